What follows belongs to an exercise in optimizing a design on an open flow for a short achievable clock period and few clock cycles; a production flow would make more cautious choices. At most, simulation tests tie the RTL to the original design; equivalence was not proved. Order is by start time. A run may have started before the one above it ended, and the first run may already hold edits. Some runs may be left out. An edit can pass the tests and still lose a function that they never use. Only the layout flow was run in run 2; the RTL was not checked for function there.

==> flow/design.v <==
`timescale 1ns / 1ps
module ControlUnit (
    input  logic        clk,
    input  logic        reset,
    input  logic [31:0] instrCode,
    output logic        regFileWe,
    output logic [ 3:0] aluControl,
    output logic        aluSrcMuxSel,
    output logic        dataWe,
    output logic [ 2:0] RFWDSrcMuxSel,
    output logic        branch,
    output logic        jal,
    output logic        jalr,
    output logic        PCEn,
    output logic        transfer,
    input  logic        ready
);
    wire [6:0] opcode = instrCode[6:0];
    wire [3:0] operators = {
        instrCode[30], instrCode[14:12]
    };   
    logic [10:0] signals;
    assign {PCEn, regFileWe, aluSrcMuxSel, dataWe, RFWDSrcMuxSel, branch, jal, jalr,transfer} = signals;
    typedef enum {
        FETCH,
        DECODE,
        R_EXE,
        I_EXE,
        B_EXE,
        LU_EXE,
        AU_EXE,
        J_EXE,
        JL_EXE,
        S_EXE,
        S_MEM,
        L_EXE,
        L_MEM,
        L_WB
    } state_e;
    state_e state, state_next;
    always_ff @(posedge clk, posedge reset) begin
        if (reset) state <= FETCH;
        else state <= state_next;
    end
    always_comb begin
        state_next = state;
        case (state)
            FETCH:  state_next = DECODE;
            DECODE: begin
                case (opcode)
                    7'b0110011:  state_next = R_EXE;
                    7'b0100011:  state_next = S_EXE;
                    7'b0000011:  state_next = L_EXE;
                    7'b0010011:  state_next = I_EXE;
                    7'b1100011:  state_next = B_EXE;
                    7'b0110111: state_next = LU_EXE;
                    7'b0010111: state_next = AU_EXE;
                    7'b1101111:  state_next = J_EXE;
                    7'b1100111: state_next = JL_EXE;
                endcase
            end
            R_EXE:  state_next = FETCH;
            S_EXE:  state_next = S_MEM;
            S_MEM:  if (ready) state_next = FETCH;
            L_EXE:  state_next = L_MEM;
            L_MEM:  if (ready) state_next = L_WB;
            L_WB:   state_next = FETCH;
            I_EXE:  state_next = FETCH;
            B_EXE:  state_next = FETCH;
            LU_EXE: state_next = FETCH;
            AU_EXE: state_next = FETCH;
            J_EXE:  state_next = FETCH;
            JL_EXE: state_next = FETCH;
        endcase
    end
    always_comb begin
        signals = 11'b0_0_0_0_000_0_0_0_0;
        aluControl = operators;
        case (state)
            FETCH:  signals = 11'b1_0_0_0_000_0_0_0_0;
            DECODE: signals = 11'b0_0_0_0_000_0_0_0_0;
            R_EXE:  signals = 11'b0_1_0_0_000_0_0_0_0;
            S_EXE: begin
                signals    = 11'b0_0_1_0_000_0_0_0_0;
                aluControl = 4'b0000;
            end
            S_MEM: begin
                signals    = 11'b0_0_1_1_000_0_0_0_1;
                aluControl = 4'b0000;
            end
            L_EXE: begin
                signals = 11'b0_0_1_0_001_0_0_0_0;
                aluControl = 4'b0000;
            end
            L_MEM: begin
                signals    = 11'b0_0_1_0_001_0_0_0_1;
                aluControl = 4'b0000;
            end
            L_WB:   signals = 11'b0_1_1_0_001_0_0_0_0;
            I_EXE: begin
                signals = 11'b0_1_1_0_000_0_0_0_0;
                if (operators == 4'b1101)
                    aluControl = operators;   
                else aluControl = {1'b0, operators[2:0]};   
            end
            B_EXE:  signals = 11'b0_0_0_0_000_1_0_0_0;
            LU_EXE: signals = 11'b0_1_0_0_010_0_0_0_0;
            AU_EXE: signals = 11'b0_1_0_0_011_0_0_0_0;
            J_EXE:  signals = 11'b0_1_0_0_100_0_1_0_0;
            JL_EXE: begin
                signals    = 11'b0_1_0_0_100_0_1_1_0;
                aluControl = 4'b0000;
            end
        endcase
    end
endmodule
`timescale 1ns / 1ps
module DataPath (
    input  logic        clk,
    input  logic        reset,
    input  logic        regFileWe,
    input  logic [ 3:0] aluControl,
    input  logic        aluSrcMuxSel,
    input  logic [ 2:0] RFWDSrcMuxSel,
    input  logic        branch,
    input  logic        jal,
    input  logic        jalr,
    input  logic        PCEn,
    output logic [31:0] instrMemAddr,
    input  logic [31:0] instrCode,
    output logic [31:0] dataAddr,
    output logic [31:0] dataWData,
    input  logic [31:0] dataRData
);
    logic [31:0] aluResult, RFData1, RFData2;
    logic [31:0] PCSrcData, PCOutData, PC_Imm_Adder_SrcMuxOut;
    logic [31:0] immExt, aluSrcMuxOut, RFWDSrcMuxOut;
    logic btaken, PCSrcMuxSel;
    logic [31:0] PC_Imm_AdderResult, PC_4_AdderResult, PCSrcMuxOut;
    logic [31:0] DecReg_RFData1, DecReg_RFData2, DecReg_immExt;
    logic [31:0] ExeReg_aluResult, ExeReg_RFData2, ExeReg_PCSrcMuxOut, MemAccReg_dataRData;
    assign instrMemAddr = PCOutData;
    assign dataAddr     = ExeReg_aluResult;
    assign dataWData    = ExeReg_RFData2;
    assign PCSrcMuxSel  = jal | (btaken & branch);
    RegisterFile U_RegFile (
        .clk(clk),
        .we(regFileWe),
        .RAddr1(instrCode[19:15]),
        .RAddr2(instrCode[24:20]),
        .WAddr(instrCode[11:7]),
        .WData(RFWDSrcMuxOut),
        .RData1(RFData1),
        .RData2(RFData2)
    );
    register U_DecReg_RFRD1 (
        .clk  (clk),
        .reset(reset),
        .d    (RFData1),
        .q    (DecReg_RFData1)
    );
    register U_DecReg_RFRD2 (
        .clk  (clk),
        .reset(reset),
        .d    (RFData2),
        .q    (DecReg_RFData2)
    );
    register U_ExeReg_RFRD2 (
        .clk  (clk),
        .reset(reset),
        .d    (DecReg_RFData2),
        .q    (ExeReg_RFData2)
    );
    mux_2x1 U_ALUSrcMux (
        .sel(aluSrcMuxSel),
        .x0 (DecReg_RFData2),
        .x1 (DecReg_immExt),
        .y  (aluSrcMuxOut)
    );
    register U_MemAccReg_dataRData (
        .clk  (clk),
        .reset(reset),
        .d    (dataRData),
        .q    (MemAccReg_dataRData)
    );
    mux_5x1 U_RFWDSrcMux (
        .sel(RFWDSrcMuxSel),
        .x0 (aluResult),
        .x1 (MemAccReg_dataRData),
        .x2 (DecReg_immExt),
        .x3 (PC_Imm_AdderResult),
        .x4 (PC_4_AdderResult),
        .y  (RFWDSrcMuxOut)
    );
    alu U_ALU (
        .aluControl(aluControl),
        .a(DecReg_RFData1),
        .b(aluSrcMuxOut),
        .btaken(btaken),
        .result(aluResult)
    );
    register U_ExeReg_ALU (
        .clk  (clk),
        .reset(reset),
        .d    (aluResult),
        .q    (ExeReg_aluResult)
    );
    extend U_ImmExtend (
        .instrCode(instrCode),
        .immExt(immExt)
    );
    register U_DecReg_ImmExtend (
        .clk  (clk),
        .reset(reset),
        .d    (immExt),
        .q    (DecReg_immExt)
    );
    mux_2x1 U_PC_Imm_Adder_SrcMux (
        .sel(jalr),
        .x0 (PCOutData),
        .x1 (RFData1),
        .y  (PC_Imm_Adder_SrcMuxOut)
    );
    adder U_PC_Imm_Adder (
        .a(DecReg_immExt),
        .b(PC_Imm_Adder_SrcMuxOut),
        .y(PC_Imm_AdderResult)
    );
    adder U_PC_4_Adder (
        .a(32'd4),
        .b(PCOutData),
        .y(PC_4_AdderResult)
    );
    mux_2x1 U_PCSrcMux (
        .sel(PCSrcMuxSel),
        .x0 (PC_4_AdderResult),
        .x1 (PC_Imm_AdderResult),
        .y  (PCSrcMuxOut)
    );
    register U_ExeReg_PCSrcMux (
        .clk  (clk),
        .reset(reset),
        .d    (PCSrcMuxOut),
        .q    (ExeReg_PCSrcMuxOut)
    );
    registerEn U_PC (
        .clk  (clk),
        .reset(reset),
        .en   (PCEn),
        .d    (ExeReg_PCSrcMuxOut),
        .q    (PCOutData)
    );
endmodule
module alu (
    input  logic [ 3:0] aluControl,
    input  logic [31:0] a,
    input  logic [31:0] b,
    output logic        btaken,
    output logic [31:0] result
);
    always_comb begin
        case (aluControl)
            4'b0000:    result = a + b;
            4'b1000:    result = a - b;
            4'b0001:    result = a << b[4:0];
            4'b0101:    result = a >> b[4:0];
            4'b1101:    result = $signed(a) >>> b[4:0];
            4'b0010:    result = ($signed(a) < $signed(b)) ? 1 : 0;
            4'b0011:   result = (a < b) ? 1 : 0;
            4'b0100:    result = a ^ b;
            4'b0110:     result = a | b;
            4'b0111:    result = a & b;
            default: result = 32'bx;
        endcase
    end
    always_comb begin : branch_processor
        btaken = 1'b0;
        case (aluControl[2:0])
            3'b000:    btaken = (a == b);
            3'b001:    btaken = (a != b);
            3'b100:    btaken = ($signed(a) < $signed(b));
            3'b101:    btaken = ($signed(a) >= $signed(b));
            3'b110:   btaken = (a < b);
            3'b111:   btaken = (a >= b);
            default: btaken = 1'b0;
        endcase
    end
endmodule
module register (
    input  logic        clk,
    input  logic        reset,
    input  logic [31:0] d,
    output logic [31:0] q
);
    always_ff @(posedge clk, posedge reset) begin
        if (reset) q <= 0;
        else q <= d;
    end
endmodule
module registerEn (
    input  logic        clk,
    input  logic        reset,
    input  logic        en,
    input  logic [31:0] d,
    output logic [31:0] q
);
    always_ff @(posedge clk, posedge reset) begin
        if (reset) q <= 0;
        else begin
            if (en) q <= d;
        end
    end
endmodule
module adder (
    input  logic [31:0] a,
    input  logic [31:0] b,
    output logic [31:0] y
);
    assign y = a + b;
endmodule
module RegisterFile (
    input  logic        clk,
    input  logic        we,
    input  logic [ 4:0] RAddr1,
    input  logic [ 4:0] RAddr2,
    input  logic [ 4:0] WAddr,
    input  logic [31:0] WData,
    output logic [31:0] RData1,
    output logic [31:0] RData2
);
    logic [31:0] RegFile[0:2**5-1];
    always_ff @(posedge clk) begin
        if (we) RegFile[WAddr] <= WData;
    end
    assign RData1 = (RAddr1 != 0) ? RegFile[RAddr1] : 32'b0;
    assign RData2 = (RAddr2 != 0) ? RegFile[RAddr2] : 32'b0;
endmodule
module mux_2x1 (
    input  logic        sel,
    input  logic [31:0] x0,
    input  logic [31:0] x1,
    output logic [31:0] y
);
    always_comb begin
        case (sel)
            1'b0:    y = x0;
            1'b1:    y = x1;
            default: y = 32'bx;
        endcase
    end
endmodule
module mux_5x1 (
    input  logic [ 2:0] sel,
    input  logic [31:0] x0,
    input  logic [31:0] x1,
    input  logic [31:0] x2,
    input  logic [31:0] x3,
    input  logic [31:0] x4,
    output logic [31:0] y
);
    always_comb begin
        y = 32'bx;
        case (sel)
            3'd0: y = x0;
            3'd1: y = x1;
            3'd2: y = x2;
            3'd3: y = x3;
            3'd4: y = x4;
        endcase
    end
endmodule
module extend (
    input  logic [31:0] instrCode,
    output logic [31:0] immExt
);
    wire [6:0] opcode = instrCode[6:0];
    wire [2:0] func3 = instrCode[14:12];
    always_comb begin
        immExt = 32'bx;
        case (opcode)
            7'b0110011: immExt = 32'bx;
            7'b0000011: immExt = {{20{instrCode[31]}}, instrCode[31:20]};
            7'b0100011:
            immExt = {{20{instrCode[31]}}, instrCode[31:25], instrCode[11:7]};
            7'b0010011: begin
                case (func3)
                    3'b001:  immExt = {27'b0, instrCode[24:20]};
                    3'b101:  immExt = {27'b0, instrCode[24:20]};
                    3'b011:  immExt = {{20{instrCode[31]}}, instrCode[31:20]};
                    default: immExt = {{20{instrCode[31]}}, instrCode[31:20]};
                endcase
            end
            7'b1100011:
            immExt = {
                {20{instrCode[31]}},
                instrCode[7],
                instrCode[30:25],
                instrCode[11:8],
                1'b0
            };
            7'b0110111: immExt = {instrCode[31:12], 12'b0};
            7'b0010111: immExt = {instrCode[31:12], 12'b0};
            7'b1101111:
            immExt = {
                {12{instrCode[31]}},
                instrCode[19:12],
                instrCode[20],
                instrCode[30:21],
                1'b0
            };
            7'b1100111: immExt = {{20{instrCode[31]}}, instrCode[31:20]};
            default: immExt = 32'bx;
        endcase
    end
endmodule
`timescale 1ns / 1ps
module RV32I_Core (
    input  logic        clk,
    input  logic        reset,
    input  logic [31:0] instrCode,
    output logic [31:0] instrMemAddr,
    output logic        dataWe,
    output logic [31:0] dataAddr,
    output logic [31:0] dataWData,
    input  logic [31:0] dataRData,
    output logic        transfer,
    input  logic        ready
);
    logic        regFileWe;
    logic [ 3:0] aluControl;
    logic        aluSrcMuxSel;
    logic [ 2:0] RFWDSrcMuxSel;
    logic        branch;
    logic        jal;
    logic        jalr;
    logic        PCEn;
    ControlUnit U_ControlUnit (.*);
    DataPath U_DataPath (.*);
endmodule
==> flow/run.sh <==
#!/bin/bash
# synth_recipe.tcl (not shown) runs the flow's synth.tcl, then flattens the netlist and writes it again
# the make line also repeats each setting of config.mk as NAME=value (left out here)
make -C /OpenROAD-flow-scripts/flow DESIGN_CONFIG=/design/flow/config.mk WORK_HOME=/design/flow/orfs CLKGATE_MAP_FILE= SYNTH_SCRIPT=/design/flow/synth_recipe.tcl finish
==> flow/config.mk <==
export PLATFORM = sky130hd
export DESIGN_NAME = RV32I_Core
export DESIGN_NICKNAME = RV32I_Core
export VERILOG_FILES = /design/flow/design.v
export SDC_FILE = /design/flow/constraint.sdc
export NUM_CORES = 4
export LEC_CHECK = 0
export CAP_MARGIN = 20
export CORE_MARGIN = 2
export CORE_UTILIZATION = 40
export SLEW_MARGIN = 20
==> flow/constraint.sdc <==
create_clock -name core_clock -period 12.0 [get_ports {clk}]
set_input_delay 2.4000 -clock core_clock [delete_from_list [all_inputs] [get_ports {clk}]]
set_output_delay 2.4000 -clock core_clock [all_outputs]
set_load 0.01 [all_outputs]
==> impl_metrics.csv, run 1 <==
group,metric,value,unit
die,die_w,417,microns
die,core.rowCount,151,
yosys,synth_compound_gate_area_share,0.0934,
placement,dp.cells,6772,
finish,nNetsFinal,4891,
placement,place_area,72600,sq um
clocking,h-tree-depth,4,
global_route,grt_use_met3,0.0467,
drt,vias_per_cell,6.55,
sta,maxSlewHeadroom,0.154,
sta,rsz0062_at_grt,"no",
setup_path,r2r_setup_slack,3.58,ns
placement,gp_congestion,0.975,
status,run_status,"finished clean",
setup_path,path_class,"input port to flip-flop",
die,io_pins,165,
yosys,synth.distinct_cells,95,
clocking,hold_buffers,0,
global_route,grt-ovfl-total,0,
finish,synthToLayoutAreaGrowth,13.3,%
finish,final_area,77300,sq um
die,die_area,174000,sq um
clocking,clock_tree.buffer_depth,3,
global_route,grt_pass1_wl,334000,microns
yosys,muxShareOfSynthArea,0.240,
drt,wl,235000,microns
yosys,syn-num-nets,4811,
clocking,root_buffer,"clkbuf_16",
clocking,clk_pin_slew_worst_paths,0.06,ns
global_route,grt_max_degree,160,
clocking,numCtsBuffers,142,
sta,worst_pin_slew,1.27,ns
yosys,synth_adder_area_share,0.0230,
global_route,met2_usage,0.440,
sta,hold_viol_final,0,
finish,drive_gt1_frac,0.245,
sta,skew,0.0455,ns
job,cap_viol_max_count,0,
placement,numPortBuffers,164,
global_route,grt_util_met1,0.355,
yosys,ys_ff_latch,1284,
setup_path,arrival,9.09,ns
finish,finalNonFillerCells,7039,
yosys,ys_warn_count,8,
setup_path,crit_end,"U_DataPath.U_RegFile.RegFile[10][29]",
min_path,hp-class,"flip-flop to flip-flop",
clocking,tritoncts,"built",
sta,worst_slack,3.37,ns
sta,final.setup.tns,0,ns
global_route,grtUsageTotal,0.268,
yosys,synth_edf_count,1024,
die,initial_core_util,0.403,
yosys,async_flop_share,0.202,
sta,setup_viol,0,
setup_path,end_kind,"flip-flop",
sta,clock.fmax,116,MHz
setup_path,r2r.worst_path.cells,17,
yosys,synthFlopType,"edfxtp_1",
drt,drt_iter0_markers,6188,
global_route,first_global_vias,45100,
setup_path,crit_required,12.47,ns
setup_path,rr_endpoint,"U_DataPath.U_RegFile.RegFile[8][12]",
die,chipHeight,417,microns
placement,pre_cts_slack,1.89,ns
die,core_area,169000,sq um
clocking,cts_setup_buffers,0,
drt,first_pass_iters,14,
sta,fin_crit,8.63,ns
drt,drc,0,
drt,wire_per_inst,33.4,microns
sta,drv_slew,0,
yosys,syn_area_per_cell,14.8,sq um
clocking,clk_latency,0.80,ns
yosys,synth_top_family_by_area,"multiplexers",
sta,period_share,0.719,
global_route,antenna_found_initial,8,
yosys,synth_area,68200,sq um
clocking,cts_resized,0,
placement,detailed_place_hpwl,152000,microns
drt,vias,46100,
yosys,netlist_instances,4620,
setup_path,worstReg2RegStart,"U_ControlUnit.state[1]",
global_route,grt_most_used_layer,"met2",
yosys,yosysSeqAreaShare,0.546,
setup_path,startpoint_type,"input port",
clocking,cts.sink_count,1284,
setup_path,startpoint,"instrCode[16]",
yosys,synth_xor_area_frac,0.00886,
setup_path,cp_max_fo,90,
yosys,synthSimpleGateAreaFrac,0.0618,
drt,drtAntennaViolNets,0,
==> how the worst min path moves through the flow <==
stage | slack (ns) | depth (start not counted) | endpoint | startpoint
finish | 0.41 | 0 | U_DataPath.U_ExeReg_RFRD2.q[0] | U_DataPath.U_DecReg_RFRD2.q[0]
global placement | 0.40 | 0 | U_DataPath.U_ExeReg_RFRD2.q[1] | U_DataPath.U_DecReg_RFRD2.q[1]
detailed placement | 0.40 | 0 | U_DataPath.U_ExeReg_RFRD2.q[11] | U_DataPath.U_DecReg_RFRD2.q[11]
floorplan | 0.35 | 0 | U_DataPath.U_ExeReg_RFRD2.q[10] | U_DataPath.U_DecReg_RFRD2.q[10]
global route | 0.43 | 0 | U_DataPath.U_ExeReg_RFRD2.q[0] | U_DataPath.U_DecReg_RFRD2.q[0]
CTS | 0.41 | 0 | U_DataPath.U_ExeReg_RFRD2.q[0] | U_DataPath.U_DecReg_RFRD2.q[0]
==> per-layer routing <==
metal / wire length [microns] / up-vias
li1: - / 18900
met1: 89400 / 24200
met2: 114000 / 2572
met3: 21000 / 484
met4: 10200 / 4
met5: 34 / -
==> critical path, cell delays in order <==
cell      delay [ns]
buf_8           0.54
buf_4           0.63
buf_4           0.48
mux4_2          0.35
mux4_2          0.46
nand2b_1        0.09
a21oi_1         0.19
mux2_2          0.32
ha_1            0.36
nand2_1         0.12
o21ai_0         0.17
nand2_1         0.07
a31oi_1         0.34
a21oi_1         0.32
o41ai_1         0.79
a21o_1          0.27
mux2i_1         0.21
a21oi_1         0.08
o21ba_2         0.73
==> kinds of logic after synthesis <==
| group | after synthesis |
|---|---|
| buf+inv | 466 |
| compound gates | 955 |
| flops | 1284 |
| simple gates | 901 |
| fa+ha+maj | 124 |
| mux | 821 |
| xor+xnor | 69 |
==> final cells by class <==
type                    count  area [sq um]
clock buffers             192          3940
clock inverters            68           766
inverters                 127           497
repair buffers            275          2540
diodes                      5          12.5
well taps                2218          2780
multi-input cells        2870         29500
flip-flops and latches   1284         37300
fillers                 14700         92100
==> Yosys cell counts, types with 20 or more instances <==
cell type  instances  area [sq um]
a211oi_1          51           383
a21o_1            58           435
a21oi_1          282          1410
a221oi_1          32           280
a31oi_1           20           125
buf_1             70           263
clkbuf_1         241           905
dfrtp_1          260          6510
edfxtp_1        1024         30700
ha_1             122          1530
inv_1            120           450
mux2_2            90          1010
mux2i_1           81           811
mux4_2           641         14400
nand2_1          201           754
nand2b_1          56           350
nand3_1          115           576
nor2_1           278          1040
nor2b_1           21           131
nor3_1           110           551
o211ai_1          37           278
o21a_1            44           330
o21ai_0          164           821
o221ai_1          26           228
o22ai_1           25           156
o31ai_1           21           158
xnor2_1           38           333
xor2_1            31           272
==> placed cells by master, fill, tap and decap left out, types with 26 or more instances in the layout <==
cell	instances
xnor2_1	38
mux4_2	641
xor2_1	31
a21oi_1	281
nor2_4	35
inv_1	119
dfrtp_1	260
edfxtp_1	1024
o21a_1	33
a211oi_1	51
mux2_2	90
clkbuf_16	146
buf_4	110
nand3_1	114
o211ai_1	37
mux2i_1	81
clkdlybuf4s50_1	152
clkbuf_1	35
ha_1	122
a221oi_1	31
nor3_1	108
o21ai_0	164
nand2_1	200
a21o_1	57
nand2b_1	56
nor2_1	243
o221ai_1	26
==> state kept, by name (all words and copies together), names as in the netlist <==
signal,count
U_ControlUnit.state,4
U_DataPath.U_ExeReg_RFRD2.q,32
U_DataPath.U_PC.q,32
U_DataPath.U_DecReg_RFRD1.q,32
U_DataPath.U_DecReg_RFRD2.q,32
U_DataPath.U_ExeReg_ALU.q,32
U_DataPath.U_DecReg_ImmExtend.q,32
U_DataPath.U_MemAccReg_dataRData.q,32
U_DataPath.U_ExeReg_PCSrcMux.q,32
U_DataPath.U_RegFile.RegFile,1024
==> metrics by stage <==
step / util / hold slack (ns)
after global placement: 0.428 / 0.402
after detailed placement: 0.428 / 0.399
final: 0.456 / 0.414
after floorplan: - / 0.349
after global routing: 0.456 / 0.427
after CTS: 0.456 / 0.415
Testbench counts, summed over its fixed seeds: cycles 110,900.
Power of run 1 is not shown: the default activity estimate is doubtful for this run.
==> run 2: changes to the inputs <==
==> flow/design.v (replaced) <==
`timescale 1ns / 1ps
module RV32I_Core (
    input  logic        clk,
    input  logic        reset,
    input  logic [31:0] instrCode,
    output logic [31:0] instrMemAddr,
    output logic        dataWe,
    output logic [31:0] dataAddr,
    output logic [31:0] dataWData,
    input  logic [31:0] dataRData,
    output logic        transfer,
    input  logic        ready
);
    logic [31:0] pc;
    logic        d_valid;
    logic [31:0] d_instr, d_pc;
    logic        e_wen, e_load, e_mem, e_store, e_br, e_jalr;
    logic [ 4:0] e_rd;
    logic [31:0] e_opA, e_opB, e_sdata, e_alt, e_altPC;
    logic        e_sAdd, e_sSub, e_sSll, e_sSrl, e_sSra, e_sSlt, e_sSltu;
    logic        e_sXor, e_sOr, e_sAnd, e_sAlt;
    logic        e_rEq, e_rNe, e_rLt, e_rGe, e_rLtu, e_rGeu;
    logic        m_mem, m_we, m_load, m_wen;
    logic [ 4:0] m_rd;
    logic [31:0] m_result, m_wdata;
    logic        w_wen;
    logic [ 4:0] w_rd;
    logic [31:0] w_result;
    logic [31:0] rf[1:31];
    assign instrMemAddr = pc;
    wire [6:0] op = d_instr[6:0];
    wire [2:0] f3 = d_instr[14:12];
    wire       f7b5 = d_instr[30];
    wire [4:0] rs1 = d_instr[19:15];
    wire [4:0] rs2 = d_instr[24:20];
    wire [4:0] rd = d_instr[11:7];
    wire isR = (op == 7'b0110011);
    wire isI = (op == 7'b0010011);
    wire isL = (op == 7'b0000011);
    wire isS = (op == 7'b0100011);
    wire isB = (op == 7'b1100011);
    wire isLUI = (op == 7'b0110111);
    wire isAUIPC = (op == 7'b0010111);
    wire isJAL = (op == 7'b1101111);
    wire isJALR = (op == 7'b1100111);
    wire useRs1 = isR | isI | isL | isS | isB | isJALR;
    wire useRs2 = isR | isS | isB;
    wire dWen = (isR | isI | isL | isLUI | isAUIPC | isJAL | isJALR) & (rd != 5'd0);
    wire [31:0] immI = {{20{d_instr[31]}}, d_instr[31:20]};
    wire [31:0] immS = {{20{d_instr[31]}}, d_instr[31:25], d_instr[11:7]};
    wire [31:0] immB = {{20{d_instr[31]}}, d_instr[7], d_instr[30:25], d_instr[11:8], 1'b0};
    wire [31:0] immJ = {{12{d_instr[31]}}, d_instr[19:12], d_instr[20], d_instr[30:21], 1'b0};
    wire [31:0] immU = {d_instr[31:12], 12'b0};
    wire [31:0] pcImm = d_pc + (isJAL ? immJ : isAUIPC ? immU : immB);
    wire [31:0] pc4 = d_pc + 32'd4;
    wire predT = isB & d_instr[31];
    wire redirectD = d_valid & (isJAL | predT);
    wire [31:0] sum = e_opA + e_opB;
    wire [31:0] diff = e_opA - e_opB;
    wire [4:0] sh = e_opB[4:0];
    wire [31:0] sllv = e_opA << sh;
    wire [31:0] srlv = e_opA >> sh;
    wire [31:0] srav = $signed(e_opA) >>> sh;
    wire eq = (e_opA == e_opB);
    wire lt = ($signed(e_opA) < $signed(e_opB));
    wire ltu = (e_opA < e_opB);
    wire [31:0] eResult =
        ({32{e_sAdd}} & sum) |
        ({32{e_sSub}} & diff) |
        ({32{e_sSll}} & sllv) |
        ({32{e_sSrl}} & srlv) |
        ({32{e_sSra}} & srav) |
        ({32{e_sSlt}} & {31'b0, lt}) |
        ({32{e_sSltu}} & {31'b0, ltu}) |
        ({32{e_sXor}} & (e_opA ^ e_opB)) |
        ({32{e_sOr}} & (e_opA | e_opB)) |
        ({32{e_sAnd}} & (e_opA & e_opB)) |
        ({32{e_sAlt}} & e_alt);
    wire brRedirect = (e_rEq & eq) | (e_rNe & ~eq) | (e_rLt & lt) | (e_rGe & ~lt) |
                      (e_rLtu & ltu) | (e_rGeu & ~ltu);
    wire redirectE = e_jalr | brRedirect;
    wire [31:0] targetE = e_jalr ? {sum[31:1], 1'b0} : e_altPC;
    assign transfer = m_mem;
    assign dataWe = m_we;
    assign dataAddr = m_result;
    assign dataWData = m_wdata;
    wire mstall = m_mem & ~ready;
    wire [31:0] mFwd = m_load ? dataRData : m_result;
    wire e1 = e_wen & (e_rd == rs1);
    wire m1 = m_wen & (m_rd == rs1);
    wire w1 = w_wen & (w_rd == rs1);
    wire e2 = e_wen & (e_rd == rs2);
    wire m2 = m_wen & (m_rd == rs2);
    wire w2 = w_wen & (w_rd == rs2);
    wire [31:0] rf1 = (rs1 == 5'd0) ? 32'd0 : rf[rs1];
    wire [31:0] rf2 = (rs2 == 5'd0) ? 32'd0 : rf[rs2];
    wire [31:0] v1o = m1 ? mFwd : w1 ? w_result : rf1;
    wire [31:0] v2o = m2 ? mFwd : w2 ? w_result : rf2;
    wire [31:0] v1 = e1 ? eResult : v1o;
    wire [31:0] v2 = e2 ? eResult : v2o;
    wire hazard = d_valid & e_load & ((useRs1 & e1) | (useRs2 & e2));
    wire holdD = mstall | hazard;
    wire goE = d_valid & ~hazard & ~redirectE;
    wire bImm = isI | isL | isS | isJALR;
    wire [31:0] imm = isS ? immS : immI;
    always_ff @(posedge clk, posedge reset) begin
        if (reset) begin
            pc <= 32'd0;
            d_valid <= 1'b0;
        end else begin
            if (redirectE) pc <= targetE;
            else if (!holdD) pc <= redirectD ? pcImm : pc + 32'd4;
            if (redirectE) d_valid <= 1'b0;
            else if (!holdD) d_valid <= ~redirectD;
        end
    end
    always_ff @(posedge clk) begin
        if (!holdD) begin
            d_instr <= instrCode;
            d_pc <= pc;
        end
    end
    always_ff @(posedge clk, posedge reset) begin
        if (reset) begin
            e_wen <= 1'b0;
            e_load <= 1'b0;
            e_mem <= 1'b0;
            e_br <= 1'b0;
            e_jalr <= 1'b0;
            e_rEq <= 1'b0;
            e_rNe <= 1'b0;
            e_rLt <= 1'b0;
            e_rGe <= 1'b0;
            e_rLtu <= 1'b0;
            e_rGeu <= 1'b0;
        end else if (!mstall) begin
            e_wen <= goE & dWen;
            e_load <= goE & isL;
            e_mem <= goE & (isL | isS);
            e_br <= goE & isB;
            e_jalr <= goE & isJALR;
            e_rEq <= goE & isB & (f3 == 3'b000) & ~predT | goE & isB & (f3 == 3'b001) & predT;
            e_rNe <= goE & isB & (f3 == 3'b001) & ~predT | goE & isB & (f3 == 3'b000) & predT;
            e_rLt <= goE & isB & (f3 == 3'b100) & ~predT | goE & isB & (f3 == 3'b101) & predT;
            e_rGe <= goE & isB & (f3 == 3'b101) & ~predT | goE & isB & (f3 == 3'b100) & predT;
            e_rLtu <= goE & isB & (f3 == 3'b110) & ~predT | goE & isB & (f3 == 3'b111) & predT;
            e_rGeu <= goE & isB & (f3 == 3'b111) & ~predT | goE & isB & (f3 == 3'b110) & predT;
        end else if (redirectE) begin
            e_jalr <= 1'b0;
            e_rEq <= 1'b0;
            e_rNe <= 1'b0;
            e_rLt <= 1'b0;
            e_rGe <= 1'b0;
            e_rLtu <= 1'b0;
            e_rGeu <= 1'b0;
        end
    end
    always_ff @(posedge clk) begin
        if (!mstall) begin
            e_store <= isS;
            e_rd <= rd;
            e_opA <= v1;
            e_opB <= bImm ? imm : v2;
            e_sdata <= v2;
            e_alt <= isLUI ? immU : isAUIPC ? pcImm : pc4;
            e_altPC <= predT ? pc4 : pcImm;
            e_sAdd <= ((isR | isI) & f3 == 3'b000 & ~(isR & f7b5)) | isL | isS;
            e_sSub <= isR & f3 == 3'b000 & f7b5;
            e_sSll <= (isR | isI) & f3 == 3'b001;
            e_sSrl <= (isR | isI) & f3 == 3'b101 & ~f7b5;
            e_sSra <= (isR | isI) & f3 == 3'b101 & f7b5;
            e_sSlt <= (isR | isI) & f3 == 3'b010;
            e_sSltu <= (isR | isI) & f3 == 3'b011;
            e_sXor <= (isR | isI) & f3 == 3'b100;
            e_sOr <= (isR | isI) & f3 == 3'b110;
            e_sAnd <= (isR | isI) & f3 == 3'b111;
            e_sAlt <= isLUI | isAUIPC | isJAL | isJALR;
        end
    end
    always_ff @(posedge clk, posedge reset) begin
        if (reset) begin
            m_mem <= 1'b0;
            m_wen <= 1'b0;
            m_load <= 1'b0;
        end else if (!mstall) begin
            m_mem <= e_mem;
            m_wen <= e_wen;
            m_load <= e_load;
        end
    end
    always_ff @(posedge clk) begin
        if (!mstall) begin
            m_we <= e_store;
            m_rd <= e_rd;
            m_result <= eResult;
            m_wdata <= e_sdata;
        end
    end
    always_ff @(posedge clk, posedge reset) begin
        if (reset) w_wen <= 1'b0;
        else w_wen <= m_wen & ~mstall;
    end
    always_ff @(posedge clk) begin
        w_rd <= m_rd;
        w_result <= mFwd;
    end
    always_ff @(posedge clk) begin
        if (w_wen) rf[w_rd] <= w_result;
    end
endmodule
==> run 2 against run 1 <==
Compared with the run above:
- still clean on timing, DRC and antenna
- clock skew increased by 0.011 ns
- register-to-register slack improved by 3.1 ns
- via count increased by 11%
- worst setup slack improved by 3.3 ns
- cell area increased by 10%
- sequential share of layout area increased by 0.34 points
- count of clock-buffer cells in the layout decreased by 7
- cell count increased by 13%
==> impl_metrics.csv, run 2 <==
group,metric,value,unit
sta,setup_viol,0,
sta,worst_pin_slew,1.15,ns
clocking,h-tree-depth,4,
yosys,ys_warn_count,1,
finish,n_fill_cell,16500,
clocking,tritoncts,"built",
global_route,grt_pass1_wl,377000,microns
global_route,grtUsageTotal,0.272,
global_route,grt_max_degree,139,
clocking,clk_latency,0.80,ns
yosys,synth.area.top_cells,"edfxtp_1 (52%), mux4_2 (18%), mux2i_1 (3.3%), ha_1 (2.3%), a21oi_1 (1.7%)",
drt,drtAntennaViolNets,0,
finish,drive_gt1_frac,0.210,
global_route,grt-ovfl-total,0,
sta,rsz0062_at_grt,"no",
clocking,clk_pin_slew_worst_paths,0.06,ns
clocking,root_buffer,"clkbuf_16",
clocking,cts.sink_count,1397,
die,io_pins,165,
drt,wl_met2,130000,microns
drt,wl_met1,102000,microns
yosys,syn-num-nets,5504,
die,die_w,439,microns
clocking,clock_tree.buffer_depth,3,
yosys,syn_area_per_cell,14.3,sq um
yosys,synth_area,75800,sq um
sta,worst_slack,6.64,ns
finish,nNetsFinal,5559,
placement,detailed_place_hpwl,174000,microns
drt,drt_iter0_markers,6210,
drt,wl_met3,20100,microns
finish,regArea,41300,sq um
yosys,synth_edf_count,1303,
finish,multi_input_area,32500,sq um
yosys,synth.distinct_cells,89,
setup_path,cp_max_fo,24,
job,cap_viol_max_count,0,
yosys,synth_area_leader_cell,"edfxtp_1",
setup_path,startpoint_type,"flip-flop",
drt,first_pass_iters,6,
sta,period_share,0.446,
drt,vias,51400,
sta,fin_crit,5.36,ns
sta,maxSlewHeadroom,0.235,
placement,pre_cts_slack,6.04,ns
setup_path,arrival,5.90,ns
drt,drc,0,
yosys,ys_ff_latch,1397,
finish,final_area,85100,sq um
sta,hold_viol_final,0,
min_path,hp-class,"flip-flop to flip-flop",
finish,regMostFlops,"rf",
drt,wl,267000,microns
status,run_status,"finished clean",
drt,highest_layer,"met5",
finish,layout_commonest_cell,"edfxtp_1",
die,chipHeight,439,microns
yosys,synthFlopType,"edfxtp_1",
global_route,antenna_found_initial,8,
placement,place_area,80200,sq um
clocking,numCtsBuffers,152,
sta,skew,0.0566,ns
setup_path,path_class,"flip-flop to flip-flop",
drt,vias_per_cell,6.45,
yosys,yosysSeqAreaShare,0.544,
clocking,hold_buffers,0,
setup_path,end_kind,"flip-flop",
finish,synthToLayoutAreaGrowth,12.4,%
placement,numPortBuffers,164,
placement,gp_congestion,0.995,
drt,wire_per_inst,33.5,microns
setup_path,crit_required,12.54,ns
finish,largest_register_ffs,992,
finish,post-route-util,0.453,
sta,final.setup.tns,0,ns
sta,drv_slew,0,
clocking,cts_resized,0,
yosys,post-synth-top-count-cell,"edfxtp_1",
yosys,ys_top_cells_by_count,"edfxtp_1 (1303), mux4_2 (610), nor2_1 (344), nand2_1 (301), a21oi_1 (260)",
yosys,synth_top_area_frac,0.516,
die,initial_core_util,0.403,
yosys,async_flop_share,0.0336,
die,core.rowCount,159,
clocking,cts_setup_buffers,0,
sta,clock.fmax,187,MHz
die,core_area,188000,sq um
finish,layout_common_cells,"edfxtp_1 (1303), mux4_2 (610), nor2_1 (312)",
yosys,netlist_instances,5293,
global_route,first_global_vias,50500,
die,die_area,193000,sq um
==> run 2: cell types whose count changed after synthesis, sizes merged, moves of 45 or more <==
cell / delta
dfxtp: +47
nor3: -46
o21ai: +49
buf: +45
nand2: +100
dfrtp: -213
edfxtp: +279
mux2i: +166
nor2: +65
a211oi: +101
==> run 2: cell type report <==
| cell class | count | share of cell area |
|---|---|---|
| well taps | 2495 | 0.0367 |
| repair buffers | 302 | 0.0320 |
| multi-input cells | 3347 | 0.382 |
| clock buffers | 185 | 0.0472 |
| clock inverters | 90 | 0.0102 |
| flip-flops and latches | 1397 | 0.485 |
| inverters | 148 | 0.00663 |
| diodes | 2 | 0.0000588 |
==> run 2: kinds of logic after synthesis <==
group | after synthesis | share of synthesized area
AND/OR/NAND/NOR | 1032 | 0.0634
buffers and inverters | 549 | 0.0302
adder cells (fa/ha/maj) | 144 | 0.0241
flip-flops | 1397 | 0.544
XOR/XNOR | 116 | 0.0134
multiplexers | 923 | 0.224
AO/OA/AOI/OAI | 1132 | 0.101
==> run 2: metrics by stage <==
stage | std cells | hold WS (ns)
floorplan | 5293 | 0.400
global route | 7964 | 0.426
global placement | 7689 | 0.405
finish | 7966 | 0.419
detailed placement | 7689 | 0.405
CTS | 7964 | 0.418
==> run 2: final timing paths <==
path                       slack, ns         from          end  depth (start not counted)
max in group asynchronous       9.27        reset       m_load                          3
max                             6.64   d_instr[4]    e_alt[31]                         17
min reg2reg                     0.42  e_sdata[11]  m_wdata[11]                          0
min                             0.42  e_sdata[11]  m_wdata[11]                          0
min in group asynchronous       2.14        reset        pc[4]                          3
max reg2reg                     6.64   d_instr[4]    e_alt[31]                         17
==> run 2: metal layers <==
| metal | vias to the layer above | track usage |
|---|---|---|
| met4 | 2 | 0.136 |
| met2 | 2602 | 0.451 |
| met3 | 552 | 0.0417 |
| met1 | 26800 | 0.349 |
| met5 | - | 0 |
| li1 | 21500 | - |
==> run 2: worst max-delay path, cell delays in order, from the launching register on <==
cell	delay, ns
edfxtp_1	0.48
inv_1	0.09
nor2_1	0.24
and3_1	0.19
buf_4	0.29
nand2b_1	0.43
and2_1	0.49
a21o_1	0.22
ha_1	0.41
nand4_1	0.14
nor2_1	0.24
nand2_1	0.08
o32ai_1	0.66
o2111ai_1	0.36
and3_1	0.28
nor3_1	0.21
xnor2_1	0.16
mux2i_1	0.09
Power of run 2 is not shown: the default activity estimate is doubtful for this run.
==> run 3: changes to the inputs <==
==> flow/design.v (replaced) <==
`timescale 1ns / 1ps
module ks_add #(
    parameter int W = 32
) (
    input  logic [W-1:0] a,
    input  logic [W-1:0] b,
    input  logic         cin,
    output logic [W-1:0] s,
    output logic         cout
);
    localparam int L = 5;   
    logic [L:0][W-1:0] g;
    logic [L:0][W-1:0] p;
    logic [W-1:0] x;
    assign x = a ^ b;
    always_comb begin
        g[0] = a & b;
        p[0] = x;
        g[0][0] = (a[0] & b[0]) | (x[0] & cin);
        for (int l = 0; l < L; l++) begin
            for (int i = 0; i < W; i++) begin
                if (i >= (1 << l)) begin
                    g[l+1][i] = g[l][i] | (p[l][i] & g[l][i-(1<<l)]);
                    p[l+1][i] = p[l][i] & p[l][i-(1<<l)];
                end else begin
                    g[l+1][i] = g[l][i];
                    p[l+1][i] = p[l][i];
                end
            end
        end
    end
    assign s = x ^ {g[L][W-2:0], cin};
    assign cout = g[L][W-1];
endmodule
`timescale 1ns / 1ps
module RV32I_Core (
    input  logic        clk,
    input  logic        reset,
    input  logic [31:0] instrCode,
    output logic [31:0] instrMemAddr,
    output logic        dataWe,
    output logic [31:0] dataAddr,
    output logic [31:0] dataWData,
    input  logic [31:0] dataRData,
    output logic        transfer,
    input  logic        ready
);
    localparam int NB = 4;   
    localparam int NQ = 3;   
    logic [31:0] pc;
    logic [NB-1:0] b_valid;
    logic [31:2] b_pc[NB];
    logic [31:0] b_tgt[NB];
    logic [1:0] b_ptr;
    logic        bw_v, bw_inv;
    logic [NB-1:0] bw_invVec;
    logic [31:2] bw_pc;
    logic [31:0] bw_tgt;
    logic        d_valid, d_hit;
    logic [31:0] d_instr, d_pc;
    logic [NB-1:0] d_hitVec;
    logic        e_wen, e_load, e_mem, e_store, e_jalr;
    logic [ 4:0] e_rd;
    logic [31:0] e_opA, e_opB, e_sdata, e_alt;
    logic [ 3:0] e_shA;
    logic [ 7:0] e_shB;
    logic        e_sAdd, e_sSub, e_sSll, e_sSr, e_sSra, e_sSlt, e_sSltu;
    logic        e_sXor, e_sOr, e_sAnd, e_sAlt;
    logic        e_rEq, e_rNe, e_rLt, e_rGe, e_rLtu, e_rGeu;
    logic        w_wen;
    logic [ 4:0] w_rd;
    logic [31:0] w_result;
    logic [NQ-1:0] q_v;
    logic [NQ-1:0] q_we, q_ld;
    logic [ 4:0] q_rd[NQ];
    logic [31:0] q_addr[NQ];
    logic [31:0] q_wdata[NQ];
    logic [ 1:0] q_cnt;
    logic        w2_wen;
    logic [ 4:0] w2_rd;
    logic [31:0] w2_data;
    logic [31:0] rf[1:31];
    assign instrMemAddr = pc;
    logic [NB-1:0] bHitVec;
    logic [31:0] bTgt;
    always_comb begin
        bTgt = '0;
        for (int i = 0; i < NB; i++) begin
            bHitVec[i] = b_valid[i] & (b_pc[i] == pc[31:2]);
            bTgt = bTgt | ({32{bHitVec[i]}} & b_tgt[i]);
        end
    end
    wire bHit = |bHitVec;
    wire [31:0] pcNext4 = {pc[31:2] + 30'd1, pc[1:0]};
    wire [6:0] op = d_instr[6:0];
    wire [2:0] f3 = d_instr[14:12];
    wire       f7b5 = d_instr[30];
    wire [4:0] rs1 = d_instr[19:15];
    wire [4:0] rs2 = d_instr[24:20];
    wire [4:0] rd = d_instr[11:7];
    wire isR = (op == 7'b0110011);
    wire isI = (op == 7'b0010011);
    wire isL = (op == 7'b0000011);
    wire isS = (op == 7'b0100011);
    wire isB = (op == 7'b1100011);
    wire isLUI = (op == 7'b0110111);
    wire isAUIPC = (op == 7'b0010111);
    wire isJAL = (op == 7'b1101111);
    wire isJALR = (op == 7'b1100111);
    wire useRs1 = isR | isI | isL | isS | isB | isJALR;
    wire useRs2 = isR | isS | isB;
    wire rdNZ = (rd != 5'd0);
    wire dWen = (isR | isI | isLUI | isAUIPC | isJAL | isJALR) & rdNZ;
    wire dLdw = isL & rdNZ;
    wire dMem = isL | isS;
    wire [31:0] immI = {{20{d_instr[31]}}, d_instr[31:20]};
    wire [31:0] immS = {{20{d_instr[31]}}, d_instr[31:25], d_instr[11:7]};
    wire [31:0] immB = {{20{d_instr[31]}}, d_instr[7], d_instr[30:25], d_instr[11:8], 1'b0};
    wire [31:0] immJ = {{12{d_instr[31]}}, d_instr[19:12], d_instr[20], d_instr[30:21], 1'b0};
    wire [31:0] immU = {d_instr[31:12], 12'b0};
    logic [31:0] tgtB, tgtJ;
    logic [31:12] auiHi;
    ks_add #(32) u_tgtB (.a(d_pc), .b(immB), .cin(1'b0), .s(tgtB), .cout());
    ks_add #(32) u_tgtJ (.a(d_pc), .b(immJ), .cin(1'b0), .s(tgtJ), .cout());
    ks_add #(20) u_auipc (.a(d_pc[31:12]), .b(d_instr[31:12]), .cin(1'b0), .s(auiHi), .cout());
    wire [31:0] pc4 = {d_pc[31:2] + 30'd1, d_pc[1:0]};
    wire predT = isB & d_instr[31];
    wire wantT = isJAL | predT;
    wire redirectD = d_valid & (wantT ^ d_hit);
    wire [31:0] targetD = isJAL ? tgtJ : predT ? tgtB : pc4;
    logic [31:0] sum, diff;
    logic        noBorrow;
    ks_add #(32) u_sum (.a(e_opA), .b(e_opB), .cin(1'b0), .s(sum), .cout());
    ks_add #(32) u_diff (.a(e_opA), .b(~e_opB), .cin(1'b1), .s(diff), .cout(noBorrow));
    wire ltu = ~noBorrow;
    wire lt = ltu ^ e_opA[31] ^ e_opB[31];
    wire eq = (e_opA == e_opB);
    logic [31:0] sr1, sr2, sl1, sl2;
    wire fill = e_sSra & e_opA[31];
    always_comb begin
        for (int i = 0; i < 32; i++) begin
            sr1[i] = 1'b0;
            sl1[i] = 1'b0;
            for (int k = 0; k < 4; k++) begin
                sr1[i] = sr1[i] | (e_shA[k] & ((i + k < 32) ? e_opA[(i+k)%32] : fill));
                sl1[i] = sl1[i] | (e_shA[k] & ((i >= k) ? e_opA[(i-k+32)%32] : 1'b0));
            end
        end
        for (int i = 0; i < 32; i++) begin
            sr2[i] = 1'b0;
            sl2[i] = 1'b0;
            for (int j = 0; j < 8; j++) begin
                sr2[i] = sr2[i] | (e_shB[j] & ((i + 4 * j < 32) ? sr1[(i+4*j)%32] : fill));
                sl2[i] = sl2[i] | (e_shB[j] & ((i >= 4 * j) ? sl1[(i-4*j+32)%32] : 1'b0));
            end
        end
    end
    wire [31:0] eResult =
        ({32{e_sAdd}} & sum) |
        ({32{e_sSub}} & diff) |
        ({32{e_sSll}} & sl2) |
        ({32{e_sSr}} & sr2) |
        ({32{e_sSlt}} & {31'b0, lt}) |
        ({32{e_sSltu}} & {31'b0, ltu}) |
        ({32{e_sXor}} & (e_opA ^ e_opB)) |
        ({32{e_sOr}} & (e_opA | e_opB)) |
        ({32{e_sAnd}} & (e_opA & e_opB)) |
        ({32{e_sAlt}} & e_alt);
    wire brRedirect = (e_rEq & eq) | (e_rNe & ~eq) | (e_rLt & lt) | (e_rGe & ~lt) |
                      (e_rLtu & ltu) | (e_rGeu & ~ltu);
    wire redirectE = e_jalr | brRedirect;
    wire [31:0] targetE = e_jalr ? {sum[31:1], 1'b0} : e_alt;
    assign transfer = q_v[0];
    assign dataWe = q_we[0];
    assign dataAddr = q_addr[0];
    assign dataWData = q_wdata[0];
    wire pop = q_v[0] & ready;
    wire e1 = e_wen & (e_rd == rs1);
    wire w1 = w_wen & (w_rd == rs1);
    wire l1 = w2_wen & (w2_rd == rs1);
    wire e2 = e_wen & (e_rd == rs2);
    wire w2 = w_wen & (w_rd == rs2);
    wire l2 = w2_wen & (w2_rd == rs2);
    wire [31:0] rf1 = (rs1 == 5'd0) ? 32'd0 : rf[rs1];
    wire [31:0] rf2 = (rs2 == 5'd0) ? 32'd0 : rf[rs2];
    wire [31:0] v1o = w1 ? w_result : l1 ? w2_data : rf1;
    wire [31:0] v2o = w2 ? w_result : l2 ? w2_data : rf2;
    wire [31:0] v1 = e1 ? eResult : v1o;
    wire [31:0] v2 = e2 ? eResult : v2o;
    logic p1, p2, pd;
    always_comb begin
        p1 = e_load & (e_rd == rs1);
        p2 = e_load & (e_rd == rs2);
        pd = e_load & (e_rd == rd);
        for (int k = 0; k < NQ; k++) begin
            p1 = p1 | (q_v[k] & q_ld[k] & (q_rd[k] == rs1));
            p2 = p2 | (q_v[k] & q_ld[k] & (q_rd[k] == rs2));
            pd = pd | (q_v[k] & q_ld[k] & (q_rd[k] == rd));
        end
    end
    wire qFull = (q_cnt == 2'd3) | ((q_cnt == 2'd2) & e_mem);
    wire hazard = d_valid & ((useRs1 & p1) | (useRs2 & p2) | ((dWen | dLdw) & pd) |
                             (dMem & qFull));
    wire goE = d_valid & ~hazard & ~redirectE;
    wire bImm = isI | isL | isS | isJALR;
    wire [31:0] imm = isS ? immS : immI;
    wire [31:0] opB = bImm ? imm : v2;
    wire [31:0] pcNext = redirectE ? targetE :
                         hazard ? pc : redirectD ? targetD : bHit ? bTgt : pcNext4;
    always_ff @(posedge clk, posedge reset) begin
        if (reset) begin
            pc <= 32'd0;
            d_valid <= 1'b0;
        end else begin
            pc <= pcNext;
            d_valid <= ~redirectE & (hazard ? d_valid : ~redirectD);
        end
    end
    wire takeD = ~hazard;
    always_ff @(posedge clk) begin
        d_instr <= ({32{takeD}} & instrCode) | ({32{~takeD}} & d_instr);
        d_pc <= ({32{takeD}} & pc) | ({32{~takeD}} & d_pc);
        d_hit <= (takeD & bHit) | (~takeD & d_hit);
        d_hitVec <= ({NB{takeD}} & bHitVec) | ({NB{~takeD}} & d_hitVec);
    end
    always_ff @(posedge clk, posedge reset) begin
        if (reset) begin
            bw_v <= 1'b0;
            bw_inv <= 1'b0;
            b_valid <= '0;
            b_ptr <= '0;
        end else begin
            bw_v <= redirectD & ~hazard & wantT;
            bw_inv <= redirectD & ~hazard & d_hit;
            b_valid <= (b_valid & ~(bw_inv ? bw_invVec : '0)) |
                       (bw_v ? (NB'(1) << b_ptr) : '0);
            if (bw_v) b_ptr <= b_ptr + 1'b1;
        end
    end
    always_ff @(posedge clk) begin
        bw_invVec <= d_hitVec;
        bw_pc <= d_pc[31:2];
        bw_tgt <= targetD;
        for (int i = 0; i < NB; i++) begin
            if (bw_v && b_ptr == i) begin
                b_pc[i] <= bw_pc;
                b_tgt[i] <= bw_tgt;
            end
        end
    end
    always_ff @(posedge clk, posedge reset) begin
        if (reset) begin
            e_wen <= 1'b0;
            e_load <= 1'b0;
            e_mem <= 1'b0;
            e_jalr <= 1'b0;
            e_rEq <= 1'b0;
            e_rNe <= 1'b0;
            e_rLt <= 1'b0;
            e_rGe <= 1'b0;
            e_rLtu <= 1'b0;
            e_rGeu <= 1'b0;
        end else begin
            e_wen <= goE & dWen;
            e_load <= goE & dLdw;
            e_mem <= goE & dMem;
            e_jalr <= goE & isJALR;
            e_rEq <= goE & isB & ((f3 == 3'b000) & ~predT | (f3 == 3'b001) & predT);
            e_rNe <= goE & isB & ((f3 == 3'b001) & ~predT | (f3 == 3'b000) & predT);
            e_rLt <= goE & isB & ((f3 == 3'b100) & ~predT | (f3 == 3'b101) & predT);
            e_rGe <= goE & isB & ((f3 == 3'b101) & ~predT | (f3 == 3'b100) & predT);
            e_rLtu <= goE & isB & ((f3 == 3'b110) & ~predT | (f3 == 3'b111) & predT);
            e_rGeu <= goE & isB & ((f3 == 3'b111) & ~predT | (f3 == 3'b110) & predT);
        end
    end
    always_ff @(posedge clk) begin
        e_store <= isS;
        e_rd <= rd;
        e_opA <= v1;
        e_opB <= opB;
        e_sdata <= v2;
        for (int k = 0; k < 4; k++) e_shA[k] <= (opB[1:0] == k);
        for (int j = 0; j < 8; j++) e_shB[j] <= (opB[4:2] == j);
        e_alt <= isB ? (predT ? pc4 : tgtB) :
                 isLUI ? immU : isAUIPC ? {auiHi, d_pc[11:0]} : pc4;
        e_sAdd <= ((isR | isI) & f3 == 3'b000 & ~(isR & f7b5)) | isL | isS;
        e_sSub <= isR & f3 == 3'b000 & f7b5;
        e_sSll <= (isR | isI) & f3 == 3'b001;
        e_sSr <= (isR | isI) & f3 == 3'b101;
        e_sSra <= (isR | isI) & f3 == 3'b101 & f7b5;
        e_sSlt <= (isR | isI) & f3 == 3'b010;
        e_sSltu <= (isR | isI) & f3 == 3'b011;
        e_sXor <= (isR | isI) & f3 == 3'b100;
        e_sOr <= (isR | isI) & f3 == 3'b110;
        e_sAnd <= (isR | isI) & f3 == 3'b111;
        e_sAlt <= isLUI | isAUIPC | isJAL | isJALR;
    end
    always_ff @(posedge clk, posedge reset) begin
        if (reset) w_wen <= 1'b0;
        else w_wen <= e_wen;
    end
    always_ff @(posedge clk) begin
        w_rd <= e_rd;
        w_result <= eResult;
    end
    logic [NQ-1:0] bv, take, nv;
    always_comb begin
        for (int k = 0; k < NQ; k++) begin
            bv[k] = pop ? ((k + 1 < NQ) ? q_v[(k+1)%NQ] : 1'b0) : q_v[k];
            take[k] = e_mem & ~bv[k] & ((k == 0) ? 1'b1 : bv[(k+NQ-1)%NQ]);
            nv[k] = bv[k] | take[k];
        end
    end
    always_ff @(posedge clk, posedge reset) begin
        if (reset) begin
            q_v <= '0;
            q_cnt <= '0;
            w2_wen <= 1'b0;
        end else begin
            q_v <= nv;
            q_cnt <= q_cnt + {1'b0, e_mem} - {1'b0, pop};
            w2_wen <= pop & q_ld[0];
        end
    end
    always_ff @(posedge clk) begin
        for (int k = 0; k < NQ; k++) begin
            logic sh, tk, hd;
            sh = pop & ((k + 1 < NQ) ? q_v[(k+1)%NQ] : 1'b0);
            tk = take[k];
            hd = ~sh & ~tk;
            q_we[k] <= (sh & ((k + 1 < NQ) ? q_we[(k+1)%NQ] : 1'b0)) | (tk & e_store) | (hd & q_we[k]);
            q_ld[k] <= (sh & ((k + 1 < NQ) ? q_ld[(k+1)%NQ] : 1'b0)) | (tk & e_load) | (hd & q_ld[k]);
            q_rd[k] <= ({5{sh}} & ((k + 1 < NQ) ? q_rd[(k+1)%NQ] : 5'd0)) | ({5{tk}} & e_rd) |
                       ({5{hd}} & q_rd[k]);
            q_addr[k] <= ({32{sh}} & ((k + 1 < NQ) ? q_addr[(k+1)%NQ] : 32'd0)) | ({32{tk}} & sum) |
                         ({32{hd}} & q_addr[k]);
            q_wdata[k] <= ({32{sh}} & ((k + 1 < NQ) ? q_wdata[(k+1)%NQ] : 32'd0)) |
                          ({32{tk}} & e_sdata) | ({32{hd}} & q_wdata[k]);
        end
        w2_rd <= q_rd[0];
        w2_data <= dataRData;
    end
    always_ff @(posedge clk) begin
        for (int i = 1; i < 32; i++) begin
            logic a2, a1;
            a2 = w2_wen & (w2_rd == i);
            a1 = w_wen & (w_rd == i);
            rf[i] <= ({32{a2}} & w2_data) | ({32{a1 & ~a2}} & w_result) |
                     ({32{~a1 & ~a2}} & rf[i]);
        end
    end
endmodule
==> flow/flow/run.sh (new file) <==
#!/bin/bash
# Standard layout (standard synthesis unchanged), with repair_timing asked to
# leave extra setup slack so that the achieved period (12 ns less slack) is
# pushed down. make's full output goes to standard_make.log.
set -euo pipefail
bash standard.sh SETUP_SLACK_MARGIN=8.6 finish > standard_make.log 2>&1
==> flow/standard.sh (new file) <==
#!/bin/bash
# synth_recipe.tcl (not shown) runs the flow's synth.tcl, then flattens the netlist and writes it again
# the make line also repeats each setting of config.mk as NAME=value (left out here)
make -C /OpenROAD-flow-scripts/flow DESIGN_CONFIG=/design/flow/config.mk WORK_HOME=/design/flow/orfs CLKGATE_MAP_FILE= SYNTH_SCRIPT=/design/flow/synth_recipe.tcl "${@:-finish}"
--- a/flow/config.mk
+++ b/flow/config.mk
@@ -5,7 +5,8 @@
 export SDC_FILE = /design/flow/constraint.sdc
 export NUM_CORES = 4
 export LEC_CHECK = 0
+export ABC_CLOCK_PERIOD_IN_PS = 3000
 export CAP_MARGIN = 20
 export CORE_MARGIN = 2
-export CORE_UTILIZATION = 40
+export CORE_UTILIZATION = 65
 export SLEW_MARGIN = 20
removed: flow/run.sh
==> run 3 against run 2 <==
Compared with the run above:
- synthesized cell count increased by 110%
- area after synthesis grew 31%
- the flow now stops in 5_1_grt
==> impl_metrics.csv, run 3 <==
group,metric,value,unit
status,run_status,"stopped before the end",
status,haltStage,"5_1_grt",
status,tool.error,"[ERROR GRT-0232] Routing congestion too high. Check the congestion heatmap in the GUI.",
placement,gp_congestion,1.07,
clocking,numCtsBuffers,187,
yosys,synth.area.top_cells,"dfxtp_1 (29%), edfxtp_1 (12%), mux2i_1 (10%), a22oi_1 (7.4%), nand2_1 (5.0%)",
yosys,post-synth-top-count-cell,"dfxtp_1",
sta,timing.worst_endpoint.kind,"primary output",
yosys,synthSimpleGateAreaFrac,0.138,
yosys,synthFlopType,"dfxtp_1",
yosys,syn-num-nets,11500,
yosys,yosysSeqAreaShare,0.421,
yosys,synth_area_leader_cell,"dfxtp_1",
sta,worst_endpoint,"instrMemAddr[25]",
clocking,root_buffer,"clkbuf_16",
die,core.rowCount,143,
yosys,synth_area,99100,sq um
yosys,synth_compound_gate_area_share,0.226,
die,initial_core_util,0.653,
clocking,clock_tree.buffer_depth,3,
global_route,grtUsageTotal,0.755,
yosys,syn_area_per_cell,8.80,sq um
yosys,muxShareOfSynthArea,0.111,
die,io_pins,165,
yosys,ys_warn_count,41,
clocking,cts.sink_count,1877,
global_route,grt-ovfl-total,154,
die,chipHeight,395,microns
yosys,ys_top_cells_by_count,"dfxtp_1 (1431), nand2_1 (1321), mux2i_1 (1038), a22oi_1 (972), a21oi_1 (862)",
yosys,synth_adder_area_share,0.0210,
yosys,ys_ff_latch,1877,
global_route,grt_max_degree,72,
yosys,synth_edf_count,388,
placement,pre_cts_slack,6.63,ns
yosys,async_flop_share,0.0309,
clocking,h-tree-depth,4,
yosys,synth_xor_area_frac,0.0321,
clocking,hold_buffers,0,
placement,detailed_place_hpwl,292000,microns
die,die_w,395,microns
yosys,synth_top_family_by_area,"compound AO/OA/AOI/OAI gates",
yosys,netlist_instances,11300,
yosys,synth_top_area_frac,0.289,
yosys,synth.distinct_cells,102,
placement,numPortBuffers,164,
[run 3: cell types whose count changed after synthesis, moves of 518 or more]
| cell | delta |
|---|---|
| a21oi_1 | +602 |
| a22oi_1 | +947 |
| clkbuf_1 | +518 |
| dfxtp_1 | +1384 |
| edfxtp_1 | -915 |
| mux2i_1 | +791 |
| mux4_2 | -610 |
| nand2_1 | +1020 |
[run 3: repair_timing]
action,in CTS
setup endpoints to repair,586
gates cloned,24
resized for setup,1265
buffers inserted,300
pin swaps,133
[run 3: how the worst max path moves through the flow]
stage	endpoint	slack, ns
CTS	instrMemAddr[25]	8.04
floorplan	flip-flop	8.18
detailed placement	flip-flop	6.63
global placement	flip-flop	6.66
[run 3: kinds of logic after synthesis]
group,after synthesis
XOR/XNOR,363
AO/OA/AOI/OAI,3408
buffers and inverters,1298
AND/OR/NAND/NOR,3071
flip-flops,1877
multiplexers,1089
adder cells (fa/ha/maj),163
[run 3: per-stage QoR]
step / instance area (sq um) / instances
after floorplan: 99200 / 11300
after global placement: 102000 / 12600
after detailed placement: 102000 / 12600
after CTS: 115000 / 13300
[run 3: routing by layer]
metal	global-route usage	overflow
met5	0.337	0
met4	0.699	73
met3	0.599	6
met1	0.796	1
met2	0.894	74
Testbench counts for the RTL of run 3, summed over its fixed seeds: cycles 38,967.
==> run 4: changes to the inputs <==
--- a/flow/design.v
+++ b/flow/design.v
@@ -52,21 +52,39 @@
     logic [31:2] b_pc[NB];
     logic [31:0] b_tgt[NB];
     logic [1:0] b_ptr;
-    logic        bw_v, bw_inv;
+    logic        bw_v, bw_inv, be_v, be_inv;
+    logic [NB-1:0] be_invVec;
+    logic [31:2] be_pc;
+    logic [31:0] be_tgt;
     logic [NB-1:0] bw_invVec;
     logic [31:2] bw_pc;
     logic [31:0] bw_tgt;
     logic        d_valid, d_hit;
     logic [31:0] d_instr, d_pc;
     logic [NB-1:0] d_hitVec;
-    logic        e_wen, e_load, e_mem, e_store, e_jalr;
+    logic        e_store, e_kill;
+    logic        e_wen_q, e_load_q, e_mem_q, e_jalr_q, e_fwdNT_q, e_fwdHit_q;
+    logic        e_rEq_q, e_rNe_q, e_rLt_q, e_rGe_q, e_rLtu_q, e_rGeu_q;
+    wire         e_wen = e_wen_q & ~e_kill;
+    wire         e_load = e_load_q & ~e_kill;
+    wire         e_mem = e_mem_q & ~e_kill;
+    wire         e_jalr = e_jalr_q & ~e_kill;
+    wire         e_fwdNT = e_fwdNT_q & ~e_kill;
+    wire         e_fwdHit = e_fwdHit_q & ~e_kill;
+    logic [31:2] e_pcw;
+    logic [NB-1:0] e_hitVec;
     logic [ 4:0] e_rd;
     logic [31:0] e_opA, e_opB, e_sdata, e_alt;
     logic [ 3:0] e_shA;
     logic [ 7:0] e_shB;
     logic        e_sAdd, e_sSub, e_sSll, e_sSr, e_sSra, e_sSlt, e_sSltu;
     logic        e_sXor, e_sOr, e_sAnd, e_sAlt;
-    logic        e_rEq, e_rNe, e_rLt, e_rGe, e_rLtu, e_rGeu;
+    wire         e_rEq = e_rEq_q & ~e_kill;
+    wire         e_rNe = e_rNe_q & ~e_kill;
+    wire         e_rLt = e_rLt_q & ~e_kill;
+    wire         e_rGe = e_rGe_q & ~e_kill;
+    wire         e_rLtu = e_rLtu_q & ~e_kill;
+    wire         e_rGeu = e_rGeu_q & ~e_kill;
     logic        w_wen;
     logic [ 4:0] w_rd;
     logic [31:0] w_result;
@@ -124,7 +142,7 @@
     ks_add #(32) u_tgtJ (.a(d_pc), .b(immJ), .cin(1'b0), .s(tgtJ), .cout());
     ks_add #(20) u_auipc (.a(d_pc[31:12]), .b(d_instr[31:12]), .cin(1'b0), .s(auiHi), .cout());
     wire [31:0] pc4 = {d_pc[31:2] + 30'd1, d_pc[1:0]};
-    wire predT = isB & d_instr[31];
+    wire predT = isB & (d_instr[31] | d_hit);
     wire wantT = isJAL | predT;
     wire redirectD = d_valid & (wantT ^ d_hit);
     wire [31:0] targetD = isJAL ? tgtJ : predT ? tgtB : pc4;
@@ -201,18 +219,20 @@
     wire qFull = (q_cnt == 2'd3) | ((q_cnt == 2'd2) & e_mem);
     wire hazard = d_valid & ((useRs1 & p1) | (useRs2 & p2) | ((dWen | dLdw) & pd) |
                              (dMem & qFull));
-    wire goE = d_valid & ~hazard & ~redirectE;
+    wire goD = d_valid & ~hazard;
     wire bImm = isI | isL | isS | isJALR;
     wire [31:0] imm = isS ? immS : immI;
     wire [31:0] opB = bImm ? imm : v2;
     wire [31:0] pcNext = redirectE ? targetE :
                          hazard ? pc : redirectD ? targetD : bHit ? bTgt : pcNext4;
+    always_ff @(posedge clk) begin
+        pc <= reset ? 32'd0 : pcNext;
+        q_v <= reset ? '0 : nv;
+    end
     always_ff @(posedge clk, posedge reset) begin
         if (reset) begin
-            pc <= 32'd0;
             d_valid <= 1'b0;
         end else begin
-            pc <= pcNext;
             d_valid <= ~redirectE & (hazard ? d_valid : ~redirectD);
         end
     end
@@ -227,54 +247,69 @@
         if (reset) begin
             bw_v <= 1'b0;
             bw_inv <= 1'b0;
+            be_v <= 1'b0;
+            be_inv <= 1'b0;
             b_valid <= '0;
             b_ptr <= '0;
         end else begin
             bw_v <= redirectD & ~hazard & wantT;
             bw_inv <= redirectD & ~hazard & d_hit;
-            b_valid <= (b_valid & ~(bw_inv ? bw_invVec : '0)) |
-                       (bw_v ? (NB'(1) << b_ptr) : '0);
-            if (bw_v) b_ptr <= b_ptr + 1'b1;
+            be_v <= (e_rEq | e_rNe | e_rLt | e_rGe | e_rLtu | e_rGeu) & e_fwdNT & brRedirect;
+            be_inv <= e_fwdHit & brRedirect;
+            b_valid <= (b_valid & ~(bw_inv ? bw_invVec : '0) & ~(be_inv ? be_invVec : '0)) |
+                       ((bw_v | be_v) ? (NB'(1) << b_ptr) : '0);
+            if (bw_v | be_v) b_ptr <= b_ptr + 1'b1;
         end
     end
     always_ff @(posedge clk) begin
         bw_invVec <= d_hitVec;
+        be_invVec <= e_hitVec;
+        be_pc <= e_pcw;
+        be_tgt <= e_alt;
         bw_pc <= d_pc[31:2];
         bw_tgt <= targetD;
         for (int i = 0; i < NB; i++) begin
-            if (bw_v && b_ptr == i) begin
-                b_pc[i] <= bw_pc;
-                b_tgt[i] <= bw_tgt;
+            if ((bw_v | be_v) && b_ptr == i) begin
+                b_pc[i] <= be_v ? be_pc : bw_pc;
+                b_tgt[i] <= be_v ? be_tgt : bw_tgt;
             end
         end
     end
     always_ff @(posedge clk, posedge reset) begin
         if (reset) begin
-            e_wen <= 1'b0;
-            e_load <= 1'b0;
-            e_mem <= 1'b0;
-            e_jalr <= 1'b0;
-            e_rEq <= 1'b0;
-            e_rNe <= 1'b0;
-            e_rLt <= 1'b0;
-            e_rGe <= 1'b0;
-            e_rLtu <= 1'b0;
-            e_rGeu <= 1'b0;
+            e_kill <= 1'b0;
+            e_wen_q <= 1'b0;
+            e_load_q <= 1'b0;
+            e_mem_q <= 1'b0;
+            e_jalr_q <= 1'b0;
+            e_fwdNT_q <= 1'b0;
+            e_fwdHit_q <= 1'b0;
+            e_rEq_q <= 1'b0;
+            e_rNe_q <= 1'b0;
+            e_rLt_q <= 1'b0;
+            e_rGe_q <= 1'b0;
+            e_rLtu_q <= 1'b0;
+            e_rGeu_q <= 1'b0;
         end else begin
-            e_wen <= goE & dWen;
-            e_load <= goE & dLdw;
-            e_mem <= goE & dMem;
-            e_jalr <= goE & isJALR;
-            e_rEq <= goE & isB & ((f3 == 3'b000) & ~predT | (f3 == 3'b001) & predT);
-            e_rNe <= goE & isB & ((f3 == 3'b001) & ~predT | (f3 == 3'b000) & predT);
-            e_rLt <= goE & isB & ((f3 == 3'b100) & ~predT | (f3 == 3'b101) & predT);
-            e_rGe <= goE & isB & ((f3 == 3'b101) & ~predT | (f3 == 3'b100) & predT);
-            e_rLtu <= goE & isB & ((f3 == 3'b110) & ~predT | (f3 == 3'b111) & predT);
-            e_rGeu <= goE & isB & ((f3 == 3'b111) & ~predT | (f3 == 3'b110) & predT);
+            e_kill <= redirectE;
+            e_wen_q <= goD & dWen;
+            e_load_q <= goD & dLdw;
+            e_mem_q <= goD & dMem;
+            e_jalr_q <= goD & isJALR;
+            e_fwdNT_q <= goD & isB & ~d_instr[31] & ~d_hit;
+            e_fwdHit_q <= goD & isB & ~d_instr[31] & d_hit;
+            e_rEq_q <= goD & isB & ((f3 == 3'b000) & ~predT | (f3 == 3'b001) & predT);
+            e_rNe_q <= goD & isB & ((f3 == 3'b001) & ~predT | (f3 == 3'b000) & predT);
+            e_rLt_q <= goD & isB & ((f3 == 3'b100) & ~predT | (f3 == 3'b101) & predT);
+            e_rGe_q <= goD & isB & ((f3 == 3'b101) & ~predT | (f3 == 3'b100) & predT);
+            e_rLtu_q <= goD & isB & ((f3 == 3'b110) & ~predT | (f3 == 3'b111) & predT);
+            e_rGeu_q <= goD & isB & ((f3 == 3'b111) & ~predT | (f3 == 3'b110) & predT);
         end
     end
     always_ff @(posedge clk) begin
         e_store <= isS;
+        e_pcw <= d_pc[31:2];
+        e_hitVec <= d_hitVec;
         e_rd <= rd;
         e_opA <= v1;
         e_opB <= opB;
@@ -313,11 +348,9 @@
     end
     always_ff @(posedge clk, posedge reset) begin
         if (reset) begin
-            q_v <= '0;
             q_cnt <= '0;
             w2_wen <= 1'b0;
         end else begin
-            q_v <= nv;
             q_cnt <= q_cnt + {1'b0, e_mem} - {1'b0, pop};
             w2_wen <= pop & q_ld[0];
         end
==> flow/flow/run.sh (replaced) <==
#!/bin/bash
# Standard layout (standard synthesis unchanged), with repair_timing asked to
# leave extra setup slack so that the achieved period (12 ns less slack) is
# pushed down. make's full output goes to standard_make.log.
set -euo pipefail
bash standard.sh SETUP_SLACK_MARGIN=8.2 finish > standard_make.log 2>&1
--- a/flow/config.mk
+++ b/flow/config.mk
@@ -8,5 +8,8 @@
 export ABC_CLOCK_PERIOD_IN_PS = 3000
 export CAP_MARGIN = 20
 export CORE_MARGIN = 2
-export CORE_UTILIZATION = 65
+export CORE_UTILIZATION = 35
+export CTS_CLUSTER_DIAMETER = 100
+export CTS_CLUSTER_SIZE = 25
+export PLACE_DENSITY = 0.5
 export SLEW_MARGIN = 20
==> run 4 against run 3 <==
Compared with the run above:
- area after synthesis increased by 1.9%
- synthesized cell count increased by 1.8%
- now clean on timing, DRC and antenna
==> impl_metrics.csv, run 4 <==
group,metric,value,unit
drt,first_pass_iters,15,
status,run_status,"finished clean",
setup_path,r2r_setup_slack,8.03,ns
yosys,yosysSeqAreaShare,0.426,
min_path,min_from,"e_pcw[10]",
min_path,hold_end,"be_pc[10]",
global_route,grt_most_used_layer,"met2",
setup_path,cp.depth,1,
yosys,ys_ff_latch,1948,
global_route,antenna_found_initial,22,
drt,wire_per_inst,37.9,microns
yosys,synth_edf_count,388,
setup_path,crit_family,"flip-flops",
yosys,ys_warn_count,41,
clocking,clk_latency,0.97,ns
yosys,synthFlopType,"dfxtp_1",
placement,numPortBuffers,164,
die,core_area,288000,sq um
die,die_w,541,microns
setup_path,path_class,"flip-flop to output port",
clocking,root_buffer,"clkbuf_16",
finish,largest_register_ffs,992,
drt,vias,101000,
global_route,grt-ovfl-total,0,
yosys,synth_area,101000,sq um
drt,drtAntennaViolNets,0,
global_route,grtUsageTotal,0.373,
drt,vias_per_cell,6.67,
setup_path,rr_endpoint,"e_opB[6]",
finish,regMostFlops,"rf",
setup_path,slowest_stage,"dfxtp_4",
setup_path,cp_num_buf_inv,1,
sta,fin_crit,3.98,ns
yosys,syn-num-nets,11700,
setup_path,worstPathCellList,"buf_6",
finish,reg.largest.list,"rf x992, b_tgt x128, b_pc x120",
finish,drive_gt1_frac,0.154,
clocking,h-tree-depth,3,
yosys,ys_top_cells_by_count,"dfxtp_1 (1532), nand2_1 (1312), a22oi_1 (1075), mux2i_1 (1002), a21oi_1 (940)",
sta,maxSlewHeadroom,0.120,
job,cap_viol_max_count,0,
yosys,syn_area_per_cell,8.81,sq um
die,io_pins,165,
global_route,grt_use_met3,0.122,
yosys,synth_area_leader_cell,"dfxtp_1",
sta,period_share,0.331,
drt,drt_iter0_markers,18600,
yosys,async_flop_share,0.0144,
global_route,first_global_vias,92300,
finish,nNetsFinal,11600,
die,initial_core_util,0.351,
setup_path,r2r.worst_path.cells,15,
drt,wl,576000,microns
placement,detailed_place_hpwl,352000,microns
setup_path,cpPeakStageDelay,0.47,ns
sta,setup_viol,0,
sta,hold_viol_final,0,
die,core.rowCount,197,
setup_path,crit_required,9.60,ns
setup_path,cp_max_fo,3,
yosys,netlist_instances,11500,
finish,layout_common_cells,"dfxtp_1 (1375), nand2_1 (1277), a22oi_1 (1072)",
sta,clock.fmax,251,MHz
setup_path,startpoint,"pc[17]",
sta,rsz0062_at_grt,"yes",
yosys,synth.distinct_cells,120,
min_path,hp-class,"flip-flop to flip-flop",
clocking,clock_tree.buffer_depth,4,
drt,drc,0,
setup_path,startpoint_type,"flip-flop",
clocking,tritoncts,"built",
setup_path,arrival,1.58,ns
clocking,cts.sink_count,1948,
finish,synthToLayoutAreaGrowth,16.2,%
die,chipHeight,541,microns
finish,layout_commonest_cell,"dfxtp_1",
clocking,hold_buffers,0,
yosys,synth_top_area_frac,0.304,
min_path,hold_depth,0,
global_route,grt_util_met1,0.469,
sta,skew,0.109,ns
sta,worst_pin_slew,1.32,ns
global_route,grt_pass1_wl,772000,microns
sta,final.setup.tns,0,ns
finish,n_fill_cell,28400,
placement,gp_congestion,1.01,
sta,drv_slew,0,
global_route,grt_max_degree,75,
setup_path,end_kind,"output port",
yosys,post-synth-top-count-cell,"dfxtp_1",
global_route,met2_usage,0.539,
yosys,synth.area.top_cells,"dfxtp_1 (30%), edfxtp_1 (12%), mux2i_1 (9.9%), a22oi_1 (8.0%), nand2_1 (4.9%)",
die,die_area,293000,sq um
clocking,numCtsBuffers,111,
clocking,clk_pin_slew_worst_paths,0.10,ns
[run 4: metrics by stage]
stage	area (sq um)	utilization	setup WS (ns)	std cells	hold slack [ns]
3_3_place_gp	107000	0.370	6.34	14600	0.327
3_5_place_dp	107000	0.371	6.26	14600	0.327
4_1_cts	115000	0.398	8.01	15100	0.350
6_report	117000	0.408	8.02	15200	0.346
5_1_grt	117000	0.408	7.99	15200	0.357
2_1_floorplan	101000	-	7.63	11500	0.323
[run 4: how the worst max path moves through the flow]
stage and to:
2_1_floorplan flip-flop, 3_3_place_gp q_addr[1][30], 3_5_place_dp q_addr[1][6], 4_1_cts instrMemAddr[15], 5_1_grt instrMemAddr[22], 6_report instrMemAddr[17]
[run 4: kinds of logic (layout without fill, tap and decap cells)]
kind of cell    after synthesis  in the layout  synth area share
compound gates             3436           3436             0.221
simple gates               3171           3177             0.140
flops                      1948           1948             0.426
buf+inv                    1293           1230            0.0507
mux                        1095           1095             0.110
xor+xnor                    362            362            0.0315
fa+ha+maj                   163            163            0.0206
other cells                   0             20                 0
[run 4: final cells by class]
type                            count  area (sq um)  share of cell area
Clock inverter                     48           663             0.00565
Clock buffer                      141          3030              0.0258
Sequential cell                  1948         43300               0.369
Multi-Input combinational cell   8233         56500               0.482
Tap cell                         3781          4730              0.0403
Antenna cell                       20          50.0            0.000427
Timing Repair Buffer              869          8310              0.0708
Inverter                          172           672             0.00573
[run 4: routing by layer]
layer,vias up,part of all wire
met5,-,0.0013
met4,25,0.088
met3,2478,0.13
met2,8405,0.41
met1,48900,0.38
li1,41600,-
[run 4: timing repair]
| item | in CTS | in global routing |
|---|---|---|
| cloned | 15 | 7 |
| pin swaps | 80 | 80 |
| buffers inserted | 228 | 110 |
| gates resized for setup | 1072 | 315 |
| endpoints found under the setup margin | 531 | 316 |
Testbench counts for the RTL of run 4, summed over its fixed seeds: cycles 38,227.
Power of run 4 is not shown: the default activity estimate is doubtful for this run.
==> run 5: changes to the inputs <==
==> flow/flow/run.sh (replaced) <==
#!/bin/bash
# Standard layout (standard synthesis unchanged), with repair_timing asked to
# leave extra setup slack so that the achieved period (12 ns less slack) is
# pushed down. make's full output goes to standard_make.log.
set -euo pipefail
bash standard.sh SETUP_SLACK_MARGIN=8.1 finish > standard_make.log 2>&1
--- a/flow/config.mk
+++ b/flow/config.mk
@@ -8,8 +8,8 @@
 export ABC_CLOCK_PERIOD_IN_PS = 3000
 export CAP_MARGIN = 20
 export CORE_MARGIN = 2
-export CORE_UTILIZATION = 35
+export CORE_UTILIZATION = 30
 export CTS_CLUSTER_DIAMETER = 100
 export CTS_CLUSTER_SIZE = 25
-export PLACE_DENSITY = 0.5
+export PLACE_DENSITY = 0.45
 export SLEW_MARGIN = 20
==> run 5 against run 4 <==
Compared with the run above:
- still clean
- via count shrank 0.92%
- cell area fell by 1.1%
- count of clock-buffer cells in the layout shrank 3
==> impl_metrics.csv, run 5 <==
group,metric,value,unit
drt,drtAntennaViolNets,0,
global_route,grt_pass1_wl,795000,microns
yosys,yosysSeqAreaShare,0.426,
setup_path,crit_end,"e_opA[9]",
placement,pre_cts_slack,6.23,ns
sta,maxSlewHeadroom,0.142,
sta,worst_slack,7.91,ns
drt,vias_per_cell,6.38,
yosys,syn-num-nets,11700,
setup_path,arrival,4.89,ns
clocking,clk_pin_slew_worst_paths,0.10,ns
yosys,synth.distinct_cells,120,
yosys,synth_area,101000,sq um
drt,drc,0,
sta,period_share,0.340,
finish,n_fill_cell,34300,
yosys,ys_top_cells_by_count,"dfxtp_1 (1532), nand2_1 (1312), a22oi_1 (1075), mux2i_1 (1002), a21oi_1 (940)",
setup_path,cp_max_fo,23,
yosys,ys_warn_count,41,
drt,wl,595000,microns
finish,reg.largest.list,"rf x992, b_tgt x128, b_pc x120",
die,core.rowCount,213,
setup_path,end_kind,"flip-flop",
die,chipHeight,584,microns
die,die_w,584,microns
yosys,synthFlopType,"dfxtp_1",
global_route,grt_max_degree,74,
yosys,netlist_instances,11500,
setup_path,crit_required,12.80,ns
status,run_status,"finished clean",
finish,layout_commonest_cell,"dfxtp_1",
yosys,synth_top_area_frac,0.304,
sta,worst_pin_slew,1.29,ns
min_path,hp-class,"flip-flop to flip-flop",
sta,hold_viol_final,0,
placement,detailed_place_hpwl,373000,microns
global_route,antenna_found_initial,33,
sta,skew,0.111,ns
die,initial_core_util,0.301,
setup_path,r2r.worst_path.cells,14,
die,die_area,341000,sq um
finish,regMostFlops,"rf",
global_route,grt-ovfl-total,0,
global_route,grtUsageTotal,0.333,
drt,wire_per_inst,37.8,microns
drt,first_pass_iters,13,
sta,setup_viol,0,
die,core_area,336000,sq um
die,io_pins,165,
yosys,ys_ff_latch,1948,
setup_path,startpoint_type,"flip-flop",
placement,gp_congestion,0.974,
finish,layout_common_cells,"dfxtp_1 (1382), nand2_1 (1280), a22oi_1 (1073)",
sta,rsz0062_at_grt,"yes",
finish,synthToLayoutAreaGrowth,14.8,%
clocking,cts.sink_count,1948,
placement,numPortBuffers,164,
clocking,clock_tree.buffer_depth,4,
drt,drt_iter0_markers,17700,
job,cap_viol_max_count,0,
sta,clock.fmax,245,MHz
clocking,numCtsBuffers,108,
clocking,tritoncts,"built",
sta,drv_slew,0,
setup_path,r2r_setup_slack,7.91,ns
finish,largest_register_ffs,992,
yosys,synth.area.top_cells,"dfxtp_1 (30%), edfxtp_1 (12%), mux2i_1 (9.9%), a22oi_1 (8.0%), nand2_1 (4.9%)",
global_route,first_global_vias,91400,
yosys,async_flop_share,0.0144,
setup_path,path_class,"flip-flop to flip-flop",
yosys,synth_edf_count,388,
sta,fin_crit,4.09,ns
finish,nNetsFinal,11500,
yosys,syn_area_per_cell,8.81,sq um
sta,holdWs,0.351,ns
yosys,synth_area_leader_cell,"dfxtp_1",
clocking,clk_latency,0.96,ns
clocking,root_buffer,"clkbuf_16",
sta,final.setup.tns,0,ns
yosys,post-synth-top-count-cell,"dfxtp_1",
drt,vias,100000,
clocking,h-tree-depth,3,
finish,drive_gt1_frac,0.140,
setup_path,rr_endpoint,"e_opA[9]",
==> run 5: cell counts after synthesis <==
Identical to the previous run, type by type.
==> run 5: through the flow <==
step | area (sq um) | instances | utilization
6_report | 116000 | 15700 | 0.345
5_1_grt | 116000 | 15700 | 0.345
4_1_cts | 115000 | 15700 | 0.341
3_5_place_dp | 108000 | 15300 | 0.320
3_3_place_gp | 107000 | 15300 | 0.320
2_1_floorplan | 101000 | 11500 | -
==> run 5: worst min path at each step <==
stage	slack [ns]	to	start	cells past startpoint
after global routing	0.36	e_hitVec[2]	flip-flop	0
final	0.35	e_hitVec[2]	flip-flop	0
after CTS	0.35	e_hitVec[2]	flip-flop	0
after global placement	0.33	e_hitVec[2]	flip-flop	0
after detailed placement	0.33	e_hitVec[2]	flip-flop	0
after floorplan	0.32	e_hitVec[0]	flip-flop	0
==> run 5: cell type report <==
cell class | instances | area (sq um) | share of cell area
timing repair buffer | 772 | 7040 | 0.0607
antenna | 23 | 57.6 | 0.000496
clock inverter | 51 | 709 | 0.00612
inverter | 172 | 656 | 0.00565
multi-input combinational | 8230 | 55800 | 0.481
clock buffer | 138 | 2880 | 0.0248
tap | 4407 | 5510 | 0.0476
sequential | 1948 | 43300 | 0.374
==> run 5: worst max-delay path, stage by stage, from the launching register on <==
cell and delay, ns:
edfxtp_1 0.39, buf_6 0.19, or3b_2 0.63, nor2_4 0.14, buf_4 0.34, buf_6 0.53
a22oi_1 0.17, nand4_1 0.16, or3_1 0.14, nor4_2 0.06, nor3_2 0.52, a21oi_1 0.17
nor2_1 0.16, a21oi_1 0.09, o21ai_0 0.20
==> run 5: logic make-up after synthesis <==
| group | Yosys count | synth area share |
|---|---|---|
| AOI/OAI and AO/OA | 3436 | 0.221 |
| and+or+nand+nor | 3171 | 0.140 |
| DFF | 1948 | 0.426 |
| buffers and inverters | 1293 | 0.0507 |
| muxes | 1095 | 0.110 |
| xor gates and xnor gates | 362 | 0.0315 |
| adders and majority gates | 163 | 0.0206 |
==> run 5: per-layer routing <==
layer,track usage,wire [microns]
met2,0.489,245000
met5,0.00532,532
met4,0.189,44500
met3,0.100,70900
met1,0.430,234000
==> run 5: what timing repair did <==
item / CTS / global route
buffers inserted: 169 / 58
pin swaps: 59 / 50
gates resized for setup: 923 / 195
endpoints found under the hold margin: 0 / 0
hold buffers: 0 / 0
setup endpoints to repair: 441 / 216
cloned: 12 / 3
Power of run 5 is not shown: the default activity estimate is doubtful for this run.

what the ideal ports hide:
Ports are ideal in the flow. The routed layouts listed here were re-timed in OpenROAD.
Step 1: set_driving_cell puts a clkbuf_16 on clk and a buf_2 on each other input, an assumption about the parent block.
Step 2 adds t to the input delays and takes it off the output delays; t is the mean of the earliest and latest rising clock arrival at the registers after step 1. Input paths then give back, and output paths get back, about the clock's delay inside the block.
Slacks: ideal / step 1 / step 2; pairs: ideal / step 1.
run | t (ns) | slack for setup (ns) | clock arrival spread, ns
run 1 | 0.850 | 3.375 / 3.406 / 2.556 | 0.045 / 0.046
run 2 | 0.856 | 6.643 / 6.643 / 6.081 | 0.058 / 0.058
run 4 | 1.026 | 8.022 / 7.916 / 7.466 | 0.119 / 0.119
run 5 | 1.010 | 7.915 / 7.915 / 7.197 | 0.122 / 0.122
After both steps setup and hold are still met in every run listed. The setup slack of run 1, which loses most, moves by +0.031 ns with the drivers and by -0.819 ns with both steps.
